Source: an optimization exercise on an open RTL-to-GDS flow (aim: a short achievable clock period and few clock cycles). Production flows keep margins and buffers that such runs may drop.
Where RTL was checked, it was by simulation tests only, not by an equivalence proof against the original.
Order is by start time. A run may have started before the one above it ended, and the first run may already hold edits.
The series may have gaps, and a smaller design here may also do less where the tests do not look.
Only the layout flow was run in run 1; the RTL was not checked for function there.
No activity file was given, so power comes from the tool's default toggle rates.

`flow/design.v`:
```
module catv_riscv #(
  parameter logic [31:0] BOOT_ADDR = 32'h0000_2000
) (
  input logic         clk_i,
  input logic         rst_ni,
  output logic [31:0] insn_addr_o,
  output logic        insn_valid_o,
  input logic         insn_ready_i,
  input logic [31:0]  insn_data_i,
  input logic         insn_rvalid_i,
  output logic [31:0] data_addr_o,
  output logic        data_wen_o,
  output logic [31:0] data_wdata_o,
  input logic         data_rvalid_i,
  input logic [31:0]  data_rdata_i,
  output logic [3:0]  data_strb_o,
  output logic        data_valid_o,
  input logic         data_ready_i,
  input logic [19:0]  hartid_i
);
  localparam int CAP = 4;  
  localparam int NBTB = 8;  
  logic [31:0] fpcx_q;        
  logic [31:0] fpc;
  logic        fvalid_q;
  logic        kill_pend_q;    
  logic [31:0] pend_tgt_q;
  logic [2:0]  oq_cnt_q;
  logic [3:0]  oq_iq_cnt_q;  
  logic [31:0] oq_pc_q   [0:CAP-1];
  logic [CAP-1:0] oq_kill_q;
  logic [CAP-1:0] oq_pred_q;  
  logic [2:0]  oq_bidx_q [0:CAP-1];
  logic [NBTB-1:0] btb_v_q;
  logic [29:0] btb_tag_q [0:NBTB-1];
  logic [29:0] btb_tgt_q [0:NBTB-1];
  logic [2:0]  btb_ptr_q;
  logic [2:0]  iq_cnt_q;
  logic [31:0] iq_insn_q [0:CAP-1];
  logic [31:0] iq_pc_q   [0:CAP-1];
  logic [CAP-1:0] iq_pred_q;
  logic [2:0]  iq_bidx_q [0:CAP-1];
  logic        e_valid_q;
  logic        e_redir_done_q;
  logic [31:0] e_a_q, e_b_q, e_sdata_q, e_link_q, e_btgt_q;
  logic [4:0]  e_rd_q;
  logic        e_we_q, e_load_q, e_store_q, e_br_q, e_jal_q, e_jalr_q, e_pred_q, e_link_sel_q;
  logic [2:0]  e_f3_q;
  logic [31:0] e_pc_q;
  logic        e_bhit_q;
  logic [2:0]  e_bidx_q;
  logic        e_sub_q;
  logic        e_fn_add_q, e_fn_sll_q, e_fn_slt_q, e_fn_sltu_q, e_fn_xor_q,
               e_fn_srl_q, e_fn_or_q, e_fn_and_q, e_sra_q;
  logic        m_valid_q;
  logic [31:0] m_res_q, m_sdata_q;
  logic [4:0]  m_rd_q;
  logic        m_we_q, m_load_q, m_req_q, m_wen_q;
  logic [3:0]  m_strb_q;
  logic [2:0]  m_f3_q;
  logic        w_valid_q;
  logic [31:0] w_res_q;
  logic [4:0]  w_rd_q;
  logic        w_we_q, w_load_q;
  logic [2:0]  w_f3_q;
  logic        wb_we_q;
  logic [4:0]  wb_rd_q;
  logic [31:0] wb_val_q;
  logic [31:0] regs [1:31];
  logic w_stall, m_block, adv;
  assign w_stall = w_valid_q & w_load_q & ~data_rvalid_i;
  assign m_block = m_req_q & ~data_ready_i;
  assign adv     = ~w_stall & ~m_block;  
  logic [31:0] ir, dpc;
  logic        d_valid;
  assign ir      = iq_insn_q[0];
  assign dpc     = iq_pc_q[0];
  assign d_valid = iq_cnt_q != 3'd0;
  logic [6:0] opc;
  logic [2:0] f3;
  logic [4:0] rs1, rs2, rd;
  assign opc = ir[6:0];
  assign f3  = ir[14:12];
  assign rs1 = ir[19:15];
  assign rs2 = ir[24:20];
  assign rd  = ir[11:7];
  logic is_lui, is_auipc, is_jal, is_jalr, is_br, is_load, is_store, is_opimm, is_op;
  assign is_lui   = opc == 7'b0110111;
  assign is_auipc = opc == 7'b0010111;
  assign is_jal   = opc == 7'b1101111;
  assign is_jalr  = opc == 7'b1100111 && f3 == 3'b000;
  assign is_br    = opc == 7'b1100011 && f3 != 3'b010 && f3 != 3'b011;
  assign is_load  = opc == 7'b0000011 && f3 != 3'b011 && f3 != 3'b110 && f3 != 3'b111;
  assign is_store = opc == 7'b0100011 && (f3 == 3'b000 || f3 == 3'b001 || f3 == 3'b010);
  assign is_opimm = opc == 7'b0010011 &&
                    (f3 != 3'b001 || ir[31:26] == 6'b000000) &&
                    (f3 != 3'b101 || ir[31:26] == 6'b000000 || ir[31:26] == 6'b010000);
  assign is_op    = opc == 7'b0110011 &&
                    (ir[31:25] == 7'b0000000 ||
                     (ir[31:25] == 7'b0100000 && (f3 == 3'b000 || f3 == 3'b101)));
  logic use_rs1, use_rs2, d_we;
  assign use_rs1 = (is_jalr | is_br | is_load | is_store | is_opimm | is_op) && rs1 != 5'd0;
  assign use_rs2 = (is_br | is_store | is_op) && rs2 != 5'd0;
  assign d_we    = (is_lui | is_auipc | is_jal | is_jalr | is_load | is_opimm | is_op) &&
                   rd != 5'd0;
  logic [31:0] i_imm, s_imm, b_imm, u_imm, j_imm;
  assign i_imm = {{20{ir[31]}}, ir[31:20]};
  assign s_imm = {{20{ir[31]}}, ir[31:25], ir[11:7]};
  assign b_imm = {{19{ir[31]}}, ir[31], ir[7], ir[30:25], ir[11:8], 1'b0};
  assign u_imm = {ir[31:12], 12'b0};
  assign j_imm = {{11{ir[31]}}, ir[31], ir[19:12], ir[20], ir[30:21], 1'b0};
  logic d_pred_static, d_pred;
  assign d_pred_static = is_jal | (is_br & ir[31]);
  assign d_pred        = iq_pred_q[0] | d_pred_static;
  logic [31:0] d_tgt, d_link;
  assign d_tgt  = dpc + (is_jal ? j_imm : b_imm);
  assign d_link = dpc + 32'd4;
  logic [31:0] sum, sll_r, srl_r, alu_res, e_res;
  logic        eq, lt, ltu, taken;
  assign sum   = e_a_q + (e_b_q ^ {32{e_sub_q}}) + {31'b0, e_sub_q};
  assign sll_r = e_a_q << e_b_q[4:0];
  assign srl_r = $unsigned($signed({e_sra_q & e_a_q[31], e_a_q}) >>> e_b_q[4:0]);
  assign eq    = e_a_q == e_b_q;
  assign lt    = $signed(e_a_q) < $signed(e_b_q);
  assign ltu   = e_a_q < e_b_q;
  assign alu_res = ({32{e_fn_add_q}}  & sum)
                 | ({32{e_fn_sll_q}}  & sll_r)
                 | ({32{e_fn_slt_q}}  & {31'b0, lt})
                 | ({32{e_fn_sltu_q}} & {31'b0, ltu})
                 | ({32{e_fn_xor_q}}  & (e_a_q ^ e_b_q))
                 | ({32{e_fn_srl_q}}  & srl_r)
                 | ({32{e_fn_or_q}}   & (e_a_q | e_b_q))
                 | ({32{e_fn_and_q}}  & (e_a_q & e_b_q));
  assign e_res = e_link_sel_q ? e_link_q : alu_res;
  always_comb begin
    unique case (e_f3_q)
      3'b000:  taken = eq;
      3'b001:  taken = ~eq;
      3'b100:  taken = lt;
      3'b101:  taken = ~lt;
      3'b110:  taken = ltu;
      default: taken = ~ltu;
    endcase
  end
  logic e_mispred, e_redir;
  logic [31:0] e_tgt;
  assign e_mispred = e_jalr_q | (e_br_q ? (taken != e_pred_q) : (e_pred_q & ~e_jal_q));
  assign e_redir   = e_valid_q & ~e_redir_done_q & e_mispred;
  assign e_tgt     = e_jalr_q ? {sum[31:1], 1'b0} : (e_pred_q ? e_link_q : e_btgt_q);
  logic [31:0] ld_val, w_val;
  always_comb begin
    unique case (w_f3_q[1:0])
      2'b00:   ld_val = {{24{~w_f3_q[2] & data_rdata_i[7]}},  data_rdata_i[7:0]};
      2'b01:   ld_val = {{16{~w_f3_q[2] & data_rdata_i[15]}}, data_rdata_i[15:0]};
      default: ld_val = data_rdata_i;
    endcase
  end
  assign w_val = w_load_q ? ld_val : w_res_q;
  logic e_hit1, m_hit1, w_hit1, wb_hit1, e_hit2, m_hit2, w_hit2, wb_hit2;
  assign e_hit1  = e_valid_q & e_we_q & (e_rd_q == rs1);
  assign m_hit1  = m_valid_q & m_we_q & (m_rd_q == rs1);
  assign w_hit1  = w_valid_q & w_we_q & (w_rd_q == rs1);
  assign wb_hit1 = wb_we_q & (wb_rd_q == rs1);
  assign e_hit2  = e_valid_q & e_we_q & (e_rd_q == rs2);
  assign m_hit2  = m_valid_q & m_we_q & (m_rd_q == rs2);
  assign w_hit2  = w_valid_q & w_we_q & (w_rd_q == rs2);
  assign wb_hit2 = wb_we_q & (wb_rd_q == rs2);
  logic [31:0] rf1, rf2, rv1, rv2;
  assign rf1 = (rs1 == 5'd0) ? 32'b0 : regs[rs1];
  assign rf2 = (rs2 == 5'd0) ? 32'b0 : regs[rs2];
  assign rv1 = (rs1 == 5'd0) ? 32'b0 : e_hit1 ? e_res : m_hit1 ? m_res_q :
               w_hit1 ? w_val : wb_hit1 ? wb_val_q : rf1;
  assign rv2 = (rs2 == 5'd0) ? 32'b0 : e_hit2 ? e_res : m_hit2 ? m_res_q :
               w_hit2 ? w_val : wb_hit2 ? wb_val_q : rf2;
  logic hazard;
  assign hazard = (use_rs1 & ((e_hit1 & e_load_q) | (m_hit1 & m_load_q))) |
                  (use_rs2 & ((e_hit2 & e_load_q) | (m_hit2 & m_load_q)));
  logic d_fire0, d_fire;
  assign d_fire0 = d_valid & ~hazard & adv;
  assign d_fire  = d_fire0 & ~e_redir;
  logic [31:0] d_a, d_b;
  always_comb begin
    d_a = rv1;
    if (is_lui)   d_a = 32'b0;
    if (is_auipc) d_a = dpc;
    d_b = rv2;
    if (is_opimm | is_load | is_jalr) d_b = i_imm;
    if (is_store)                     d_b = s_imm;
    if (is_lui | is_auipc)            d_b = u_imm;
  end
  logic fn_add, fn_sll, fn_slt, fn_sltu, fn_xor, fn_srl, fn_or, fn_and, d_sub, d_sra;
  logic alu_f3;
  assign alu_f3  = is_opimm | is_op;
  assign fn_add  = ~alu_f3 | f3 == 3'b000;
  assign fn_sll  = alu_f3 & f3 == 3'b001;
  assign fn_slt  = alu_f3 & f3 == 3'b010;
  assign fn_sltu = alu_f3 & f3 == 3'b011;
  assign fn_xor  = alu_f3 & f3 == 3'b100;
  assign fn_srl  = alu_f3 & f3 == 3'b101;
  assign fn_or   = alu_f3 & f3 == 3'b110;
  assign fn_and  = alu_f3 & f3 == 3'b111;
  assign d_sub   = is_op & f3 == 3'b000 & ir[30];
  assign d_sra   = ir[30];
  logic [31:0] ain, apc;
  logic        a_jal, a_br, a_static, a_redir;
  assign ain      = insn_data_i;
  assign apc      = oq_pc_q[0];
  assign a_jal    = ain[6:0] == 7'b1101111;
  assign a_br     = ain[6:0] == 7'b1100011 && ain[14:13] != 2'b01;
  assign a_static = a_jal | (a_br & ain[31]);
  assign a_redir  = resp_keep0 & ~oq_pred_q[0] & a_static & ~e_redir;
  logic [13:0] a_blo;
  logic [21:0] a_jlo;
  logic [18:0] a_bup;
  logic [10:0] a_jup;
  logic [31:0] a_tgt;
  assign a_blo = {1'b0, apc[12:0]} +
                 {1'b0, ain[31], ain[7], ain[30:25], ain[11:8], 1'b0};
  assign a_jlo = {1'b0, apc[20:0]} +
                 {1'b0, ain[31], ain[19:12], ain[20], ain[30:21], 1'b0};
  assign a_bup = (ain[31] ^ a_blo[13]) ? (ain[31] ? apc[31:13] - 19'd1 : apc[31:13] + 19'd1)
                                       : apc[31:13];
  assign a_jup = (ain[31] ^ a_jlo[21]) ? (ain[31] ? apc[31:21] - 11'd1 : apc[31:21] + 11'd1)
                                       : apc[31:21];
  assign a_tgt = a_jal ? {a_jup, a_jlo[20:0]} : {a_bup, a_blo[12:0]};
  logic        acc, redir;
  logic [31:0] tgt;
  assign acc   = fvalid_q & insn_ready_i;
  assign redir = e_redir | a_redir;
  assign tgt   = e_redir ? e_tgt : a_tgt;
  assign fpc          = fpcx_q ^ BOOT_ADDR;
  assign insn_addr_o  = fpc;
  assign insn_valid_o = fvalid_q;
  logic            btb_hit;
  logic [NBTB-1:0] btb_match;
  logic [29:0]     btb_pred_tgt;
  logic [2:0]      btb_hidx;
  always_comb begin
    btb_pred_tgt = '0;
    btb_hidx     = '0;
    for (int i = 0; i < NBTB; i++) begin
      btb_match[i] = btb_v_q[i] && btb_tag_q[i] == fpc[31:2];
      btb_pred_tgt = btb_pred_tgt | ({30{btb_match[i]}} & btb_tgt_q[i]);
      btb_hidx     = btb_hidx | ({3{btb_match[i]}} & 3'(i));
    end
    btb_hit = |btb_match;
  end
  logic e_taken_ctl, btb_ins_d, btb_del_d, btb_ins, btb_del;
  logic [2:0]  btb_uidx_q;
  logic [29:0] btb_upc_q, btb_utgt_q;
  assign e_taken_ctl = e_jal_q | (e_br_q & taken);
  assign btb_ins_d = e_valid_q & ~e_redir_done_q & e_taken_ctl & ~e_bhit_q;
  assign btb_del_d = e_valid_q & ~e_redir_done_q & e_bhit_q & ~e_taken_ctl;
  always_ff @(posedge clk_i, negedge rst_ni) begin : btb_upd
    if (!rst_ni) begin
      btb_ins <= 1'b0;
      btb_del <= 1'b0;
    end else begin
      btb_ins <= btb_ins_d;
      btb_del <= btb_del_d;
    end
  end : btb_upd
  always_ff @(posedge clk_i) begin : btb_upd_data
    btb_uidx_q <= e_bidx_q;
    btb_upc_q  <= e_pc_q[31:2];
    btb_utgt_q <= e_btgt_q[31:2];
  end : btb_upd_data
  always_ff @(posedge clk_i, negedge rst_ni) begin : btb_ctrl
    if (!rst_ni) begin
      btb_v_q   <= '0;
      btb_ptr_q <= '0;
    end else begin
      if (btb_ins) begin
        btb_v_q[btb_ptr_q] <= 1'b1;
        btb_ptr_q          <= btb_ptr_q + 3'd1;
      end else if (btb_del) begin
        btb_v_q[btb_uidx_q] <= 1'b0;
      end
    end
  end : btb_ctrl
  always_ff @(posedge clk_i) begin : btb_data
    if (btb_ins) begin
      btb_tag_q[btb_ptr_q] <= btb_upc_q;
      btb_tgt_q[btb_ptr_q] <= btb_utgt_q;
    end
  end : btb_data
  logic resp, resp_keep0;
  assign resp      = insn_rvalid_i;
  assign resp_keep0 = resp & ~oq_kill_q[0];
  logic [2:0] oq_cnt_d, iq_cnt_d;
  always_comb begin
    oq_cnt_d = oq_cnt_q + {2'b0, acc} - {2'b0, resp};
    if (e_redir)      iq_cnt_d = 3'd0;
    else               iq_cnt_d = iq_cnt_q + {2'b0, resp_keep0} - {2'b0, d_fire0};
  end
  always_ff @(posedge clk_i, negedge rst_ni) begin : fetch
    if (!rst_ni) begin
      fpcx_q      <= '0;
      fvalid_q    <= 1'b0;
      oq_iq_cnt_q <= 4'd0;
      kill_pend_q <= 1'b0;
      pend_tgt_q  <= '0;
      oq_cnt_q    <= 3'd0;
      oq_kill_q   <= '0;
      oq_pred_q   <= '0;
      iq_pred_q   <= '0;
      iq_cnt_q    <= 3'd0;
    end else begin
      fvalid_q <= (fvalid_q & ~insn_ready_i) | (oq_iq_cnt_q + {3'b0, acc} < CAP);
      if (e_redir)       oq_iq_cnt_q <= {1'b0, oq_cnt_d};
      else               oq_iq_cnt_q <= {1'b0, oq_cnt_d} + {1'b0, iq_cnt_q} +
                                        {3'b0, resp_keep0} - {3'b0, d_fire0};
      if (redir) begin
        if (fvalid_q & ~insn_ready_i) begin
          kill_pend_q <= 1'b1;
          pend_tgt_q  <= tgt;
        end else begin
          kill_pend_q <= 1'b0;
          fpcx_q      <= tgt ^ BOOT_ADDR;
        end
      end else if (acc) begin
        kill_pend_q <= 1'b0;
        fpcx_q      <= (kill_pend_q ? pend_tgt_q :
                        btb_hit ? {btb_pred_tgt, 2'b00} : fpc + 32'd4) ^ BOOT_ADDR;
      end
      oq_cnt_q <= oq_cnt_d;
      for (int i = 0; i < CAP; i++) begin
        logic [2:0] n;
        logic       k;
        n = resp ? oq_cnt_q - 3'd1 : oq_cnt_q;  
        if (resp) k = (i < CAP - 1) ? oq_kill_q[i+1] : 1'b0;
        else      k = oq_kill_q[i];
        if (acc && n == 3'(i)) k = redir | kill_pend_q;
        if (redir) k = 1'b1;
        oq_kill_q[i] <= k;
        if (resp) oq_pred_q[i] <= (i < CAP - 1) ? oq_pred_q[i+1] : 1'b0;
        if (acc && n == 3'(i)) oq_pred_q[i] <= btb_hit & ~kill_pend_q;
      end
      iq_cnt_q <= iq_cnt_d;
      for (int i = 0; i < CAP; i++) begin
        if (d_fire0) begin
          if (3'(i + 1) < iq_cnt_q) iq_pred_q[i] <= (i < CAP - 1) ? iq_pred_q[i+1] : oq_pred_q[0];
          else                      iq_pred_q[i] <= oq_pred_q[0];
        end else if (3'(i) >= iq_cnt_q) begin
          iq_pred_q[i] <= oq_pred_q[0];
        end
      end
    end
  end : fetch
  always_ff @(posedge clk_i) begin : fetch_data
    for (int i = 0; i < CAP; i++) begin
      logic [2:0] n;
      n = resp ? oq_cnt_q - 3'd1 : oq_cnt_q;
      if (resp) begin
        oq_pc_q[i]   <= (i < CAP - 1) ? oq_pc_q[i+1] : fpc;
        oq_bidx_q[i] <= (i < CAP - 1) ? oq_bidx_q[i+1] : btb_hidx;
      end
      if (acc && n == 3'(i)) begin
        oq_pc_q[i]   <= fpc;
        oq_bidx_q[i] <= btb_hidx;
      end
    end
    for (int i = 0; i < CAP; i++) begin
      if (d_fire0) begin
        if (3'(i + 1) < iq_cnt_q) begin
          iq_insn_q[i] <= (i < CAP - 1) ? iq_insn_q[i+1] : insn_data_i;
          iq_pc_q[i]   <= (i < CAP - 1) ? iq_pc_q[i+1]   : oq_pc_q[0];
          iq_bidx_q[i] <= (i < CAP - 1) ? iq_bidx_q[i+1] : oq_bidx_q[0];
        end else begin
          iq_bidx_q[i] <= oq_bidx_q[0];
          iq_insn_q[i] <= insn_data_i;
          iq_pc_q[i]   <= oq_pc_q[0];
        end
      end else if (3'(i) >= iq_cnt_q) begin
        iq_bidx_q[i] <= oq_bidx_q[0];
        iq_insn_q[i] <= insn_data_i;
        iq_pc_q[i]   <= oq_pc_q[0];
      end
    end
  end : fetch_data
  always_ff @(posedge clk_i, negedge rst_ni) begin : pipe_ctrl
    if (!rst_ni) begin
      e_valid_q      <= 1'b0;
      e_redir_done_q <= 1'b0;
      e_we_q         <= 1'b0;
      e_load_q       <= 1'b0;
      e_store_q      <= 1'b0;
      e_br_q         <= 1'b0;
      e_jalr_q       <= 1'b0;
      e_jal_q        <= 1'b0;
      e_pred_q       <= 1'b0;
      e_bhit_q       <= 1'b0;
      e_rd_q         <= 5'd0;
      m_valid_q      <= 1'b0;
      m_we_q         <= 1'b0;
      m_load_q       <= 1'b0;
      m_req_q        <= 1'b0;
      m_rd_q         <= 5'd0;
      w_valid_q      <= 1'b0;
      w_we_q         <= 1'b0;
      w_load_q       <= 1'b0;
      w_rd_q         <= 5'd0;
      wb_we_q        <= 1'b0;
      wb_rd_q        <= 5'd0;
    end else begin
      if (adv) begin
        e_valid_q      <= d_fire;
        e_redir_done_q <= 1'b0;
        e_we_q         <= d_fire0 & d_we;
        e_load_q       <= d_fire0 & is_load;
        e_store_q      <= d_fire0 & is_store;
        e_br_q         <= d_fire0 & is_br;
        e_jalr_q       <= d_fire0 & is_jalr;
        e_jal_q        <= d_fire0 & is_jal;
        e_pred_q       <= d_fire0 & d_pred;
        e_bhit_q       <= d_fire0 & iq_pred_q[0];
        e_rd_q         <= rd;
      end else if (e_redir) begin
        e_redir_done_q <= 1'b1;
      end
      if (adv) begin
        m_valid_q <= e_valid_q;
        m_we_q    <= e_valid_q & e_we_q;
        m_load_q  <= e_valid_q & e_load_q;
        m_req_q   <= e_valid_q & (e_load_q | e_store_q);
        m_rd_q    <= e_rd_q;
      end else if (data_ready_i) begin
        m_req_q   <= 1'b0;
      end
      if (!w_stall) begin
        w_valid_q <= m_valid_q & ~m_block;
        w_we_q    <= m_we_q & ~m_block;
        w_load_q  <= m_load_q & ~m_block;
        w_rd_q    <= m_rd_q;
      end
      wb_we_q <= w_valid_q & w_we_q & ~w_stall;
      wb_rd_q <= w_rd_q;
    end
  end : pipe_ctrl
  always_ff @(posedge clk_i) begin : pipe_data
    if (adv) begin
      e_a_q        <= d_a;
      e_b_q        <= d_b;
      e_sdata_q    <= rv2;
      e_link_q     <= d_link;
      e_btgt_q     <= d_tgt;
      e_pc_q       <= dpc;
      e_bidx_q     <= iq_bidx_q[0];
      e_f3_q       <= f3;
      e_sub_q      <= d_sub;
      e_sra_q      <= d_sra;
      e_link_sel_q <= is_jal | is_jalr;
      e_fn_add_q   <= fn_add;
      e_fn_sll_q   <= fn_sll;
      e_fn_slt_q   <= fn_slt;
      e_fn_sltu_q  <= fn_sltu;
      e_fn_xor_q   <= fn_xor;
      e_fn_srl_q   <= fn_srl;
      e_fn_or_q    <= fn_or;
      e_fn_and_q   <= fn_and;
      m_res_q   <= e_res;
      m_sdata_q <= e_sdata_q;
      m_wen_q   <= e_store_q;
      m_f3_q    <= e_f3_q;
      m_strb_q  <= e_f3_q[1] ? 4'b1111 : (e_f3_q[0] ? 4'b0011 : 4'b0001);
    end
    if (!w_stall) begin
      w_res_q <= m_res_q;
      w_f3_q  <= m_f3_q;
    end
    wb_val_q <= w_val;
  end : pipe_data
  assign data_addr_o  = m_res_q;
  assign data_wdata_o = m_sdata_q;
  assign data_wen_o   = m_wen_q;
  assign data_strb_o  = m_strb_q;
  assign data_valid_o = m_req_q;
  always_ff @(posedge clk_i, negedge rst_ni) begin : gpr
    if (!rst_ni) begin
      for (int i = 1; i < 32; i++) regs[i] <= 32'b0;
    end else begin
      if (wb_we_q) regs[wb_rd_q] <= wb_val_q;
    end
  end : gpr
endmodule  
```
`flow/flow/run.sh`:
```
#!/bin/bash
set -euo pipefail
MARGIN=${MARGIN:-8.5}
sed -e "s/SETUP_SLACK_MARGIN=[0-9.]*/SETUP_SLACK_MARGIN=${MARGIN}/" standard.sh > standard_margin.sh
grep -q "SETUP_SLACK_MARGIN=${MARGIN}" standard_margin.sh
bash standard_margin.sh > make.log 2>&1
```
`flow/standard.sh`:
```
#!/bin/bash
# synth_recipe.tcl (not shown) runs the flow's synth.tcl, then flattens the netlist and writes it again
# the make line also repeats each setting of config.mk as NAME=value (left out here)
make -C /OpenROAD-flow-scripts/flow DESIGN_CONFIG=/design/flow/config.mk WORK_HOME=/design/flow/orfs CLKGATE_MAP_FILE= SYNTH_SCRIPT=/design/flow/synth_recipe.tcl "${@:-finish}"
```
`flow/config.mk`:
```
export PLATFORM = sky130hd
export DESIGN_NAME = catv_riscv
export DESIGN_NICKNAME = catv_riscv
export VERILOG_FILES = /design/flow/design.v
export SDC_FILE = /design/flow/constraint.sdc
export NUM_CORES = 4
export LEC_CHECK = 0
export ABC_CLOCK_PERIOD_IN_PS = 2500
export CAP_MARGIN = 20
export CORE_MARGIN = 2
export CORE_UTILIZATION = 35
export SETUP_SLACK_MARGIN = 5
export SLEW_MARGIN = 20
```
`flow/constraint.sdc`:
```
create_clock -name core_clock -period 12.5 [get_ports {clk_i}]
set_input_delay 2.5000 -clock core_clock [delete_from_list [all_inputs] [get_ports {clk_i}]]
set_output_delay 2.5000 -clock core_clock [all_outputs]
set_load 0.01 [all_outputs]
```
==> run notes, run 1 <==
- Detail-routed net length per standard cell: 36.5 um
- EDFF count, synth: roughly 1,200
- Pin count of the biggest net entering global routing: ~190
- Post-DR vias/cell: ~6.5
- Count of nets left with antenna violations after detail routing: 0
- Startpoint of the tightest hold check path: e_pc_q[26]$_DFFE_PP_
- Clock network fraction of total power: 0.233
- Unrepaired setup endpoints after global routing: yes
- Global-route wire length before repair: around 750,000 um
- Remaining design rule violation count: 0
- Power density cells: around 240 nW/um^2
- Final-layout setup total negative slack: 0 ns
- Average cell area after synthesis: 12.2 sq um
- Top cells by area, synth: edfxtp_1 30%, dfrtp_1 24%, mux2_2 13%, a22oi_1 5.0%, ha_1 2.3%
- Worst-skew pair later-pin latency: about 0.95 ns
- Number of antenna violations at the first check in global routing: 47
- Number of cells traversed by the worst hold path: 0
- Fraction of final layout cells sized beyond drive strength 1: 0.332
- Leakage power total: just over 60 nW
- R2R Setup Slk: ~8.1 ns
- Synth-to-layout area growth: 22.5%
- Most common cell after layout, fill and taps aside: mux2_2
- Logic gate share of total power: 0.415
- Final period util: 0.387
- Final Hold Vio Count: 0
- Main synth FF type: edfxtp_1
- Netlist area before placement: ~120,000 sq um
- Sequential fraction of design power: 0.352
- Synth unique cells: 100
- Maximum clock frequency: roughly 0.21 GHz
- Num CTS Buffers: about 270
- Result of the run: no timing/DRC/antenna violations
- Actual transition at the worst max-transition pin: 1.23 ns
- Total Nets Final: 10,636
- Arrival time of the worst setup path: 5.64 ns
- Mapped Cells: around 9,900
- Number of H-tree levels: 5
- Internal power of the cells: around 0.021 W
- Number of vias after detailed routing: ~99,000
- Worst vdd rail ir drop: 0.191 mV
- Flip-flop and latch count after synthesis: about 2,400
- Final Core Density: 0.431
- Commonest non-fill, non-tap cells in the layout: 1,253 x mux2_2, 1,199 x edfxtp_1, 1,113 x dfrtp_1
- Crit path required time: about 13 ns
- Yosys top cell by area: edfxtp_1
- Clock skew: approximately 0.07 ns
- Ports: between 150 and 200
- Global route overflow: 0
- Post-layout power: roughly 0.035 W
- Path class of the lowest-slack min-delay path: flop to flop
- DP Wirelength: between 300,000 and 400,000 um
- Number of global-route vias before repair: around 93,000
- Sw Pwr: approximately 0.014 W
- Die area: between 300,000 and 400,000 sq um
- Startpoint type of the worst setup path: input pin
- Register area share after synthesis: 0.550
- Endpoint class of the critical path: flop
- Post-CTS Hold Fix Bufs: 0
- Routability congestion estimate from global placement: slightly below 1
- Floorplan row count: roughly 220
- Total wirelength of the detailed-routed design: roughly 550,000 um
- Proportion of netlist area held by the largest area contributor: 0.299
- Number of warning messages in the yosys log: 7
- Max-Slew Margin vs Limit: 0.177
- Cell at the root of the clock tree: clkbuf_16
- Die H: 591 um
- Width of the die: between 500 and 600 um
- Reg-to-reg critical path endpoint: fpcx_q[28]$_DFFE_PN0P_
- CP Class: input pin to flop
- Min Clock Period, post-route: approximately 4.8 ns
- Clock Path Buffers: 4
- Max Slew Vio Count: 0
- Depth of the most critical reg-to-reg path: 20
- Sw Share: 0.404
- Placed insts: ~14,000
- Clk sinks: between 2,000 and 2,500
- Standard cell core area: roughly 340,000 sq um
- Hold EP: btb_upc_q[24]$_DFF_P_
- Initial Util: 0.351
- Reg2reg start: e_b_q[4]$_SDFFCE_PP0P_
- Maximum net fanout on the critical path: 5
- Max Cap Viol: 0
- Initial drt markers: 17,472
- Final setup violating endpoints: 0
- Post-synthesis async set-or-reset flop share: 0.466
- Detailed-router iteration count before antenna repair: 17
- Aggregate global-route resource usage: 0.302
- Synthesized net count: about 10,000
- Clock-pin slew reported for the worst setup and hold paths after clock tree synthesis: about 0.060 ns
- Post-Layout Cell Count: around 15,000
- Input/output buffers: about 170
- CTS tree: done
-- area by class of cell --
class	instances	area, sq um
Sequential cell	2425	66300
Fill cell	31144	195000
Multi-Input combinational cell	6437	55400
Clock buffer	369	7570
Antenna cell	24	60.1
Timing Repair inverter	3	48.8
Tap cell	4557	5700
Clock inverter	125	1360
Timing Repair Buffer	967	10300
Inverter	209	882
-- logic make-up after synthesis --
family	share of synthesized area
buf+inv	0.0350
flops	0.550
mux	0.146
fa+ha+maj	0.0244
simple gates	0.0781
compound gates	0.134
xor+xnor	0.0334
other cells	0.0000311
-- worst max-delay path, cell delays in order --
cell       delay, ns
clkbuf_4        0.17
ha_4            0.27
o21ai_2         0.20
a21oi_4         0.05
o31a_1          0.28
o41a_1          0.38
a41o_1          0.27
a2111oi_4       0.33
buf_6           0.18
o21a_4          0.20
nor2_4          0.07
a221oi_4        0.37
mux2i_1         0.16
o211ai_1        0.18
-- per-stage QoR --
stage | instance area (sq um) | hold WS (ns) | setup slack (ns)
floorplan | 122000 | 0.323 | 7.22
global placement | 128000 | 0.325 | 4.36
detailed placement | 128000 | 0.327 | 4.30
CTS | 144000 | 0.291 | 7.58
global route | 148000 | 0.316 | 7.60
finish | 148000 | 0.296 | 7.67
-- metal layers --
metal  vias to the layer above  GRT usage  wire, um
met2                      8226      0.440    231000
met3                      2640      0.112     74200
met5                         -    0.00493       375
li1                      38471          -         -
met4                        24      0.224     52200
met1                     49211      0.364    194000
-- power by group through the flow --
stage          combinational (W)  sequential (W)  clock (W)
2_1_floorplan            0.00662          0.0115          0
6_report                  0.0146          0.0124    0.00819
4_1_cts                   0.0130          0.0123    0.00820
5_1_grt                   0.0149          0.0125    0.00852
3_3_place_gp              0.0105          0.0126          0
3_5_place_dp              0.0106          0.0126          0
-- worst max path at each step --
stage	startpoint	end	slack (ns)
floorplan	insn_data_i[21]	fpcx_q[25]$_DFFE_PN0P_	7.22
global placement	data_rvalid_i	iq_pc_q[1][10]$_DFFE_PP_	4.36
detailed placement	data_rvalid_i	iq_insn_q[1][1]$_DFFE_PP_	4.30
CTS	insn_data_i[21]	fpcx_q[22]$_DFFE_PN0P_	7.58
global route	insn_data_i[21]	fpcx_q[22]$_DFFE_PN0P_	7.60
finish	insn_data_i[24]	fpcx_q[22]$_DFFE_PN0P_	7.67
-- repair_timing --
action,in CTS,in global routing
setup endpoints to repair,1549,851
buffers inserted,340,135
gates resized for setup,1382,418
pin swaps,149,199
gates cloned,43,14
-- state kept, by name, summed over array words and instances, names as in the netlist, 8 cells and up --
register	cells
e_btgt_q	31
btb_utgt_q	30
m_sdata_q	32
m_res_q	32
fpcx_q	32
iq_insn_q	128
btb_tag_q	240
btb_v_q	8
w_res_q	32
e_a_q	32
pend_tgt_q	32
e_sdata_q	32
btb_upc_q	30
oq_pc_q	128
oq_bidx_q	12
wb_val_q	32
regs	992
e_pc_q	30
e_b_q	32
btb_tgt_q	240
e_link_q	32
iq_bidx_q	12
iq_pc_q	128
-- Yosys cell counts, types with 200 or more instances --
library cell and n:
mux2_2 1341, edfxtp_1 1199, dfrtp_1 1131, a22oi_1 795, nand2_1 581, clkbuf_1 494, nor2_1 447, o21ai_0 369
a21oi_1 307, xnor2_1 259, ha_1 219, nand4_1 219, inv_1 204, xor2_1 200
==> run 2, diff against run 1 <==
--- a/flow/design.v
+++ b/flow/design.v
@@ -116,10 +116,12 @@
   assign d_tgt  = dpc + (is_jal ? j_imm : b_imm);
   assign d_link = dpc + 32'd4;
   logic [31:0] sum, sll_r, srl_r, alu_res, e_res;
+  logic [32:0] srl_x;
   logic        eq, lt, ltu, taken;
   assign sum   = e_a_q + (e_b_q ^ {32{e_sub_q}}) + {31'b0, e_sub_q};
   assign sll_r = e_a_q << e_b_q[4:0];
-  assign srl_r = $unsigned($signed({e_sra_q & e_a_q[31], e_a_q}) >>> e_b_q[4:0]);
+  assign srl_x = $signed({e_sra_q & e_a_q[31], e_a_q}) >>> e_b_q[4:0];
+  assign srl_r = srl_x[31:0];
   assign eq    = e_a_q == e_b_q;
   assign lt    = $signed(e_a_q) < $signed(e_b_q);
   assign ltu   = e_a_q < e_b_q;
==> run 2 against run 1 <==
  * Non-clock buffer count grew 150
  * Via count grew 1.8%
  * Global-route usage grew 0.61 points
  * Core utilization grew 0.68 points
  * Setup slack lost 0.0095 ns
  * Sequential power is essentially flat
  * Clock power grew 0.6%
  * Synthesized area grew 0.11%
  * Count of clock-buffer cells in the layout grew 15
  * Critical path type is now flop to flop
  * Final cell count grew 1.3%
  * Sequential cell count is the same
==> run notes, run 2 <==
- Endpoint class of the critical path: flop
- Mapped Cells: about 9,900
- Maximum net fanout on the critical path: 4
- Source of the critical timing path: e_b_q[30]$_DFFE_PP_
- Post-synthesis async set-or-reset flop share: 0.466
- Remaining design rule violation count: 0
- Cell area after layout: 150,000 sq um
- Proportion of netlist area held by the largest area contributor: 0.299
- Chain of cells forming the critical path: inv_2 > ha_4 > or4_4 > or4_4 > nor3_4 > xnor2_1 > a22o_1 > a21oi_2 > o311a_4 > a311o_2 > buf_12 > buf_12 > a2111oi_0 > a31o_4 > a211o_1
- Number of antenna violations at the first check in global routing: 43
- Total wirelength of the detailed-routed design: about 570,000 um
- FILL cells: between 30,000 and 40,000
- Sequential fraction of design power: 0.349
- Synth unique cells: 97
- CP top delay family: compound AO/OA/AOI/OAI gates
- Aggregate global-route resource usage: 0.308
- Average cell area after synthesis: around 12 sq um
- Power density cells: between 200 and 250 nW/um^2
- Routability congestion estimate from global placement: 0.981
- Synth-to-layout area growth: 24.4%
- Clock network fraction of total power: 0.231
- Setup ws final: about 7.7 ns
- Largest register by flop count: regs
- Placement-stage worst setup slack: around 5.4 ns
- Commonest non-fill, non-tap cells in the layout: 1,199 x edfxtp_1, 1,185 x mux2_2, 1,100 x dfrtp_1
- Cell at the root of the clock tree: clkbuf_16
- Main synth FF type: edfxtp_1
- Pin count of the biggest net entering global routing: 180
- Synthesized net count: a little over 10,000
- Number of H-tree levels: 5
- Final setup violating endpoints: 0
- Width of the die: a little under 600 um
- Yosys top cell by area: edfxtp_1
- Global route overflow: 0
- Internal power of the cells: between 0.02 and 0.025 W
- Clk sinks: roughly 2,400
- Reg2reg start: e_b_q[30]$_DFFE_PP_
- Slowest Stage Delay on Critical Path: between 0.6 and 0.7 ns
- Clock skew: roughly 0.085 ns
- Flip-flop count of the largest register after layout: 992
- Total Nets Final: 10,805
- Result of the run: no timing/DRC/antenna violations
- Ports: 193
- Flip-flop and latch count after synthesis: 2,425
- Final Core Density: 0.437
- Arrival time of the worst setup path: 5.67 ns
- Max Slew Vio Count: 0
- EDFF count, synth: about 1,200
- Register area share after synthesis: 0.549
- Num CTS Buffers: about 280
- Placement Cell Area: 129,000 sq um
- Post-DR vias/cell: ~6.5
- Number of warning messages in the yosys log: 7
- Sw Share: 0.406
- Number of vias after detailed routing: roughly 100k
- Logic gate share of total power: 0.420
- Dominant cell by count in the synthesized netlist: mux2_2
- Floorplan row count: approximately 220
- Die area: around 350,000 sq um
- Clock Path Buffers: 4
- Final period util: 0.387
- Max-Slew Margin vs Limit: 0.181
- Most common cell after layout, fill and taps aside: edfxtp_1
- Min Clock Period, post-route: 4.84 ns
- Area used by multi-input combinational logic: 56,500 sq um
- Post-layout power: roughly 0.036 W
- Leading post-synthesis cells by instance count: 1,331 x mux2_2, 1,199 x edfxtp_1, 1,131 x dfrtp_1, 822 x a22oi_1, 606 x clkbuf_1
- Initial drt markers: roughly 17,000
- Unrepaired setup endpoints after global routing: yes
- Top cells by area, synth: edfxtp_1 30%, dfrtp_1 23%, mux2_2 12%, a22oi_1 5.1%, ha_1 2.3%
- Standard cell core area: about 340,000 sq um
- Maximum clock frequency: approximately 0.21 GHz
- Fraction of final layout cells sized beyond drive strength 1: 0.346
- Input/output buffers: around 170
- Clock-pin slew reported for the worst setup and hold paths after clock tree synthesis: ~0.060 ns
- Global-route wire length before repair: 760,000 um
- Initial Util: 0.351
- Number of global-route vias before repair: roughly 94,000
- Detail-routed net length per standard cell: 37.1 um
- Max Cap Viol: 0
- Leakage power total: 61.6 nW
- Detailed-router iteration count before antenna repair: 12
- Worst-skew pair later-pin latency: approximately 0.96 ns
- Actual transition at the worst max-transition pin: around 1.2 ns
- Final Hold Vio Count: 0
- Worst Path Buf+Inv: 3
- Startpoint of the tightest hold check path: e_pc_q[14]$_DFFE_PP_
- Worst vdd rail ir drop: approximately 0.17 mV
- Die H: between 500 and 600 um
- Cell with the largest stage delay on the worst path: a2111oi_0
- CTS tree: done
- Startpoint type of the worst setup path: flop
- Flip-flop and latch area: ~66,000 sq um
- Netlist area before placement: 121,000 sq um
- CP Class: flop to flop
- Final-layout setup total negative slack: 0 ns
- Biggest registers after layout: regs (992), btb_tag_q (240), btb_tgt_q (240)
- Sw Pwr: between 0.01 and 0.015 W
- Count of nets left with antenna violations after detail routing: 0
- Path class of the lowest-slack min-delay path: flop to flop
- Crit path required time: 13.32 ns
- DP Wirelength: 327,000 um
-- run 2: power groups by stage --
stage	Clock, W	Combinational [W]	Sequential [W]
finish	0.00824	0.0150	0.0125
global route	0.00858	0.0153	0.0126
CTS	0.00825	0.0132	0.0124
detailed placement	0	0.0107	0.0127
global placement	0	0.0106	0.0127
floorplan	0	0.00676	0.0115
-- run 2: kinds of logic after synthesis --
family,Yosys count,synth area share
AO/OA/AOI/OAI,2316,0.138
XOR/XNOR,458,0.0333
adder cells (fa/ha/maj),229,0.0244
buffers and inverters,1023,0.0332
flip-flops,2425,0.549
multiplexers,1485,0.144
other,1,0.0000311
AND/OR/NAND/NOR,1941,0.0787
-- run 2: what timing repair did --
action                                 in CTS  in global routing
setup endpoints to repair                1320                701
pin swaps                                 237                211
gates cloned                               46                 21
endpoints found under the hold margin       0                  0
hold buffers                                0                  0
gates resized for setup                  1424                487
setup buffers                             426                170
-- run 2: final cells by class --
| type | instances | share of cell area |
|---|---|---|
| Antenna cell | 52 | 0.000868 |
| Clock buffer | 384 | 0.0521 |
| Clock inverter | 118 | 0.00786 |
| Inverter | 205 | 0.00571 |
| Multi-Input combinational cell | 6461 | 0.376 |
| Sequential cell | 2425 | 0.442 |
| Tap cell | 4557 | 0.0380 |
| Timing Repair Buffer | 1117 | 0.0770 |
| Timing Repair inverter | 1 | 0.0000501 |
-- run 2: layer usage --
metal	vias up	GRT usage	wire length [um]
met5	-	0.00379	454
met4	22	0.249	58200
met3	2707	0.105	71900
met2	8332	0.447	237000
met1	50246	0.371	200000
li1	39034	-	-
-- run 2: final timing paths --
kind	endpoint	slack [ns]	cells after the start
min in group asynchronous	regs[29][4]$_DFFE_PN0P_	1.53	1
worst max register to register	fpcx_q[30]$_DFFE_PN0P_	7.66	15
worst min register to register	btb_upc_q[12]$_DFF_P_	0.34	0
max in group asynchronous	fpcx_q[6]$_DFFE_PN0P_	8.70	3
worst min-delay path	btb_upc_q[12]$_DFF_P_	0.34	0
worst max-delay path	fpcx_q[30]$_DFFE_PN0P_	7.66	15
-- run 2: metrics by stage --
| stage | hold slack, ns | std cells |
|---|---|---|
| floorplan | 0.323 | 9878 |
| global placement | 0.324 | 14102 |
| detailed placement | 0.327 | 14102 |
| CTS | 0.340 | 15076 |
| global route | 0.345 | 15284 |
| finish | 0.340 | 15320 |
Testbench counts for the RTL of run 2, summed over its fixed seeds: cycles 116,906.
==> run 3, diff against run 2 <==
--- a/flow/design.v
+++ b/flow/design.v
@@ -21,10 +21,12 @@
   localparam int CAP = 4;  
   localparam int NBTB = 8;  
   logic [31:0] fpcx_q;        
+  logic [31:0] fpo_q;         
+  logic [31:0] fpc_n;
+  logic        kill_pend_n;
   logic [31:0] fpc;
   logic        fvalid_q;
   logic        kill_pend_q;    
-  logic [31:0] pend_tgt_q;
   logic [2:0]  oq_cnt_q;
   logic [3:0]  oq_iq_cnt_q;  
   logic [31:0] oq_pc_q   [0:CAP-1];
@@ -36,16 +38,18 @@
   logic [29:0] btb_tgt_q [0:NBTB-1];
   logic [2:0]  btb_ptr_q;
   logic [2:0]  iq_cnt_q;
+  logic [1:0]  iq_head_q, iq_tail_q;
   logic [31:0] iq_insn_q [0:CAP-1];
   logic [31:0] iq_pc_q   [0:CAP-1];
   logic [CAP-1:0] iq_pred_q;
   logic [2:0]  iq_bidx_q [0:CAP-1];
   logic        e_valid_q;
   logic        e_redir_done_q;
-  logic [31:0] e_a_q, e_b_q, e_sdata_q, e_link_q, e_btgt_q;
+  logic [31:0] e_a_q, e_b_q, e_sdata_q, e_link_q;
   logic [4:0]  e_rd_q;
   logic        e_we_q, e_load_q, e_store_q, e_br_q, e_jal_q, e_jalr_q, e_pred_q, e_link_sel_q;
   logic [2:0]  e_f3_q;
+  logic        e_ceq_q, e_clt_q, e_cltu_q, e_kx_q, e_npm_q;
   logic [31:0] e_pc_q;
   logic        e_bhit_q;
   logic [2:0]  e_bidx_q;
@@ -54,6 +58,7 @@
                e_fn_srl_q, e_fn_or_q, e_fn_and_q, e_sra_q;
   logic        m_valid_q;
   logic [31:0] m_res_q, m_sdata_q;
+  logic [31:0] m_addr_q;  
   logic [4:0]  m_rd_q;
   logic        m_we_q, m_load_q, m_req_q, m_wen_q;
   logic [3:0]  m_strb_q;
@@ -71,11 +76,18 @@
   assign w_stall = w_valid_q & w_load_q & ~data_rvalid_i;
   assign m_block = m_req_q & ~data_ready_i;
   assign adv     = ~w_stall & ~m_block;  
+  logic        resp, resp_keep0;
+  assign resp       = insn_rvalid_i;
+  assign resp_keep0 = resp & ~oq_kill_q[0];
   logic [31:0] ir, dpc;
-  logic        d_valid;
-  assign ir      = iq_insn_q[0];
-  assign dpc     = iq_pc_q[0];
-  assign d_valid = iq_cnt_q != 3'd0;
+  logic        d_valid, iq_empty, d_bpred;
+  logic [2:0]  d_bidx;
+  assign iq_empty = iq_cnt_q == 3'd0;
+  assign ir       = iq_empty ? insn_data_i  : iq_insn_q[iq_head_q];
+  assign dpc      = iq_empty ? oq_pc_q[0]   : iq_pc_q[iq_head_q];
+  assign d_bpred  = iq_empty ? oq_pred_q[0] : iq_pred_q[iq_head_q];
+  assign d_bidx   = iq_empty ? oq_bidx_q[0] : iq_bidx_q[iq_head_q];
+  assign d_valid  = ~iq_empty | resp_keep0;
   logic [6:0] opc;
   logic [2:0] f3;
   logic [4:0] rs1, rs2, rd;
@@ -111,28 +123,39 @@
   assign j_imm = {{11{ir[31]}}, ir[31], ir[19:12], ir[20], ir[30:21], 1'b0};
   logic d_pred_static, d_pred;
   assign d_pred_static = is_jal | (is_br & ir[31]);
-  assign d_pred        = iq_pred_q[0] | d_pred_static;
-  logic [31:0] d_tgt, d_link;
-  assign d_tgt  = dpc + (is_jal ? j_imm : b_imm);
+  assign d_pred        = d_bpred | d_pred_static;
+  logic [31:0] d_imm, d_link, e_imm_q, e_btgt;
+  assign d_imm  = is_jal ? j_imm : b_imm;
   assign d_link = dpc + 32'd4;
+  logic [4:0]  e_pa_q, e_pb_q, e_ps_q;
+  logic [31:0] ea, eb, esd, wb2_val_q;
+  function automatic logic [31:0] fwd(input logic [4:0] p, input logic [31:0] r,
+                                      input logic [31:0] m, input logic [31:0] w,
+                                      input logic [31:0] wb, input logic [31:0] wb2);
+    fwd = ({32{p[0]}} & r) | ({32{p[1]}} & m) | ({32{p[2]}} & w) |
+          ({32{p[3]}} & wb) | ({32{p[4]}} & wb2);
+  endfunction
+  assign ea  = fwd(e_pa_q, e_a_q,     m_res_q, w_res_q, wb_val_q, wb2_val_q);
+  assign eb  = fwd(e_pb_q, e_b_q,     m_res_q, w_res_q, wb_val_q, wb2_val_q);
+  assign esd = fwd(e_ps_q, e_sdata_q, m_res_q, w_res_q, wb_val_q, wb2_val_q);
   logic [31:0] sum, sll_r, srl_r, alu_res, e_res;
   logic [32:0] srl_x;
   logic        eq, lt, ltu, taken;
-  assign sum   = e_a_q + (e_b_q ^ {32{e_sub_q}}) + {31'b0, e_sub_q};
-  assign sll_r = e_a_q << e_b_q[4:0];
-  assign srl_x = $signed({e_sra_q & e_a_q[31], e_a_q}) >>> e_b_q[4:0];
+  assign sum   = ea + (eb ^ {32{e_sub_q}}) + {31'b0, e_sub_q};
+  assign sll_r = ea << eb[4:0];
+  assign srl_x = $signed({e_sra_q & ea[31], ea}) >>> eb[4:0];
   assign srl_r = srl_x[31:0];
-  assign eq    = e_a_q == e_b_q;
-  assign lt    = $signed(e_a_q) < $signed(e_b_q);
-  assign ltu   = e_a_q < e_b_q;
+  assign eq    = ea == eb;
+  assign lt    = $signed(ea) < $signed(eb);
+  assign ltu   = ea < eb;
   assign alu_res = ({32{e_fn_add_q}}  & sum)
                  | ({32{e_fn_sll_q}}  & sll_r)
                  | ({32{e_fn_slt_q}}  & {31'b0, lt})
                  | ({32{e_fn_sltu_q}} & {31'b0, ltu})
-                 | ({32{e_fn_xor_q}}  & (e_a_q ^ e_b_q))
+                 | ({32{e_fn_xor_q}}  & (ea ^ eb))
                  | ({32{e_fn_srl_q}}  & srl_r)
-                 | ({32{e_fn_or_q}}   & (e_a_q | e_b_q))
-                 | ({32{e_fn_and_q}}  & (e_a_q & e_b_q));
+                 | ({32{e_fn_or_q}}   & (ea | eb))
+                 | ({32{e_fn_and_q}}  & (ea & eb));
   assign e_res = e_link_sel_q ? e_link_q : alu_res;
   always_comb begin
     unique case (e_f3_q)
@@ -146,9 +169,11 @@
   end
   logic e_mispred, e_redir;
   logic [31:0] e_tgt;
-  assign e_mispred = e_jalr_q | (e_br_q ? (taken != e_pred_q) : (e_pred_q & ~e_jal_q));
+  assign e_mispred = e_jalr_q | e_npm_q | (e_ceq_q & (eq ^ e_kx_q)) |
+                     (e_clt_q & (lt ^ e_kx_q)) | (e_cltu_q & (ltu ^ e_kx_q));
   assign e_redir   = e_valid_q & ~e_redir_done_q & e_mispred;
-  assign e_tgt     = e_jalr_q ? {sum[31:1], 1'b0} : (e_pred_q ? e_link_q : e_btgt_q);
+  assign e_btgt    = e_pc_q + e_imm_q;
+  assign e_tgt     = e_jalr_q ? {sum[31:1], 1'b0} : (e_pred_q ? e_link_q : e_btgt);
   logic [31:0] ld_val, w_val;
   always_comb begin
     unique case (w_f3_q[1:0])
@@ -158,37 +183,49 @@
     endcase
   end
   assign w_val = w_load_q ? ld_val : w_res_q;
-  logic e_hit1, m_hit1, w_hit1, wb_hit1, e_hit2, m_hit2, w_hit2, wb_hit2;
-  assign e_hit1  = e_valid_q & e_we_q & (e_rd_q == rs1);
-  assign m_hit1  = m_valid_q & m_we_q & (m_rd_q == rs1);
-  assign w_hit1  = w_valid_q & w_we_q & (w_rd_q == rs1);
-  assign wb_hit1 = wb_we_q & (wb_rd_q == rs1);
-  assign e_hit2  = e_valid_q & e_we_q & (e_rd_q == rs2);
-  assign m_hit2  = m_valid_q & m_we_q & (m_rd_q == rs2);
-  assign w_hit2  = w_valid_q & w_we_q & (w_rd_q == rs2);
-  assign wb_hit2 = wb_we_q & (wb_rd_q == rs2);
-  logic [31:0] rf1, rf2, rv1, rv2;
-  assign rf1 = (rs1 == 5'd0) ? 32'b0 : regs[rs1];
-  assign rf2 = (rs2 == 5'd0) ? 32'b0 : regs[rs2];
-  assign rv1 = (rs1 == 5'd0) ? 32'b0 : e_hit1 ? e_res : m_hit1 ? m_res_q :
-               w_hit1 ? w_val : wb_hit1 ? wb_val_q : rf1;
-  assign rv2 = (rs2 == 5'd0) ? 32'b0 : e_hit2 ? e_res : m_hit2 ? m_res_q :
-               w_hit2 ? w_val : wb_hit2 ? wb_val_q : rf2;
+  logic m_hit1, w_hit1, wb_hit1, x_hit1, m_hit2, w_hit2, wb_hit2, x_hit2;
+  assign m_hit1  = e_valid_q & e_we_q & (e_rd_q == rs1);
+  assign w_hit1  = m_valid_q & m_we_q & (m_rd_q == rs1);
+  assign wb_hit1 = w_valid_q & w_we_q & (w_rd_q == rs1);
+  assign x_hit1  = wb_we_q & (wb_rd_q == rs1);
+  assign m_hit2  = e_valid_q & e_we_q & (e_rd_q == rs2);
+  assign w_hit2  = m_valid_q & m_we_q & (m_rd_q == rs2);
+  assign wb_hit2 = w_valid_q & w_we_q & (w_rd_q == rs2);
+  assign x_hit2  = wb_we_q & (wb_rd_q == rs2);
+  logic [4:0] p1, p2;
+  assign p1 = ~use_rs1 ? 5'b00001 : m_hit1 ? 5'b00010 : w_hit1 ? 5'b00100 :
+              wb_hit1 ? 5'b01000 : x_hit1 ? 5'b10000 : 5'b00001;
+  assign p2 = ~use_rs2 ? 5'b00001 : m_hit2 ? 5'b00010 : w_hit2 ? 5'b00100 :
+              wb_hit2 ? 5'b01000 : x_hit2 ? 5'b10000 : 5'b00001;
+  logic [31:0] rf1, rf2;
+  always_comb begin
+    rf1 = 32'b0;
+    rf2 = 32'b0;
+    for (int i = 1; i < 32; i++) begin
+      rf1 = rf1 | ({32{rs1 == 5'(i)}} & regs[i]);
+      rf2 = rf2 | ({32{rs2 == 5'(i)}} & regs[i]);
+    end
+  end
   logic hazard;
-  assign hazard = (use_rs1 & ((e_hit1 & e_load_q) | (m_hit1 & m_load_q))) |
-                  (use_rs2 & ((e_hit2 & e_load_q) | (m_hit2 & m_load_q)));
+  assign hazard = ((m_hit1 | m_hit2) & e_load_q) | ((w_hit1 | w_hit2) & m_load_q);
   logic d_fire0, d_fire;
   assign d_fire0 = d_valid & ~hazard & adv;
   assign d_fire  = d_fire0 & ~e_redir;
   logic [31:0] d_a, d_b;
+  logic [4:0]  d_pa, d_pb, d_ps;
   always_comb begin
-    d_a = rv1;
+    d_a  = rf1;
+    d_pa = p1;
     if (is_lui)   d_a = 32'b0;
     if (is_auipc) d_a = dpc;
-    d_b = rv2;
+    d_b  = rf2;
+    d_pb = p2;
+    d_ps = p2;
     if (is_opimm | is_load | is_jalr) d_b = i_imm;
     if (is_store)                     d_b = s_imm;
     if (is_lui | is_auipc)            d_b = u_imm;
+    if (!(is_op | is_br))             d_pb = 5'b00001;
+    if (!is_store)                    d_ps = 5'b00001;
   end
   logic fn_add, fn_sll, fn_slt, fn_sltu, fn_xor, fn_srl, fn_or, fn_and, d_sub, d_sra;
   logic alu_f3;
@@ -216,10 +253,29 @@
   logic [18:0] a_bup;
   logic [10:0] a_jup;
   logic [31:0] a_tgt;
-  assign a_blo = {1'b0, apc[12:0]} +
-                 {1'b0, ain[31], ain[7], ain[30:25], ain[11:8], 1'b0};
-  assign a_jlo = {1'b0, apc[20:0]} +
-                 {1'b0, ain[31], ain[19:12], ain[20], ain[30:21], 1'b0};
+  function automatic logic [21:0] add21(input logic [20:0] x, input logic [20:0] y);
+    logic [20:0] g, p, gg, pp, g2, p2;
+    g  = x & y;
+    p  = x ^ y;
+    gg = g;
+    pp = p;
+    for (int d = 1; d < 21; d = d * 2) begin
+      g2 = gg;
+      p2 = pp;
+      for (int i = d; i < 21; i++) begin
+        g2[i] = gg[i] | (pp[i] & gg[i-d]);
+        p2[i] = pp[i] & pp[i-d];
+      end
+      gg = g2;
+      pp = p2;
+    end
+    add21 = {gg[20], p ^ {gg[19:0], 1'b0}};
+  endfunction
+  logic [21:0] a_bsum;
+  assign a_bsum = add21({8'b0, apc[12:0]},
+                        {8'b0, ain[31], ain[7], ain[30:25], ain[11:8], 1'b0});
+  assign a_blo  = a_bsum[13:0];
+  assign a_jlo  = add21(apc[20:0], {ain[31], ain[19:12], ain[20], ain[30:21], 1'b0});
   assign a_bup = (ain[31] ^ a_blo[13]) ? (ain[31] ? apc[31:13] - 19'd1 : apc[31:13] + 19'd1)
                                        : apc[31:13];
   assign a_jup = (ain[31] ^ a_jlo[21]) ? (ain[31] ? apc[31:21] - 11'd1 : apc[31:21] + 11'd1)
@@ -231,7 +287,20 @@
   assign redir = e_redir | a_redir;
   assign tgt   = e_redir ? e_tgt : a_tgt;
   assign fpc          = fpcx_q ^ BOOT_ADDR;
-  assign insn_addr_o  = fpc;
+  assign insn_addr_o  = fpo_q;
+  logic        f_hold;
+  logic [31:0] fpc_a;
+  assign f_hold = fvalid_q & ~insn_ready_i;  
+  always_comb begin
+    fpc_a = fpc;
+    if (a_redir)                 fpc_a = a_tgt;
+    else if (acc & ~kill_pend_q) fpc_a = btb_hit ? {btb_pred_tgt, 2'b00} : fpc + 32'd4;
+    fpc_n = e_redir ? e_tgt : fpc_a;
+    kill_pend_n = redir ? f_hold : (acc ? 1'b0 : kill_pend_q);
+  end
+  always_ff @(posedge clk_i) begin : fetch_port
+    if (!f_hold) fpo_q <= fpc_n;  
+  end : fetch_port
   assign insn_valid_o = fvalid_q;
   logic            btb_hit;
   logic [NBTB-1:0] btb_match;
@@ -265,7 +334,7 @@
   always_ff @(posedge clk_i) begin : btb_upd_data
     btb_uidx_q <= e_bidx_q;
     btb_upc_q  <= e_pc_q[31:2];
-    btb_utgt_q <= e_btgt_q[31:2];
+    btb_utgt_q <= e_btgt[31:2];
   end : btb_upd_data
   always_ff @(posedge clk_i, negedge rst_ni) begin : btb_ctrl
     if (!rst_ni) begin
@@ -286,14 +355,12 @@
       btb_tgt_q[btb_ptr_q] <= btb_utgt_q;
     end
   end : btb_data
-  logic resp, resp_keep0;
-  assign resp      = insn_rvalid_i;
-  assign resp_keep0 = resp & ~oq_kill_q[0];
   logic [2:0] oq_cnt_d, iq_cnt_d;
   always_comb begin
     oq_cnt_d = oq_cnt_q + {2'b0, acc} - {2'b0, resp};
     if (e_redir)      iq_cnt_d = 3'd0;
-    else               iq_cnt_d = iq_cnt_q + {2'b0, resp_keep0} - {2'b0, d_fire0};
+    else if (d_fire0) iq_cnt_d = iq_cnt_q + {2'b0, resp_keep0} - 3'd1;
+    else              iq_cnt_d = iq_cnt_q + {2'b0, resp_keep0};
   end
   always_ff @(posedge clk_i, negedge rst_ni) begin : fetch
     if (!rst_ni) begin
@@ -301,30 +368,22 @@
       fvalid_q    <= 1'b0;
       oq_iq_cnt_q <= 4'd0;
       kill_pend_q <= 1'b0;
-      pend_tgt_q  <= '0;
       oq_cnt_q    <= 3'd0;
       oq_kill_q   <= '0;
       oq_pred_q   <= '0;
       iq_pred_q   <= '0;
       iq_cnt_q    <= 3'd0;
+      iq_head_q   <= 2'd0;
+      iq_tail_q   <= 2'd0;
     end else begin
       fvalid_q <= (fvalid_q & ~insn_ready_i) | (oq_iq_cnt_q + {3'b0, acc} < CAP);
       if (e_redir)       oq_iq_cnt_q <= {1'b0, oq_cnt_d};
+      else if (d_fire0)  oq_iq_cnt_q <= {1'b0, oq_cnt_d} + {1'b0, iq_cnt_q} +
+                                        {3'b0, resp_keep0} - 4'd1;
       else               oq_iq_cnt_q <= {1'b0, oq_cnt_d} + {1'b0, iq_cnt_q} +
-                                        {3'b0, resp_keep0} - {3'b0, d_fire0};
-      if (redir) begin
-        if (fvalid_q & ~insn_ready_i) begin
-          kill_pend_q <= 1'b1;
-          pend_tgt_q  <= tgt;
-        end else begin
-          kill_pend_q <= 1'b0;
-          fpcx_q      <= tgt ^ BOOT_ADDR;
-        end
-      end else if (acc) begin
-        kill_pend_q <= 1'b0;
-        fpcx_q      <= (kill_pend_q ? pend_tgt_q :
-                        btb_hit ? {btb_pred_tgt, 2'b00} : fpc + 32'd4) ^ BOOT_ADDR;
-      end
+                                        {3'b0, resp_keep0};
+      fpcx_q      <= fpc_n ^ BOOT_ADDR;
+      kill_pend_q <= kill_pend_n;
       oq_cnt_q <= oq_cnt_d;
       for (int i = 0; i < CAP; i++) begin
         logic [2:0] n;
@@ -339,14 +398,13 @@
         if (acc && n == 3'(i)) oq_pred_q[i] <= btb_hit & ~kill_pend_q;
       end
       iq_cnt_q <= iq_cnt_d;
-      for (int i = 0; i < CAP; i++) begin
-        if (d_fire0) begin
-          if (3'(i + 1) < iq_cnt_q) iq_pred_q[i] <= (i < CAP - 1) ? iq_pred_q[i+1] : oq_pred_q[0];
-          else                      iq_pred_q[i] <= oq_pred_q[0];
-        end else if (3'(i) >= iq_cnt_q) begin
-          iq_pred_q[i] <= oq_pred_q[0];
-        end
+      if (e_redir) begin
+        iq_head_q <= iq_tail_q;
+      end else begin
+        if (resp_keep0 & ~(iq_empty & d_fire0)) iq_tail_q <= iq_tail_q + 2'd1;
+        if (~iq_empty & d_fire0)                iq_head_q <= iq_head_q + 2'd1;
       end
+      if (resp) iq_pred_q[iq_tail_q] <= oq_pred_q[0];
     end
   end : fetch
   always_ff @(posedge clk_i) begin : fetch_data
@@ -354,30 +412,18 @@
       logic [2:0] n;
       n = resp ? oq_cnt_q - 3'd1 : oq_cnt_q;
       if (resp) begin
-        oq_pc_q[i]   <= (i < CAP - 1) ? oq_pc_q[i+1] : fpc;
+        oq_pc_q[i]   <= (i < CAP - 1) ? oq_pc_q[i+1] : fpo_q;
         oq_bidx_q[i] <= (i < CAP - 1) ? oq_bidx_q[i+1] : btb_hidx;
       end
       if (acc && n == 3'(i)) begin
-        oq_pc_q[i]   <= fpc;
+        oq_pc_q[i]   <= fpo_q;
         oq_bidx_q[i] <= btb_hidx;
       end
     end
-    for (int i = 0; i < CAP; i++) begin
-      if (d_fire0) begin
-        if (3'(i + 1) < iq_cnt_q) begin
-          iq_insn_q[i] <= (i < CAP - 1) ? iq_insn_q[i+1] : insn_data_i;
-          iq_pc_q[i]   <= (i < CAP - 1) ? iq_pc_q[i+1]   : oq_pc_q[0];
-          iq_bidx_q[i] <= (i < CAP - 1) ? iq_bidx_q[i+1] : oq_bidx_q[0];
-        end else begin
-          iq_bidx_q[i] <= oq_bidx_q[0];
-          iq_insn_q[i] <= insn_data_i;
-          iq_pc_q[i]   <= oq_pc_q[0];
-        end
-      end else if (3'(i) >= iq_cnt_q) begin
-        iq_bidx_q[i] <= oq_bidx_q[0];
-        iq_insn_q[i] <= insn_data_i;
-        iq_pc_q[i]   <= oq_pc_q[0];
-      end
+    if (resp) begin
+      iq_insn_q[iq_tail_q] <= insn_data_i;
+      iq_pc_q[iq_tail_q]   <= oq_pc_q[0];
+      iq_bidx_q[iq_tail_q] <= oq_bidx_q[0];
     end
   end : fetch_data
   always_ff @(posedge clk_i, negedge rst_ni) begin : pipe_ctrl
@@ -391,6 +437,11 @@
       e_jalr_q       <= 1'b0;
       e_jal_q        <= 1'b0;
       e_pred_q       <= 1'b0;
+      e_ceq_q        <= 1'b0;
+      e_clt_q        <= 1'b0;
+      e_cltu_q       <= 1'b0;
+      e_kx_q         <= 1'b0;
+      e_npm_q        <= 1'b0;
       e_bhit_q       <= 1'b0;
       e_rd_q         <= 5'd0;
       m_valid_q      <= 1'b0;
@@ -415,7 +466,12 @@
         e_jalr_q       <= d_fire0 & is_jalr;
         e_jal_q        <= d_fire0 & is_jal;
         e_pred_q       <= d_fire0 & d_pred;
-        e_bhit_q       <= d_fire0 & iq_pred_q[0];
+        e_ceq_q        <= d_fire0 & is_br & (f3[2:1] == 2'b00);
+        e_clt_q        <= d_fire0 & is_br & (f3[2:1] == 2'b10);
+        e_cltu_q       <= d_fire0 & is_br & (f3[2:1] == 2'b11);
+        e_kx_q         <= f3[0] ^ d_pred;
+        e_npm_q        <= d_fire0 & d_pred & ~is_br & ~is_jal;
+        e_bhit_q       <= d_fire0 & d_bpred;
         e_rd_q         <= rd;
       end else if (e_redir) begin
         e_redir_done_q <= 1'b1;
@@ -443,11 +499,14 @@
     if (adv) begin
       e_a_q        <= d_a;
       e_b_q        <= d_b;
-      e_sdata_q    <= rv2;
+      e_sdata_q    <= rf2;
+      e_pa_q       <= d_pa;
+      e_pb_q       <= d_pb;
+      e_ps_q       <= d_ps;
       e_link_q     <= d_link;
-      e_btgt_q     <= d_tgt;
+      e_imm_q      <= d_imm;
       e_pc_q       <= dpc;
-      e_bidx_q     <= iq_bidx_q[0];
+      e_bidx_q     <= d_bidx;
       e_f3_q       <= f3;
       e_sub_q      <= d_sub;
       e_sra_q      <= d_sra;
@@ -461,7 +520,8 @@
       e_fn_or_q    <= fn_or;
       e_fn_and_q   <= fn_and;
       m_res_q   <= e_res;
-      m_sdata_q <= e_sdata_q;
+      if (e_valid_q & (e_load_q | e_store_q)) m_addr_q <= sum;
+      m_sdata_q <= esd;
       m_wen_q   <= e_store_q;
       m_f3_q    <= e_f3_q;
       m_strb_q  <= e_f3_q[1] ? 4'b1111 : (e_f3_q[0] ? 4'b0011 : 4'b0001);
@@ -470,9 +530,18 @@
       w_res_q <= m_res_q;
       w_f3_q  <= m_f3_q;
     end
-    wb_val_q <= w_val;
+    wb_val_q  <= w_val;
+    wb2_val_q <= wb_val_q;
+    if (!adv) begin
+      e_a_q     <= ea;
+      e_b_q     <= eb;
+      e_sdata_q <= esd;
+      e_pa_q    <= 5'b00001;
+      e_pb_q    <= 5'b00001;
+      e_ps_q    <= 5'b00001;
+    end
   end : pipe_data
-  assign data_addr_o  = m_res_q;
+  assign data_addr_o  = m_addr_q;
   assign data_wdata_o = m_sdata_q;
   assign data_wen_o   = m_wen_q;
   assign data_strb_o  = m_strb_q;
--- a/flow/config.mk
+++ b/flow/config.mk
@@ -6,8 +6,10 @@
 export NUM_CORES = 4
 export LEC_CHECK = 0
 export ABC_CLOCK_PERIOD_IN_PS = 2500
-export CAP_MARGIN = 20
+export CAP_MARGIN = 35
+export CELL_PAD_IN_SITES_DETAIL_PLACEMENT = 1
 export CORE_MARGIN = 2
 export CORE_UTILIZATION = 35
+export PLACE_DENSITY = 0.5
 export SETUP_SLACK_MARGIN = 5
-export SLEW_MARGIN = 20
+export SLEW_MARGIN = 35
==> run 3 against run 2 <==
  * Still clean on timing, DRC and antenna
  * Total power is 4.5% higher
  * Clock skew is 0.0024 ns lower
  * Count of clock-buffer cells in the layout is 20 higher
  * Register-to-register slack hardly changed
  * Combinational power is 9% higher
  * Die area is 0.63% higher
  * Fmax is 1.3% lower
  * Critical path type is now input pin to flop
  * Largest power group unchanged
  * Highest routed layer unchanged
==> run notes, run 3 <==
- R2R Setup Slk: about 7.7 ns
- Max-Slew Margin vs Limit: 0.271
- Post-DR vias/cell: roughly 6.7
- Post-synthesis async set-or-reset flop share: 0.443
- Placement Cell Area: approximately 130,000 sq um
- Chain of cells forming the critical path: buf_4 > ha_4 > o21a_1 > o211ai_1 > a211o_1 > nand4_1 > buf_4 > a21oi_4 > nor3_1 > buf_4 > or4_1 > nand4_1 > nand3_1 > a221o_2
- Met1 demand-to-capacity share in global routing: 0.426
- Average cell area after synthesis: ~12 sq um
- Mapped Cells: 9,865
- Internal power of the cells: 0.0214 W
- Final setup violating endpoints: 0
- Max Cap Viol: 0
- Count of nets left with antenna violations after detail routing: 0
- Multiplexer area fraction after synthesis: 0.133
- Path class of the lowest-slack min-delay path: flop to flop
- Num CTS Buffers: 289
- Register area share after synthesis: 0.554
- Worst Path Buf+Inv: 3
- GR met3 Demand/Resource: 0.117
- Yosys top cell by area: edfxtp_1
- Maximum clock frequency: 0.204 GHz
- Total Nets Final: ~11,000
- Global routing usage on met2: 0.542
- Worst-skew pair later-pin latency: 1.02 ns
- Power density cells: 234 nW/um^2
- Final-layout setup total negative slack: 0 ns
- Most common cell after layout, fill and taps aside: edfxtp_1
- Number of cells traversed by the worst hold path: 0
- DP Wirelength: ~390,000 um
- Global-route wire length before repair: ~890,000 um
- Initial Util: 0.351
- Number of H-tree levels: 5
- Logic gate share of total power: 0.438
- Ports: between 150 and 200
- Sw Pwr: 0.0159 W
- FILL cells: about 35,000
- EDFF count, synth: 1,155
- Initial drt markers: roughly 16,000
- Worst hold margin: 0.342 ns
- Clock-pin slew reported for the worst setup and hold paths after clock tree synthesis: 0.06 ns
- Largest register by flop count: regs
- Routability congestion estimate from global placement: between 0.9 and 1
- Worst vdd rail ir drop: between 0.1 and 0.15 mV
- Reg2reg start: e_pb_q[1]$_SDFF_PN0_
- Area used by multi-input combinational logic: ~58,000 sq um
- Actual transition at the worst max-transition pin: roughly 1.1 ns
- Endpoint class of the critical path: flop
- Clock Path Buffers: 4
- Leakage power total: about 64 nW
- Fraction of synthesized cell area in xor and xnor cells: 0.0323
- Dominant combinational cell family by area after synthesis: compound AO/OA/AOI/OAI gates
- Floorplan row count: 216
- Flip-flop count of the largest register after layout: 992
- Cell with the largest stage delay on the worst path: or4_1
- Sequential fraction of design power: 0.329
- CP Class: input pin to flop
- Number of warning messages in the yosys log: 4
- Netlist area before placement: 121,000 sq um
- Synth unique cells: around 110
- Unrepaired setup endpoints after global routing: yes
- Input/output buffers: 171
- Startpoint type of the worst setup path: input pin
- Result of the run: no timing/DRC/antenna violations
- Detail-routed net length per standard cell: about 42 um
- Synthesized net count: about 10,000
- Placed insts: about 14,000
- Post-CTS Hold Fix Bufs: 0
- Startpoint of the tightest hold check path: e_bidx_q[0]$_DFFE_PP_
- Commonest non-fill, non-tap cells in the layout: 1,155 x edfxtp_1, 1,111 x mux2_2, 1,089 x dfrtp_1
- Proportion of netlist area held by the largest area contributor: 0.286
- Max Slew Vio Count: 0
- Post-Layout Cell Count: between 15,000 and 20,000
- Clock skew: about 0.083 ns
- Top cells by area, synth: edfxtp_1 29%, dfrtp_1 23%, mux2_2 11%, a22oi_1 4.6%, dfxtp_1 3.9%
- CP top delay family: compound AO/OA/AOI/OAI gates
- Min Clock Period, post-route: approximately 5 ns
- Pin count of the biggest net entering global routing: around 170
- Adder and majority cell fraction of the synthesized area: 0.0246
- Number of global-route vias before repair: between 100k and 150k
- Aggregate global-route resource usage: 0.366
- Final period util: 0.392
- Simple-gate share of the synthesized area: 0.0813
- Maximum net fanout on the critical path: 6
- Number of antenna violations at the first check in global routing: 69
- Dominant cell by count in the synthesized netlist: edfxtp_1
- Most prevalent standard cell on the critical path: buf_4
- Reg-to-reg critical path endpoint: fpo_q[23]$_DFFE_PN_
- Number of vias after detailed routing: 105,877
- Arrival time of the worst setup path: 5.58 ns
- Clock network fraction of total power: 0.233
- Flip-flop and latch area: 67,300 sq um
- Main synth FF type: edfxtp_1
- Depth of the most critical reg-to-reg path: 16
- Fraction of the mapped netlist area in compound gates: 0.143
- Total wirelength of the detailed-routed design: approximately 670,000 um
- Flip-flop and latch count after synthesis: between 2,000 and 3,000
- Clk sinks: about 2,500
- Biggest registers after layout: regs (992), btb_tag_q (240), btb_tgt_q (240)
- Final Hold Vio Count: 0
- Hold EP: btb_uidx_q[0]$_DFF_P_
- Global route overflow: 0
- Die area: ~350,000 sq um
- Grt peak-use layer: met2
- Synth-to-layout area growth: 31.4%
- Leading post-synthesis cells by instance count: 1,155 x edfxtp_1, 1,147 x mux2_2, 1,108 x dfrtp_1, 738 x a22oi_1, 715 x nand2_1
- Fraction of final layout cells sized beyond drive strength 1: 0.382
- CTS tree: done
- Cell at the root of the clock tree: clkbuf_16
- Width of the die: ~590 um
- Cell area after layout: around 160,000 sq um
- Crit path required time: 13.18 ns
- Slowest Stage Delay on Critical Path: 0.50 ns
- Detailed-router iteration count before antenna repair: 14
- Remaining design rule violation count: 0
- Die H: slightly below 600 um
- Sw Share: 0.426
- Standard cell core area: approximately 350,000 sq um
-- run 3: worst reg2reg max path: cells and delay by family, from the launching register on --
kind / cells / cell delay, ns
fa+ha+maj: 1 / 0.28
xor+xnor: 1 / 0.08
flops: 1 / 0.43
buf+inv: 5 / 0.84
compound gates: 5 / 1.39
simple gates: 4 / 1.49
-- run 3: kinds of logic (layout without fill, tap and decap cells) --
logic type,after synthesis,after routing
XOR/XNOR,447,447
AND/OR/NAND/NOR,2015,2023
AO/OA/AOI/OAI,2339,2339
other,1,56
multiplexers,1384,1384
buffers and inverters,945,2290
adder cells (fa/ha/maj),233,233
flip-flops,2501,2501
-- run 3: per-layer routing --
layer  up-vias  wire length (um)
li1      40453                 -
met1     54182            233000
met2      8142            284000
met3      3072             76700
met4        28             73000
met5         -               356
-- run 3: area by class of cell --
type / instances / share of cell area
Sequential cell: 2501 / 0.422
Multi-Input combinational cell: 6427 / 0.361
Timing Repair Buffer: 1564 / 0.115
Clock buffer: 404 / 0.0514
Tap cell: 4578 / 0.0359
Clock inverter: 109 / 0.00768
Inverter: 212 / 0.00552
Antenna cell: 55 / 0.000864
Timing Repair inverter: 1 / 0.000102
-- run 3: timing repair --
item	CTS	global route
resized for setup	2023	508
endpoints found under the setup margin	863	525
buffers inserted	681	273
gates cloned	66	12
pin swaps	481	380
-- run 3: power groups by stage --
stage / clock [W] / sequential [W] / combinational, W
2_1_floorplan: 0 / 0.0113 / 0.00639
3_3_place_gp: 0 / 0.0123 / 0.0115
3_5_place_dp: 0 / 0.0123 / 0.0117
4_1_cts: 0.00873 / 0.0122 / 0.0146
5_1_grt: 0.00904 / 0.0124 / 0.0165
6_report: 0.00872 / 0.0123 / 0.0163
-- run 3: worst max-delay path by stage --
stage / slack, ns / endpoint / depth (start not counted) / start
after floorplan: 7.38 / fpo_q[27]$_DFFE_PN_ / 13 / insn_data_i[21]
after global placement: 4.66 / fpo_q[29]$_DFFE_PN_ / 14 / insn_data_i[21]
after detailed placement: 4.96 / fpo_q[29]$_DFFE_PN_ / 14 / insn_data_i[21]
after CTS: 7.62 / fpo_q[31]$_DFFE_PN_ / 15 / insn_data_i[8]
after global routing: 7.56 / fpo_q[31]$_DFFE_PN_ / 15 / insn_data_i[21]
final: 7.60 / fpo_q[31]$_DFFE_PN_ / 14 / insn_data_i[27]
-- run 3: through the flow --
stage	setup WS (ns)	total power, W	utilization
after floorplan	7.38	0.0177	-
after global placement	4.66	0.0237	0.377
after detailed placement	4.96	0.0240	0.378
after CTS	7.62	0.0356	0.446
after global routing	7.56	0.0379	0.461
final	7.60	0.0373	0.461
Testbench counts for the RTL of run 3, summed over its fixed seeds: cycles 112,634.
==> run 4, diff against run 3 <==
--- a/flow/design.v
+++ b/flow/design.v
@@ -138,16 +138,38 @@
   assign ea  = fwd(e_pa_q, e_a_q,     m_res_q, w_res_q, wb_val_q, wb2_val_q);
   assign eb  = fwd(e_pb_q, e_b_q,     m_res_q, w_res_q, wb_val_q, wb2_val_q);
   assign esd = fwd(e_ps_q, e_sdata_q, m_res_q, w_res_q, wb_val_q, wb2_val_q);
+  function automatic logic [32:0] add32(input logic [31:0] x, input logic [31:0] y,
+                                        input logic cin);
+    logic [31:0] g, p, gg, pp, g2, p2;
+    g    = x & y;
+    p    = x ^ y;
+    gg   = g;
+    gg[0] = g[0] | (p[0] & cin);
+    pp   = p;
+    for (int d = 1; d < 32; d = d * 2) begin
+      g2 = gg;
+      p2 = pp;
+      for (int i = d; i < 32; i++) begin
+        g2[i] = gg[i] | (pp[i] & gg[i-d]);
+        p2[i] = pp[i] & pp[i-d];
+      end
+      gg = g2;
+      pp = p2;
+    end
+    add32 = {gg[31], p ^ {gg[30:0], cin}};
+  endfunction
   logic [31:0] sum, sll_r, srl_r, alu_res, e_res;
   logic [32:0] srl_x;
+  logic [32:0] diff;
   logic        eq, lt, ltu, taken;
-  assign sum   = ea + (eb ^ {32{e_sub_q}}) + {31'b0, e_sub_q};
+  assign sum   = add32(ea, eb ^ {32{e_sub_q}}, e_sub_q);
+  assign diff  = add32(ea, ~eb, 1'b1);  
   assign sll_r = ea << eb[4:0];
   assign srl_x = $signed({e_sra_q & ea[31], ea}) >>> eb[4:0];
   assign srl_r = srl_x[31:0];
   assign eq    = ea == eb;
-  assign lt    = $signed(ea) < $signed(eb);
-  assign ltu   = ea < eb;
+  assign ltu   = ~diff[32];
+  assign lt    = (ea[31] ^ eb[31]) ? ea[31] : diff[31];
   assign alu_res = ({32{e_fn_add_q}}  & sum)
                  | ({32{e_fn_sll_q}}  & sll_r)
                  | ({32{e_fn_slt_q}}  & {31'b0, lt})
==> run 4 against run 3 <==
  * Fmax shrank 17%
  * Clock skew is 0.018 ns lower
  * Combinational power is 4% higher
  * Non-clock buffer count fell by 75
  * Count of clock-buffer cells in the layout is 6 higher
  * Critical path depth grew 26
  * Synthesized area is 0.13% lower
  * Hold slack worse by 0.0067 ns
  * Critical endpoint is now m_res_q[9]$_DFFE_PP_
  * Largest cell class unchanged
  * Largest power group unchanged
==> run notes, run 4 <==
- Global routing usage on met2: 0.540
- Cell with the largest stage delay on the worst path: edfxtp_1
- Adder and majority cell fraction of the synthesized area: 0.0248
- Power density cells: around 240 nW/um^2
- Clock-pin slew reported for the worst setup and hold paths after clock tree synthesis: roughly 0.080 ns
- CTS tree: done
- Total wirelength of the detailed-routed design: 682,000 um
- Maximum clock frequency: between 0.15 and 0.2 GHz
- Actual transition at the worst max-transition pin: around 1.2 ns
- Flip-flop and latch count after synthesis: between 2,000 and 3,000
- Biggest registers after layout: regs (992), btb_tag_q (240), btb_tgt_q (240)
- Unrepaired setup endpoints after global routing: yes
- Fraction of synthesized cell area in xor and xnor cells: 0.0332
- Netlist area before placement: between 100,000 and 150,000 sq um
- Final Core Density: 0.458
- Grt peak-use layer: met2
- Number of vias after detailed routing: 106,736
- Depth of the most critical reg-to-reg path: 40
- Reg-to-reg critical path endpoint: m_res_q[9]$_DFFE_PP_
- Post-synthesis async set-or-reset flop share: 0.443
- Detail-routed net length per standard cell: 43.3 um
- CP Class: flop to flop
- EDFF count, synth: 1,155
- Clock Path Buffers: 4
- Multiplexer area fraction after synthesis: 0.135
- Die H: 592 um
- Total Nets Final: around 11,000
- Leading post-synthesis cells by instance count: 1,155 x edfxtp_1, 1,141 x mux2_2, 1,108 x dfrtp_1, 787 x nand2_1, 581 x a22oi_1
- Final-layout setup total negative slack: 0 ns
- Global-route wire length before repair: 901,000 um
- Post-Layout Cell Count: ~16,000
- Average cell area after synthesis: about 12 sq um
- Maximum net fanout on the critical path: 5
- Num CTS Buffers: ~290
- Most common cell after layout, fill and taps aside: edfxtp_1
- Reg2reg start: m_res_q[4]$_DFFE_PP_
- Standard cell core area: 345,000 sq um
- Aggregate global-route resource usage: 0.372
- Main synth FF type: edfxtp_1
- Pin count of the biggest net entering global routing: between 150 and 200
- Initial drt markers: approximately 17,000
- Final setup violating endpoints: 0
- Synth-to-layout area growth: 30.6%
- Most prevalent standard cell on the critical path: buf_6
- Synthesized net count: 10,150
- Top cells by area, synth: edfxtp_1 29%, dfrtp_1 23%, mux2_2 11%, dfxtp_1 3.9%, a22oi_1 3.6%
- Yosys top cell by area: edfxtp_1
- Detailed-router iteration count before antenna repair: 13
- Number of warning messages in the yosys log: 4
- Number of global-route vias before repair: ~100k
- Slowest Stage Delay on Critical Path: between 0.5 and 0.6 ns
- Final Hold Vio Count: 0
- Ports: ~190
- Placed insts: roughly 14,000
- Max-Slew Margin vs Limit: 0.219
- Final period util: 0.472
- Min Clock Period, post-route: slightly below 6 ns
- Number of cells traversed by the worst hold path: 0
- Arrival time of the worst setup path: between 6 and 7 ns
- Flip-flop and latch area: between 60,000 and 70,000 sq um
- FILL cells: 34,798
- DP Wirelength: approximately 380,000 um
- Proportion of netlist area held by the largest area contributor: 0.286
- Number of stages on the worst setup path: 40
- Number of antenna violations at the first check in global routing: 87
- Worst vdd rail ir drop: 0.208 mV
- CP top delay family: buffers and inverters
- Worst Path Buf+Inv: 36
- Fraction of the mapped netlist area in compound gates: 0.142
- Mapped Cells: ~10,000
- Leakage power total: around 64 nW
- GR met3 Demand/Resource: 0.145
- Capturing element of the worst setup path: m_res_q[9]$_DFFE_PP_
- Area used by multi-input combinational logic: 57,000 sq um
- Dominant cell by count in the synthesized netlist: edfxtp_1
- Commonest non-fill, non-tap cells in the layout: 1,155 x edfxtp_1, 1,115 x mux2_2, 1,089 x dfrtp_1
- Fraction of final layout cells sized beyond drive strength 1: 0.370
- Number of H-tree levels: 5
- Global route overflow: 0
- Dominant combinational cell family by area after synthesis: compound AO/OA/AOI/OAI gates
- Worst-skew pair later-pin latency: 0.98 ns
- Result of the run: no timing/DRC/antenna violations
- Source of the critical timing path: m_res_q[4]$_DFFE_PP_
- Simple-gate share of the synthesized area: 0.0796
- Flip-flop count of the largest register after layout: between 900 and 1,000
- Width of the die: around 590 um
- Register area share after synthesis: 0.554
- Max Cap Viol: 0
- Input/output buffers: approximately 170
- Startpoint type of the worst setup path: flop
- Endpoint class of the critical path: flop
- Post-DR vias/cell: approximately 6.8
- Largest register by flop count: regs
- Post-layout power: 0.0381 W
- Clock skew: 0.0652 ns
- Remaining design rule violation count: 0
- Post-CTS Hold Fix Bufs: 0
- Initial Util: 0.351
- Die area: 351,000 sq um
- Count of nets left with antenna violations after detail routing: 0
- Routability congestion estimate from global placement: about 0.95
- Path class of the lowest-slack min-delay path: flop to flop
- R2R Setup Slk: ~6.6 ns
- Max Slew Vio Count: 0
- Met1 demand-to-capacity share in global routing: 0.430
- Worst hold margin: 0.336 ns
- Synth unique cells: approximately 120
- Clk sinks: around 2,500
- Crit path required time: about 13 ns
- Floorplan row count: approximately 220
- Cell at the root of the clock tree: clkbuf_16
==> run 4: worst min-delay path by stage <==
stage / slack, ns / endpoint / start
4_1_cts: 0.34 / btb_uidx_q[0]$_DFF_P_ / e_bidx_q[0]$_DFFE_PP_
5_1_grt: 0.36 / btb_uidx_q[2]$_DFF_P_ / e_bidx_q[2]$_DFFE_PP_
6_report: 0.34 / btb_uidx_q[0]$_DFF_P_ / e_bidx_q[0]$_DFFE_PP_
3_3_place_gp: 0.34 / btb_uidx_q[0]$_DFF_P_ / e_bidx_q[0]$_DFFE_PP_
2_1_floorplan: 0.32 / btb_uidx_q[0]$_DFF_P_ / e_bidx_q[0]$_DFFE_PP_
3_5_place_dp: 0.33 / btb_uidx_q[0]$_DFF_P_ / e_bidx_q[0]$_DFFE_PP_
==> run 4: cell type report <==
cell class | instances | share of cell area
Timing Repair Buffer | 1489 | 0.112
Multi-Input combinational cell | 6427 | 0.360
Clock buffer | 410 | 0.0523
Clock inverter | 117 | 0.00825
Timing Repair inverter | 3 | 0.000158
Inverter | 175 | 0.00467
Tap cell | 4578 | 0.0362
Antenna cell | 60 | 0.000949
Sequential cell | 2501 | 0.425
==> run 4: metrics by stage <==
step           cell area (sq um)  worst slack, ns
5_1_grt                   158000             6.68
3_3_place_gp              130000             4.99
4_1_cts                   154000             6.94
3_5_place_dp              131000             5.10
2_1_floorplan             124000             7.30
6_report                  158000             6.59
==> run 4: cells by family (layout without fill, tap and decap cells) <==
kind of cell,count (synthesis),in the layout
fa+ha+maj,234,234
compound gates,2309,2309
flops,2501,2501
mux,1390,1390
simple gates,2019,2034
other cells,1,61
buf+inv,913,2194
xor+xnor,459,459
==> run 4: report_power, final <==
| part | total (W) | switching (W) | internal [W] | leakage, nW |
|---|---|---|---|---|
| clock | 0.00882 | 0.00378 | 0.00505 | 4.70 |
| combinational | 0.0169 | 0.0110 | 0.00588 | 31.4 |
| sequential | 0.0124 | 0.00190 | 0.0105 | 28.2 |
==> run 4: per-layer routing <==
metal  wire length, um  up-vias
li1                  -    40159
met1            238000    54350
met2            286000     8843
met3             85400     3334
met4             71500       50
met5              1120        -
==> run 4: timing repair <==
item,in CTS,in global routing
setup buffers,671,233
gates cloned,85,12
endpoints found under the setup margin,1171,641
pin swaps,427,325
endpoints found under the hold margin,0,0
gates resized for setup,1783,412
Testbench counts for the RTL of run 4, summed over its fixed seeds: cycles 112,634.
==> run 5, diff against run 4 <==
--- a/flow/design.v
+++ b/flow/design.v
@@ -49,7 +49,7 @@
   logic [4:0]  e_rd_q;
   logic        e_we_q, e_load_q, e_store_q, e_br_q, e_jal_q, e_jalr_q, e_pred_q, e_link_sel_q;
   logic [2:0]  e_f3_q;
-  logic        e_ceq_q, e_clt_q, e_cltu_q, e_kx_q, e_npm_q;
+  logic        e_ceq_q, e_clt_q, e_cltu_q, e_kx_q, e_npm_q, e_jnp_q;
   logic [31:0] e_pc_q;
   logic        e_bhit_q;
   logic [2:0]  e_bidx_q;
@@ -122,7 +122,11 @@
   assign u_imm = {ir[31:12], 12'b0};
   assign j_imm = {{11{ir[31]}}, ir[31], ir[19:12], ir[20], ir[30:21], 1'b0};
   logic d_pred_static, d_pred;
-  assign d_pred_static = is_jal | (is_br & ir[31]);
+  logic d_bshort, d_jshort;
+  assign d_bshort = &{ir[31], ir[7], ir[30:28]} | ~|{ir[31], ir[7], ir[30:28]};
+  assign d_jshort = &{ir[31], ir[19:12], ir[20], ir[30:28]} |
+                    ~|{ir[31], ir[19:12], ir[20], ir[30:28]};
+  assign d_pred_static = (is_jal & d_jshort) | (is_br & ir[31] & d_bshort);
   assign d_pred        = d_bpred | d_pred_static;
   logic [31:0] d_imm, d_link, e_imm_q, e_btgt;
   assign d_imm  = is_jal ? j_imm : b_imm;
@@ -138,38 +142,16 @@
   assign ea  = fwd(e_pa_q, e_a_q,     m_res_q, w_res_q, wb_val_q, wb2_val_q);
   assign eb  = fwd(e_pb_q, e_b_q,     m_res_q, w_res_q, wb_val_q, wb2_val_q);
   assign esd = fwd(e_ps_q, e_sdata_q, m_res_q, w_res_q, wb_val_q, wb2_val_q);
-  function automatic logic [32:0] add32(input logic [31:0] x, input logic [31:0] y,
-                                        input logic cin);
-    logic [31:0] g, p, gg, pp, g2, p2;
-    g    = x & y;
-    p    = x ^ y;
-    gg   = g;
-    gg[0] = g[0] | (p[0] & cin);
-    pp   = p;
-    for (int d = 1; d < 32; d = d * 2) begin
-      g2 = gg;
-      p2 = pp;
-      for (int i = d; i < 32; i++) begin
-        g2[i] = gg[i] | (pp[i] & gg[i-d]);
-        p2[i] = pp[i] & pp[i-d];
-      end
-      gg = g2;
-      pp = p2;
-    end
-    add32 = {gg[31], p ^ {gg[30:0], cin}};
-  endfunction
   logic [31:0] sum, sll_r, srl_r, alu_res, e_res;
   logic [32:0] srl_x;
-  logic [32:0] diff;
   logic        eq, lt, ltu, taken;
-  assign sum   = add32(ea, eb ^ {32{e_sub_q}}, e_sub_q);
-  assign diff  = add32(ea, ~eb, 1'b1);  
+  assign sum   = ea + (eb ^ {32{e_sub_q}}) + {31'b0, e_sub_q};
   assign sll_r = ea << eb[4:0];
   assign srl_x = $signed({e_sra_q & ea[31], ea}) >>> eb[4:0];
   assign srl_r = srl_x[31:0];
   assign eq    = ea == eb;
-  assign ltu   = ~diff[32];
-  assign lt    = (ea[31] ^ eb[31]) ? ea[31] : diff[31];
+  assign lt    = $signed(ea) < $signed(eb);
+  assign ltu   = ea < eb;
   assign alu_res = ({32{e_fn_add_q}}  & sum)
                  | ({32{e_fn_sll_q}}  & sll_r)
                  | ({32{e_fn_slt_q}}  & {31'b0, lt})
@@ -178,7 +160,7 @@
                  | ({32{e_fn_srl_q}}  & srl_r)
                  | ({32{e_fn_or_q}}   & (ea | eb))
                  | ({32{e_fn_and_q}}  & (ea & eb));
-  assign e_res = e_link_sel_q ? e_link_q : alu_res;
+  assign e_res = alu_res | ({32{e_link_sel_q}} & e_link_q);  
   always_comb begin
     unique case (e_f3_q)
       3'b000:  taken = eq;
@@ -191,7 +173,7 @@
   end
   logic e_mispred, e_redir;
   logic [31:0] e_tgt;
-  assign e_mispred = e_jalr_q | e_npm_q | (e_ceq_q & (eq ^ e_kx_q)) |
+  assign e_mispred = e_jalr_q | e_npm_q | e_jnp_q | (e_ceq_q & (eq ^ e_kx_q)) |
                      (e_clt_q & (lt ^ e_kx_q)) | (e_cltu_q & (ltu ^ e_kx_q));
   assign e_redir   = e_valid_q & ~e_redir_done_q & e_mispred;
   assign e_btgt    = e_pc_q + e_imm_q;
@@ -252,7 +234,7 @@
   logic fn_add, fn_sll, fn_slt, fn_sltu, fn_xor, fn_srl, fn_or, fn_and, d_sub, d_sra;
   logic alu_f3;
   assign alu_f3  = is_opimm | is_op;
-  assign fn_add  = ~alu_f3 | f3 == 3'b000;
+  assign fn_add  = (~alu_f3 & ~is_jal & ~is_jalr) | (alu_f3 & f3 == 3'b000);
   assign fn_sll  = alu_f3 & f3 == 3'b001;
   assign fn_slt  = alu_f3 & f3 == 3'b010;
   assign fn_sltu = alu_f3 & f3 == 3'b011;
@@ -268,41 +250,22 @@
   assign apc      = oq_pc_q[0];
   assign a_jal    = ain[6:0] == 7'b1101111;
   assign a_br     = ain[6:0] == 7'b1100011 && ain[14:13] != 2'b01;
-  assign a_static = a_jal | (a_br & ain[31]);
+  logic a_bshort, a_jshort;
+  assign a_bshort = &{ain[31], ain[7], ain[30:28]} | ~|{ain[31], ain[7], ain[30:28]};
+  assign a_jshort = &{ain[31], ain[19:12], ain[20], ain[30:28]} |
+                    ~|{ain[31], ain[19:12], ain[20], ain[30:28]};
+  assign a_static = (a_jal & a_jshort) | (a_br & ain[31] & a_bshort);
   assign a_redir  = resp_keep0 & ~oq_pred_q[0] & a_static & ~e_redir;
-  logic [13:0] a_blo;
-  logic [21:0] a_jlo;
-  logic [18:0] a_bup;
-  logic [10:0] a_jup;
+  logic [8:0]  a_jlo, a_blo;
+  logic [23:0] a_upm, a_upp, a_jup, a_bup;
   logic [31:0] a_tgt;
-  function automatic logic [21:0] add21(input logic [20:0] x, input logic [20:0] y);
-    logic [20:0] g, p, gg, pp, g2, p2;
-    g  = x & y;
-    p  = x ^ y;
-    gg = g;
-    pp = p;
-    for (int d = 1; d < 21; d = d * 2) begin
-      g2 = gg;
-      p2 = pp;
-      for (int i = d; i < 21; i++) begin
-        g2[i] = gg[i] | (pp[i] & gg[i-d]);
-        p2[i] = pp[i] & pp[i-d];
-      end
-      gg = g2;
-      pp = p2;
-    end
-    add21 = {gg[20], p ^ {gg[19:0], 1'b0}};
-  endfunction
-  logic [21:0] a_bsum;
-  assign a_bsum = add21({8'b0, apc[12:0]},
-                        {8'b0, ain[31], ain[7], ain[30:25], ain[11:8], 1'b0});
-  assign a_blo  = a_bsum[13:0];
-  assign a_jlo  = add21(apc[20:0], {ain[31], ain[19:12], ain[20], ain[30:21], 1'b0});
-  assign a_bup = (ain[31] ^ a_blo[13]) ? (ain[31] ? apc[31:13] - 19'd1 : apc[31:13] + 19'd1)
-                                       : apc[31:13];
-  assign a_jup = (ain[31] ^ a_jlo[21]) ? (ain[31] ? apc[31:21] - 11'd1 : apc[31:21] + 11'd1)
-                                       : apc[31:21];
-  assign a_tgt = a_jal ? {a_jup, a_jlo[20:0]} : {a_bup, a_blo[12:0]};
+  assign a_jlo = {1'b0, apc[7:0]} + {1'b0, ain[27:21], 1'b0};
+  assign a_blo = {1'b0, apc[7:0]} + {1'b0, ain[27:25], ain[11:8], 1'b0};
+  assign a_upm = apc[31:8] - 24'd1;
+  assign a_upp = apc[31:8] + 24'd1;
+  assign a_jup = (ain[31] ^ a_jlo[8]) ? (ain[31] ? a_upm : a_upp) : apc[31:8];
+  assign a_bup = (ain[31] ^ a_blo[8]) ? (ain[31] ? a_upm : a_upp) : apc[31:8];
+  assign a_tgt = a_jal ? {a_jup, a_jlo[7:0]} : {a_bup, a_blo[7:0]};
   logic        acc, redir;
   logic [31:0] tgt;
   assign acc   = fvalid_q & insn_ready_i;
@@ -464,6 +427,7 @@
       e_cltu_q       <= 1'b0;
       e_kx_q         <= 1'b0;
       e_npm_q        <= 1'b0;
+      e_jnp_q        <= 1'b0;
       e_bhit_q       <= 1'b0;
       e_rd_q         <= 5'd0;
       m_valid_q      <= 1'b0;
@@ -493,6 +457,7 @@
         e_cltu_q       <= d_fire0 & is_br & (f3[2:1] == 2'b11);
         e_kx_q         <= f3[0] ^ d_pred;
         e_npm_q        <= d_fire0 & d_pred & ~is_br & ~is_jal;
+        e_jnp_q        <= d_fire0 & ~d_pred & is_jal;
         e_bhit_q       <= d_fire0 & d_bpred;
         e_rd_q         <= rd;
       end else if (e_redir) begin
@@ -542,7 +507,7 @@
       e_fn_or_q    <= fn_or;
       e_fn_and_q   <= fn_and;
       m_res_q   <= e_res;
-      if (e_valid_q & (e_load_q | e_store_q)) m_addr_q <= sum;
+      m_addr_q  <= sum;
       m_sdata_q <= esd;
       m_wen_q   <= e_store_q;
       m_f3_q    <= e_f3_q;
==> run 5 against run 4 <==
  * Still clean on timing, DRC and antenna
  * Sequential power about the same
  * Clock skew up 0.058 ns
  * Final cell count is 0.70% lower
  * Combinational power grew 7%
  * Synthesized cell count shrank 1.8%
  * Setup slack better by 1.1 ns
  * Largest cell class unchanged
==> run notes, run 5 <==
- Total wirelength of the detailed-routed design: 674,000 um
- Path class of the lowest-slack min-delay path: flop to flop
- Width of the die: between 500 and 600 um
- Clock Path Buffers: 4
- Flip-flop and latch count after synthesis: around 2,500
- Final Core Density: 0.465
- Number of antenna violations at the first check in global routing: 85
- Ports: between 150 and 200
- Clk sinks: 2,502
- Maximum net fanout on the critical path: 6
- Sw Share: 0.433
- Area used by multi-input combinational logic: about 57,000 sq um
- Pin count of the biggest net entering global routing: 144
- Max Cap Viol: 0
- Remaining design rule violation count: 0
- Post-Layout Cell Count: roughly 16,000
- Clock skew: around 0.12 ns
- Yosys top cell by area: edfxtp_1
- Aggregate global-route resource usage: 0.368
- Fraction of final layout cells sized beyond drive strength 1: 0.387
- Number of cells traversed by the worst hold path: 0
- Actual transition at the worst max-transition pin: between 1 and 1.5 ns
- Die area: about 350,000 sq um
- CTS tree: done
- Detail-routed net length per standard cell: approximately 43 um
- Max-Slew Margin vs Limit: 0.238
- Sw Pwr: about 0.017 W
- Sequential fraction of design power: 0.313
- Maximum clock frequency: roughly 0.21 GHz
- Reg2reg start: e_pb_q[2]$_SDFF_PN0_
- Flip-flop count of the largest register after layout: between 900 and 1,000
- EDFF count, synth: roughly 1,200
- Number of vias after detailed routing: approximately 110k
- Clock network fraction of total power: 0.225
- Worst vdd rail ir drop: about 0.18 mV
- Cell at the root of the clock tree: clkbuf_16
- Post-DR vias/cell: a little under 7
- Total Nets Final: ~11,000
- Placement Cell Area: ~130,000 sq um
- Number of global-route vias before repair: approximately 100k
- Worst-skew pair later-pin latency: approximately 0.99 ns
- Standard cell core area: about 340,000 sq um
- Final setup violating endpoints: 0
- Placement-stage worst setup slack: roughly 5.4 ns
- Commonest non-fill, non-tap cells in the layout: 1,155 x edfxtp_1, 1,103 x dfrtp_1, 1,057 x mux2_2
- Post-synthesis async set-or-reset flop share: 0.443
- Reg-to-reg critical path endpoint: fpo_q[27]$_DFFE_PN_
- Register area share after synthesis: 0.559
- Die H: between 500 and 600 um
- Synth-to-layout area growth: 32.6%
- Proportion of netlist area held by the largest area contributor: 0.289
- DP Wirelength: approximately 380,000 um
- Count of nets left with antenna violations after detail routing: 0
- Largest register by flop count: regs
- Clock-pin slew reported for the worst setup and hold paths after clock tree synthesis: approximately 0.060 ns
- Routability congestion estimate from global placement: between 0.9 and 1
- Flip-flop and latch area: around 67,000 sq um
- Min Clock Period, post-route: 4.83 ns
- Global-route wire length before repair: a little under 900,000 um
- Placed insts: roughly 14,000
- Final-layout setup total negative slack: 0 ns
- Number of warning messages in the yosys log: 4
- Initial drt markers: between 15,000 and 20,000
- Input/output buffers: approximately 170
- Power density cells: ~240 nW/um^2
- Num CTS Buffers: between 200 and 300
- Leading post-synthesis cells by instance count: 1,155 x edfxtp_1, 1,125 x mux2_2, 1,109 x dfrtp_1, 651 x nand2_1, 631 x a22oi_1
- Most common cell after layout, fill and taps aside: edfxtp_1
- Synth unique cells: 103
- Startpoint of the tightest hold check path: e_pc_q[3]$_DFFE_PP_
- Detailed-router iteration count before antenna repair: 10
- Result of the run: no timing/DRC/antenna violations
- Setup ws final: 7.67 ns
- FILL cells: roughly 34,000
- Startpoint type of the worst setup path: flop
- Final Hold Vio Count: 0
- Max Slew Vio Count: 0
- Average cell area after synthesis: between 10 and 15 sq um
- Logic gate share of total power: 0.462
- Crit path required time: about 13 ns
- Initial Util: 0.351
- Unrepaired setup endpoints after global routing: yes
- Synthesized net count: around 10,000
- Dominant cell by count in the synthesized netlist: edfxtp_1
- Final period util: 0.386
- Leakage power total: 65.0 nW
- Biggest registers after layout: regs (992), btb_tag_q (240), btb_tgt_q (240)
- Number of H-tree levels: 5
- Global route overflow: 0
- Endpoint class of the critical path: flop
- Top cells by area, synth: edfxtp_1 29%, dfrtp_1 23%, mux2_2 11%, dfxtp_1 4.0%, a22oi_1 3.9%
- Hold EP: btb_upc_q[1]$_DFF_P_
- Arrival time of the worst setup path: 5.65 ns
- Depth of the most critical reg-to-reg path: 20
- Cell area after layout: around 160,000 sq um
- CP Class: flop to flop
- Main synth FF type: edfxtp_1
- R2R Setup Slk: approximately 7.7 ns
- Mapped Cells: roughly 9,700
- Netlist area before placement: between 100,000 and 150,000 sq um
- Floorplan row count: around 220
- Internal power of the cells: between 0.02 and 0.025 W
## run 5: routing by layer
| metal | wire, um | track usage |
|---|---|---|
| met5 | 1230 | 0.00520 |
| met4 | 68300 | 0.308 |
| met3 | 81800 | 0.126 |
| met2 | 284000 | 0.539 |
| met1 | 238000 | 0.434 |
## run 5: worst max path at each step
stage,from,end,slack (ns)
2_1_floorplan,insn_data_i[1],fpo_q[10]$_DFFE_PN_,7.52
3_3_place_gp,insn_data_i[24],e_b_q[4]$_DFF_P_,5.30
3_5_place_dp,insn_data_i[16],e_a_q[10]$_DFF_P_,5.43
4_1_cts,e_pb_q[0]$_SDFF_PN1_,fpo_q[31]$_DFFE_PN_,7.93
5_1_grt,e_pb_q[2]$_SDFF_PN0_,fpo_q[24]$_DFFE_PN_,7.68
6_report,e_pb_q[2]$_SDFF_PN0_,fpo_q[27]$_DFFE_PN_,7.67
## run 5: power groups by stage
stage,registers (W),clock network [W],logic (W)
CTS,0.0121,0.00874,0.0159
finish,0.0122,0.00874,0.0180
floorplan,0.0113,0,0.00670
global route,0.0122,0.00908,0.0180
global placement,0.0122,0,0.0121
detailed placement,0.0123,0,0.0123
## run 5: logic make-up (layout without fill, tap and decap cells)
kind of cell    after synthesis  count (layout)  synth area share
other cells                   1              39         0.0000312
mux                        1346            1346             0.131
flops                      2502            2502             0.559
simple gates               1942            1954            0.0790
xor+xnor                    441             441            0.0321
buf+inv                     895            2284            0.0304
fa+ha+maj                   223             223            0.0237
compound gates             2303            2303             0.144
## run 5: stage by stage
stage / hold WS (ns) / total power (W)
global placement: 0.390 / 0.0243
finish: 0.351 / 0.0389
global route: 0.358 / 0.0393
floorplan: 0.323 / 0.0180
CTS: 0.368 / 0.0367
detailed placement: 0.394 / 0.0246
## run 5: final cells by class
type | count | area share
inverter | 175 | 0.00452
multi-input combinational | 6268 | 0.360
clock inverter | 115 | 0.00812
tap | 4557 | 0.0358
clock buffer | 404 | 0.0509
timing repair inverter | 1 | 0.0000550
timing repair buffer | 1589 | 0.118
sequential | 2502 | 0.422
antenna | 38 | 0.000597
## run 5: timing repair
| item | 4_1_cts | 5_1_grt |
|---|---|---|
| setup buffers | 715 | 260 |
| cloned | 81 | 20 |
| pin swaps | 402 | 385 |
| endpoints found under the setup margin | 777 | 555 |
| gates resized for setup | 1941 | 486 |
| hold buffers | 0 | 0 |
| endpoints found under the hold margin | 0 | 0 |
## run 5: critical path: stages (launching register included)
cell	delay, ns
dfxtp_4	0.37
buf_12	0.14
buf_4	0.13
a22oi_1	0.23
nand4_1	0.25
buf_4	0.23
ha_1	0.34
nor4_4	0.24
and4_4	0.28
and4_4	0.36
xor2_4	0.11
a2111oi_4	0.39
o41ai_2	0.14
o21ai_2	0.19
buf_4	0.16
buf_8	0.13
nand3_4	0.18
buf_6	0.19
a211o_1	0.30
nand4_1	0.17
buf_6	0.16
Testbench counts for the RTL of run 5, summed over its fixed seeds: cycles 112,634.
==> run 6, diff against run 5 <==
--- a/flow/design.v
+++ b/flow/design.v
@@ -49,7 +49,7 @@
   logic [4:0]  e_rd_q;
   logic        e_we_q, e_load_q, e_store_q, e_br_q, e_jal_q, e_jalr_q, e_pred_q, e_link_sel_q;
   logic [2:0]  e_f3_q;
-  logic        e_ceq_q, e_clt_q, e_cltu_q, e_kx_q, e_npm_q, e_jnp_q;
+  logic        e_ceq_q, e_clt_q, e_cltu_q, e_kx_q, e_npm_q;
   logic [31:0] e_pc_q;
   logic        e_bhit_q;
   logic [2:0]  e_bidx_q;
@@ -122,11 +122,7 @@
   assign u_imm = {ir[31:12], 12'b0};
   assign j_imm = {{11{ir[31]}}, ir[31], ir[19:12], ir[20], ir[30:21], 1'b0};
   logic d_pred_static, d_pred;
-  logic d_bshort, d_jshort;
-  assign d_bshort = &{ir[31], ir[7], ir[30:28]} | ~|{ir[31], ir[7], ir[30:28]};
-  assign d_jshort = &{ir[31], ir[19:12], ir[20], ir[30:28]} |
-                    ~|{ir[31], ir[19:12], ir[20], ir[30:28]};
-  assign d_pred_static = (is_jal & d_jshort) | (is_br & ir[31] & d_bshort);
+  assign d_pred_static = is_jal | (is_br & ir[31]);
   assign d_pred        = d_bpred | d_pred_static;
   logic [31:0] d_imm, d_link, e_imm_q, e_btgt;
   assign d_imm  = is_jal ? j_imm : b_imm;
@@ -173,7 +169,7 @@
   end
   logic e_mispred, e_redir;
   logic [31:0] e_tgt;
-  assign e_mispred = e_jalr_q | e_npm_q | e_jnp_q | (e_ceq_q & (eq ^ e_kx_q)) |
+  assign e_mispred = e_jalr_q | e_npm_q | (e_ceq_q & (eq ^ e_kx_q)) |
                      (e_clt_q & (lt ^ e_kx_q)) | (e_cltu_q & (ltu ^ e_kx_q));
   assign e_redir   = e_valid_q & ~e_redir_done_q & e_mispred;
   assign e_btgt    = e_pc_q + e_imm_q;
@@ -250,22 +246,41 @@
   assign apc      = oq_pc_q[0];
   assign a_jal    = ain[6:0] == 7'b1101111;
   assign a_br     = ain[6:0] == 7'b1100011 && ain[14:13] != 2'b01;
-  logic a_bshort, a_jshort;
-  assign a_bshort = &{ain[31], ain[7], ain[30:28]} | ~|{ain[31], ain[7], ain[30:28]};
-  assign a_jshort = &{ain[31], ain[19:12], ain[20], ain[30:28]} |
-                    ~|{ain[31], ain[19:12], ain[20], ain[30:28]};
-  assign a_static = (a_jal & a_jshort) | (a_br & ain[31] & a_bshort);
+  assign a_static = a_jal | (a_br & ain[31]);
   assign a_redir  = resp_keep0 & ~oq_pred_q[0] & a_static & ~e_redir;
-  logic [8:0]  a_jlo, a_blo;
-  logic [23:0] a_upm, a_upp, a_jup, a_bup;
+  logic [13:0] a_blo;
+  logic [21:0] a_jlo;
+  logic [18:0] a_bup;
+  logic [10:0] a_jup;
   logic [31:0] a_tgt;
-  assign a_jlo = {1'b0, apc[7:0]} + {1'b0, ain[27:21], 1'b0};
-  assign a_blo = {1'b0, apc[7:0]} + {1'b0, ain[27:25], ain[11:8], 1'b0};
-  assign a_upm = apc[31:8] - 24'd1;
-  assign a_upp = apc[31:8] + 24'd1;
-  assign a_jup = (ain[31] ^ a_jlo[8]) ? (ain[31] ? a_upm : a_upp) : apc[31:8];
-  assign a_bup = (ain[31] ^ a_blo[8]) ? (ain[31] ? a_upm : a_upp) : apc[31:8];
-  assign a_tgt = a_jal ? {a_jup, a_jlo[7:0]} : {a_bup, a_blo[7:0]};
+  function automatic logic [21:0] add21(input logic [20:0] x, input logic [20:0] y);
+    logic [20:0] g, p, gg, pp, g2, p2;
+    g  = x & y;
+    p  = x ^ y;
+    gg = g;
+    pp = p;
+    for (int d = 1; d < 21; d = d * 2) begin
+      g2 = gg;
+      p2 = pp;
+      for (int i = d; i < 21; i++) begin
+        g2[i] = gg[i] | (pp[i] & gg[i-d]);
+        p2[i] = pp[i] & pp[i-d];
+      end
+      gg = g2;
+      pp = p2;
+    end
+    add21 = {gg[20], p ^ {gg[19:0], 1'b0}};
+  endfunction
+  logic [21:0] a_bsum;
+  assign a_bsum = add21({8'b0, apc[12:0]},
+                        {8'b0, ain[31], ain[7], ain[30:25], ain[11:8], 1'b0});
+  assign a_blo  = a_bsum[13:0];
+  assign a_jlo  = add21(apc[20:0], {ain[31], ain[19:12], ain[20], ain[30:21], 1'b0});
+  assign a_bup = (ain[31] ^ a_blo[13]) ? (ain[31] ? apc[31:13] - 19'd1 : apc[31:13] + 19'd1)
+                                       : apc[31:13];
+  assign a_jup = (ain[31] ^ a_jlo[21]) ? (ain[31] ? apc[31:21] - 11'd1 : apc[31:21] + 11'd1)
+                                       : apc[31:21];
+  assign a_tgt = a_jal ? {a_jup, a_jlo[20:0]} : {a_bup, a_blo[12:0]};
   logic        acc, redir;
   logic [31:0] tgt;
   assign acc   = fvalid_q & insn_ready_i;
@@ -427,7 +442,6 @@
       e_cltu_q       <= 1'b0;
       e_kx_q         <= 1'b0;
       e_npm_q        <= 1'b0;
-      e_jnp_q        <= 1'b0;
       e_bhit_q       <= 1'b0;
       e_rd_q         <= 5'd0;
       m_valid_q      <= 1'b0;
@@ -457,7 +471,6 @@
         e_cltu_q       <= d_fire0 & is_br & (f3[2:1] == 2'b11);
         e_kx_q         <= f3[0] ^ d_pred;
         e_npm_q        <= d_fire0 & d_pred & ~is_br & ~is_jal;
-        e_jnp_q        <= d_fire0 & ~d_pred & is_jal;
         e_bhit_q       <= d_fire0 & d_bpred;
         e_rd_q         <= rd;
       end else if (e_redir) begin
==> run 6 against run 5 <==
  * Still clean on timing, DRC and antenna
  * Critical path depth up 3
  * Sequential power about the same
  * Sequential cell count down 1
  * Final area down 1.7%
  * Register-to-register slack worse by 0.07 ns
  * Critical path type unchanged
  * Largest power group unchanged
==> run notes, run 6 <==
- Floorplan row count: 215
- Count of nets left with antenna violations after detail routing: 0
- FILL cells: around 35,000
- Total wirelength of the detailed-routed design: about 670,000 um
- Logic gate share of total power: 0.443
- Depth of the most critical reg-to-reg path: 23
- Worst vdd rail ir drop: between 0.15 and 0.2 mV
- Num CTS Buffers: roughly 290
- Length of routed wiring on met1: 235,000 um
- Cell at the root of the clock tree: clkbuf_16
- Startpoint type of the worst setup path: flop
- CTS tree: done
- Min Clock Period, post-route: about 5 ns
- Flip-flop and latch count after synthesis: ~2,500
- Sw Pwr: about 0.016 W
- Slowest Stage Delay on Critical Path: roughly 0.57 ns
- Die area: roughly 350,000 sq um
- Internal power of the cells: 0.0214 W
- Most prevalent standard cell on the critical path: buf_6
- Remaining design rule violation count: 0
- Clk sinks: roughly 2,500
- Hold EP: btb_upc_q[3]$_DFF_P_
- Worst Path Buf+Inv: 9
- Startpoint of the tightest hold check path: e_pc_q[5]$_DFFE_PP_
- Post-DR vias/cell: around 6.7
- Input/output buffers: about 170
- Standard cell core area: roughly 340,000 sq um
- Synth-to-layout area growth: 29.6%
- Fraction of final layout cells sized beyond drive strength 1: 0.352
- Area used by multi-input combinational logic: 56,600 sq um
- Flip-flop and latch area: 67,300 sq um
- Number of antenna violations at the first check in global routing: 80
- Proportion of netlist area held by the largest area contributor: 0.287
- Power density cells: approximately 240 nW/um^2
- EDFF count, synth: between 1,000 and 1,500
- Unrepaired setup endpoints after global routing: yes
- Cell with the largest stage delay on the worst path: or4_4
- Detailed-router iteration count before antenna repair: 13
- Synth unique cells: between 100 and 150
- Highest Signal Layer: met5
- DP Wirelength: approximately 380,000 um
- Final setup violating endpoints: 0
- Worst-skew pair later-pin latency: 1.00 ns
- Top cells by area, synth: edfxtp_1 29%, dfrtp_1 23%, mux2_2 9.9%, dfxtp_1 3.9%, a22oi_1 3.8%
- Placed insts: 14,292
- Met2 wire length: about 280,000 um
- Ports: between 150 and 200
- Clock Path Buffers: 4
- Clock network fraction of total power: 0.231
- Endpoint class of the critical path: flop
- Number of warning messages in the yosys log: 4
- Aggregate global-route resource usage: 0.365
- Detail-routed net length per standard cell: 42.3 um
- Number of vias after detailed routing: around 110k
- Dominant combinational cell family by area after synthesis: compound AO/OA/AOI/OAI gates
- Fraction of the mapped netlist area in compound gates: 0.140
- Most common cell after layout, fill and taps aside: edfxtp_1
- Reg-to-reg critical path endpoint: fpo_q[28]$_DFFE_PN_
- Leakage power total: 63.8 nW
- Register area share after synthesis: 0.556
- Number of cells traversed by the worst hold path: 0
- Final period util: 0.392
- Leading post-synthesis cells by instance count: 1,155 x edfxtp_1, 1,108 x dfrtp_1, 1,067 x mux2_2, 1,023 x nand2_1, 615 x a22oi_1
- Netlist area before placement: between 100,000 and 150,000 sq um
- Total Nets Final: between 10,000 and 15,000
- Clock-pin slew reported for the worst setup and hold paths after clock tree synthesis: 0.06 ns
- Pin count of the biggest net entering global routing: around 160
- Result of the run: no timing/DRC/antenna violations
- Multiplexer area fraction after synthesis: 0.126
- Maximum net fanout on the critical path: 7
- Largest register by flop count: regs
- Average cell area after synthesis: ~12 sq um
- Max-Slew Margin vs Limit: 0.262
- R2R Setup Slk: approximately 7.6 ns
- Cell area after layout: 157,000 sq um
- Width of the die: about 590 um
- Sw Share: 0.432
- Path class of the lowest-slack min-delay path: flop to flop
- Length of routed met3 wiring: approximately 84,000 um
- Maximum clock frequency: 0.204 GHz
- Initial Util: 0.352
- Flip-flop count of the largest register after layout: slightly below 1,000
- Max Cap Viol: 0
- Adder and majority cell fraction of the synthesized area: 0.0247
- Number of global-route vias before repair: roughly 100k
- Global route overflow: 0
- Placement Cell Area: approximately 130,000 sq um
- Routability congestion estimate from global placement: 0.991
- Actual transition at the worst max-transition pin: 1.11 ns
- Clock skew: between 0.09 and 0.1 ns
- Final Hold Vio Count: 0
- Simple-gate share of the synthesized area: 0.0894
- Post-synthesis async set-or-reset flop share: 0.443
- Die H: about 590 um
- Global-route wire length before repair: 884,000 um
- Final-layout setup total negative slack: 0 ns
- Mapped Cells: around 10,000
- Setup ws final: 7.60 ns
- Chain of cells forming the critical path: buf_12 > buf_6 > buf_6 > nand2_1 > nand4_1 > buf_6 > inv_8 > buf_12 > xnor2_2 > ha_4 > a211oi_4 > o21bai_4 > and4_4 > o211ai_1 > buf_4 > buf_6 > a21bo_4 > nand2_4 > a2111o_1 > nand2_2 > nor3_1 > buf_4 > or4_4
- Number of H-tree levels: 5
- Placement-stage worst setup slack: about 5.0 ns
- CP top delay family: buffers and inverters
- CP Class: flop to flop
- Arrival time of the worst setup path: ~5.6 ns
- Main synth FF type: edfxtp_1
- Biggest registers after layout: regs (992), btb_tag_q (240), btb_tgt_q (240)
- Commonest non-fill, non-tap cells in the layout: 1,155 x edfxtp_1, 1,082 x dfrtp_1, 1,020 x mux2_2
- Initial drt markers: approximately 17,000
- Synthesized net count: ~10,000
- Max Slew Vio Count: 0
- Dominant cell by count in the synthesized netlist: edfxtp_1
- Fraction of synthesized cell area in xor and xnor cells: 0.0326
- Sequential fraction of design power: 0.326
- Crit path required time: ~13 ns
- Reg2reg start: e_pb_q[1]$_SDFF_PN0_
- Yosys top cell by area: edfxtp_1
- Post-Layout Cell Count: approximately 16,000
[run 6: logic make-up (layout without fill, tap and decap cells)]
logic type                 count (synthesis)  after routing
AOI/OAI and AO/OA                       2288           2288
and+or+nand+nor                         2312           2323
DFF                                     2501           2501
adders and majority gates                233            233
buffers and inverters                    918           2096
other                                      1             68
xor gates and xnor gates                 450            450
muxes                                   1297           1297
[run 6: layout make-up]
class | instances | share of cell area
diodes | 67 | 0.00107
clock buffers | 392 | 0.0521
clock inverters | 129 | 0.00827
inverters | 167 | 0.00476
multi-input cells | 6592 | 0.361
flip-flops and latches | 2501 | 0.430
well taps | 4557 | 0.0364
repair buffers | 1407 | 0.106
repair inverters | 1 | 0.0000559
[run 6: worst max-delay path by stage]
| stage | startpoint | end | cells after the start |
|---|---|---|---|
| 6_report | e_pb_q[1]$_SDFF_PN0_ | fpo_q[28]$_DFFE_PN_ | 23 |
| 5_1_grt | insn_data_i[22] | fpo_q[28]$_DFFE_PN_ | 15 |
| 4_1_cts | insn_data_i[21] | fpo_q[28]$_DFFE_PN_ | 14 |
| 3_5_place_dp | insn_data_i[16] | e_a_q[12]$_DFF_P_ | 11 |
| 3_3_place_gp | insn_data_i[17] | e_a_q[7]$_DFF_P_ | 11 |
| 2_1_floorplan | insn_data_i[31] | fpo_q[28]$_DFFE_PN_ | 11 |
[run 6: stage by stage]
stage               utilization  hold WS, ns  total power [W]
floorplan                     -        0.323           0.0178
global placement          0.378        0.382           0.0239
detailed placement        0.379        0.379           0.0242
CTS                       0.443        0.385           0.0357
global route              0.456        0.384           0.0382
finish                    0.456        0.390           0.0377
[run 6: timing repair]
action / 4_1_cts / 5_1_grt
hold buffers: 0 / 0
buffers inserted: 636 / 205
setup endpoints to repair: 1102 / 773
pin swaps: 402 / 344
resized for setup: 1738 / 432
cloned: 67 / 19
[run 6: power groups by stage]
| stage | logic, W | registers [W] | clock network (W) |
|---|---|---|---|
| CTS | 0.0148 | 0.0122 | 0.00870 |
| global placement | 0.0115 | 0.0124 | 0 |
| detailed placement | 0.0118 | 0.0124 | 0 |
| finish | 0.0167 | 0.0123 | 0.00869 |
| floorplan | 0.00649 | 0.0113 | 0 |
| global route | 0.0168 | 0.0124 | 0.00903 |
[run 6: metal layers]
layer,track usage,vias to the layer above
met5,0.00974,-
met4,0.295,36
met3,0.131,3033
met2,0.535,8460
met1,0.430,54264
li1,-,40361
Testbench counts for the RTL of run 6, summed over its fixed seeds: cycles 112,634.

==> re-timing with driven ports <==
No port has a modelled driver above. Below, the same layouts with a new extraction and two added sets of constraints.
Step 1 (the two cells are an assumption about what drives the block):
set clk [get_ports {clk_i}]
set_driving_cell -lib_cell sky130_fd_sc_hd__clkbuf_16 $clk
set_driving_cell -lib_cell sky130_fd_sc_hd__buf_2 [delete_from_list [all_inputs] $clk]
Step 2 moves the port delays by t, midway between the first and last clock arrival at a register: inputs arrive t later, outputs are due t later. That takes back most of the time a late clock gives input paths.
Slacks: ideal / step 1 / step 2; pairs: ideal / step 1.
run | shift t [ns] | setup WS [ns] | worst register clock-pin slew, ns | worst data-port slew with drivers (ns) | cell pins on the clock port's net
run 1 | 1.018 | 7.666 / 7.655 / 6.637 | 0.07 / 0.07 | 0.29 | 1
run 2 | 1.028 | 7.657 / 7.657 / 6.667 | 0.07 / 0.07 | 0.31 | 1
run 3 | 1.071 | 7.595 / 7.559 / 6.487 | 0.08 / 0.08 | 0.18 | 1
run 4 | 1.063 | 6.595 / 6.595 / 6.098 | 0.08 / 0.08 | 0.16 | 1
run 5 | 1.031 | 7.672 / 7.672 / 6.830 | 0.07 / 0.07 | 0.17 | 1
run 6 | 1.079 | 7.597 / 7.587 / 6.508 | 0.08 / 0.08 | 0.28 | 1
After both steps every run listed still meets setup and hold. For run 3, which loses most, drivers alone change the setup slack by -0.036 ns; drivers and shift together by -1.108 ns.
